From an optimization exercise on the open Yosys and OpenROAD flow, aimed at small area and a short achievable clock period; shortcuts taken in it are not production practice.
The RTL was checked by simulation tests, not by an equivalence proof against the original design.
Runs are listed by start time; runs that overlapped did not see each other's results, and the first one shown may already differ from the original design.
Some runs may be left out. An edit can pass the tests and still lose a function that they never use.

<file path="design/flow/design.v">
`timescale 1ns/1ps
module mux2dimto1(in, sel, out);
parameter 	WIDTH=32,
			INPUTS=32;
localparam sel_width=$clog2(INPUTS);
input wire [WIDTH-1:0][INPUTS-1:0] in;
input wire [sel_width-1:0] sel;
output wire [WIDTH-1:0] out;
assign out=in[sel];
endmodule
`timescale 1ns/1ps
module register #(parameter WIDTH = 32) (clk, we, d, q, arst);
	input clk,we,arst;
	input [WIDTH-1:0] d;
	output reg [WIDTH-1:0] q;
	always @(posedge clk or negedge arst) begin 
		if(!arst) begin 
			q <= '0;
		end else if(we) begin
			q <= d;
		end else begin 
			q <= q;
		end 
	end
endmodule 
`timescale 1ns/1ps
module regfile  (clk, we, arstn, ra, rb, waddr, wdata, rd1, rd2, r31);
parameter 	REGS_NUM = 32,
			REGS_WIDTH = 32;
localparam addr_width = $clog2(REGS_NUM);
input wire clk;
input wire we;
input wire arstn;
input wire [addr_width-1:0] ra, rb, waddr;
input wire [REGS_WIDTH-1:0] wdata;
output wire [REGS_WIDTH-1:0] rd1, rd2, r31;
reg [REGS_WIDTH-1:1][REGS_NUM-1:0] regs; 
wire [REGS_WIDTH-1:0][REGS_NUM-1:0] state;
always_ff @ (posedge clk or negedge arstn) begin
	if(!arstn)regs <= '0;
	else if (we && waddr) regs[waddr] <= wdata;
	else regs <= regs;
end
assign state[31:1] = regs[31:1];
assign state[0] = 32'h0;
assign r31 = regs[31];
mux2dimto1 #(32,32) mux1 (.in(state),.out(rd1),.sel(ra));
mux2dimto1 #(32,32) mux2 (.in(state),.out(rd2),.sel(rb));
endmodule
`timescale 1ns/1ps
module barrel_shifter (data_in, bs_opsel, shift_amount, result);
parameter REGS_WIDTH = 32;
localparam addr_width = $clog2(REGS_WIDTH);
input wire [REGS_WIDTH-1:0] data_in;
input wire [2:0] bs_opsel;
input wire [addr_width-1:0] shift_amount;
output logic [REGS_WIDTH-1:0] result;
wire sign;
assign sign = data_in[REGS_WIDTH-1] & bs_opsel[2];
wire [REGS_WIDTH*2-1:0] left;
wire [REGS_WIDTH*2:0] right;
assign left = {data_in, data_in} << shift_amount;
assign right = $signed({sign, data_in, data_in}) >>> shift_amount;
always_comb begin
	casez(bs_opsel)
		3'b?00: result = left[0+:REGS_WIDTH]; 
		3'b010: result = right[REGS_WIDTH+:REGS_WIDTH];  
		3'b11?: result = right[REGS_WIDTH+:REGS_WIDTH];  
		3'b011: result = right[0+:REGS_WIDTH];  
		3'b?01: result = left[REGS_WIDTH+:REGS_WIDTH];  
	endcase
end
endmodule
`timescale 1ns/1ps
module alu #(parameter WIDTH = 32) (
    input logic [WIDTH-1:0] a, b,
    input logic [1:0] instr,
    input logic [1:0] alusel,
    output logic [WIDTH-1:0] y,
    output logic zero, carry, sign, ovf);
	wire [WIDTH-1:0] shout, logout, arout, mulout;
	wire cout, sf, of;
	assign carry = ((~|alusel) && cout);
	assign sign = ((~|alusel) && sf);
	assign ovf = ((~|alusel) && of);
	addsub #(WIDTH)  ar1(a, b, instr, arout, of, sf, cout);
	muldiv #(WIDTH)  md1(a, b, instr, mulout);
	logic_op #(WIDTH)  log1(instr, a, b, logout);
	sh_wrapper #(WIDTH)  sw1(a, b, instr, shout);
	always_comb begin
	    case (alusel)
	    	2'b00: y = arout;
	    	2'b01: y = mulout;
	    	2'b10: y = logout;
	    	2'b11: y = shout;  
	    	default: y = '0;
	   	endcase
	   	zero = ~| y;
	end        
endmodule
module addsub #(parameter WIDTH = 32) (input logic [WIDTH-1:0] a, b, input logic [1:0] f, output logic [WIDTH-1:0] y, output logic ovf, sign, carry);
	wire inv_b;
	wire [WIDTH-1:0] b_alu;
	wire cout;
	wire [WIDTH-1:0] temp_y;
	assign inv_b = |f;
	assign b_alu = b ^ {WIDTH{inv_b}};
	assign sign = temp_y[WIDTH-1];
	assign y = f[1] ? {{(WIDTH-1){1'b0}}, (f[0] ? (sign^ovf) : carry)} : temp_y;
	assign carry = cout;
	assign ovf = (a[31]^temp_y[31]) & (b_alu[31]^temp_y[31]);
	adder #(WIDTH) aluadder(a, b_alu, inv_b, temp_y, cout);
endmodule
module adder #(parameter WIDTH = 32) (input logic [WIDTH-1:0] a, b, input logic cin, output logic [WIDTH-1:0] y, output logic cout);
	var logic [WIDTH+1:0] temp;
	always_comb begin
		temp = {a, cin} + {b, cin};
		{cout, y} = temp[WIDTH+1:1];
	end
endmodule
module logic_op #(parameter WIDTH = 32) (input logic [1:0] f, input logic [WIDTH-1:0] a, b, output logic [WIDTH-1:0] y);
	always_comb begin 
		case(f)
			2'h0: y = a & b;
			2'h1: y = a | b;
			2'h2: y = ~(a | b); 
			2'h3: y = a ^ b;
			default: y = '0;
		endcase
	end
endmodule
module sh_wrapper #(parameter WIDTH = 32) (input logic [WIDTH-1:0] a, shamt, input logic [1:0] f, output logic [WIDTH-1:0] result);
	var logic [2:0] opsel;
	localparam sel_width = $clog2(WIDTH);
	always_comb begin 
		case(f)
			2'h0: opsel = 3'b000;
			2'h1: opsel = 3'b010;
			2'h2: opsel = 3'b110;
			2'h3: opsel = 3'b011;
			default: opsel = '0;
		endcase
	end
	barrel_shifter #(WIDTH) bs(a, opsel, shamt[sel_width-1:0], result);
endmodule
module muldiv #(parameter WIDTH = 32) (input logic [WIDTH-1:0] a, b, input logic [1:0] f, output logic [WIDTH-1:0] y);
	wire [WIDTH*2-1:0] mulout, divout;
	wire [WIDTH*2-1:0] result;
	mul #(WIDTH) mul1 (a, b, mulout);
	div #(WIDTH) div1(a, b, divout);
	assign result = (f[0]) ? divout : mulout;
	assign y = (f[1]) ? result[WIDTH+:WIDTH] : result[0+:WIDTH];
endmodule
module mul #(parameter WIDTH = 32) (input logic [WIDTH-1:0] a, b, output logic [WIDTH*2-1:0] y);
	assign y = $signed(a) * $signed(b);
endmodule
module div #(parameter WIDTH = 32) (input logic [WIDTH-1:0] a, b, output logic [WIDTH*2-1:0] y);
	wire b_zero = ~|b;
	wire d_ovf = (a == {1'b1, {(WIDTH-1){1'b0}}}) && (&b);
	wire [WIDTH-1:0] b_safe = (b_zero | d_ovf) ? {{(WIDTH-1){1'b0}}, 1'b1} : b;
	wire [WIDTH-1:0] q = $signed(a) / $signed(b_safe);
	wire [WIDTH-1:0] r = $signed(a) % $signed(b_safe);
	assign y[0+:WIDTH] = b_zero ? a : d_ovf ? {WIDTH{1'b0}} : r;
	assign y[WIDTH+:WIDTH] = b_zero ? {WIDTH{1'b1}} : d_ovf ? a : q;
endmodule
module timer #(parameter WIDTH=32) (
	input clk,     
	input 	rst_n,   
			tcnt_we, ocra_we, ocrb_we, ocrc_we, tccr_we, ext_clk,
	input 	[WIDTH-1:0] data_in,
	output 	inta, intb, intc, into, pwma, pwmb, pwmc,
	output [WIDTH-1:0] o_tcnt, o_ocra, o_ocrb, o_ocrc, o_tccr,
	output [4:0] extclk_select
);
reg [WIDTH-1:0] TCNT, OCRA, OCRB, OCRC, TCCR;
wire ctl_clear, ctl_count, ctl_direction, compa, compb, compc, presc_clken, edge_clken;
reg [WIDTH-1:0] TOP;
wire [1:0] TOPVAL;
wire DIR, PEA, PEB, PEC, INTAE, INTBE, INTCE, INTOE, CLKSRC;
wire [4:0] PRESCALE;
wire PCI, PBI, PAI, CNTEN;
const_div prescaler(clk, rst_n, (1<<PRESCALE), presc_clken);
edge_detector det  (clk, rst_n, ext_clk, edge_clken);
assign ctl_count = (CLKSRC)? edge_clken : presc_clken;
assign ctl_direction = !DIR;
assign {extclk_select, PRESCALE, CLKSRC, INTOE, INTCE, INTBE, INTAE, PCI, PEC, PBI, PEB, PAI, PEA, DIR, TOPVAL, CNTEN} = TCCR; 
assign inta = compa & INTAE;
assign intb = compb & INTBE;
assign intc = compc & INTCE;
assign into = ctl_clear & INTOE;
assign pwma = ((OCRA > TCNT)^PAI) & PEA;
assign pwmb = ((OCRB > TCNT)^PBI) & PEB;
assign pwmc = ((OCRC > TCNT)^PCI) & PEC;
assign compa = (OCRA == TCNT);
assign compb = (OCRB == TCNT);
assign compc = (OCRC == TCNT);
assign o_tcnt = TCNT;
assign o_ocra = OCRA;
assign o_ocrb = OCRB;
assign o_ocrc = OCRC;
assign o_tccr = TCCR;
always_comb begin
	casez(TOPVAL)
		2'h0: TOP = 32'hffffffff;
		2'h1: TOP = OCRA;
		2'h2: TOP = OCRB;
		2'h3: TOP = OCRC;
	endcase
end
assign ctl_clear = (!CNTEN) | (ctl_direction? (TCNT==TOP) : (TCNT==0));
always_ff @(posedge clk or negedge rst_n) begin
	if(~rst_n) begin
		TCNT <= 0;
	end else begin
		if (tcnt_we) begin
			TCNT <= data_in;
		end else begin
			if (ctl_clear) begin
				if (ctl_direction) begin
					TCNT <= 0;
				end else begin
					TCNT <= TOP;
				end
			end else begin
				if (ctl_count) begin
					if (ctl_direction) begin
						TCNT <= TCNT+1;
					end else begin 
						TCNT <= TCNT-1;
					end
				end
			end
		end
	end
end
always_ff @(posedge clk or negedge rst_n) begin
	if(~rst_n) begin
		OCRA <= 0;
	end else begin
		if (ocra_we) begin
			OCRA <= data_in;
		end
	end
end
always_ff @(posedge clk or negedge rst_n) begin
	if(~rst_n) begin
		OCRB <= 0;
	end else begin
		if (ocrb_we) begin
			OCRB <= data_in;
		end
	end
end
always_ff @(posedge clk or negedge rst_n) begin
	if(~rst_n) begin
		OCRC <= 0;
	end else begin
		if (ocrc_we) begin
			OCRC <= data_in;
		end
	end
end
always_ff @(posedge clk or negedge rst_n) begin
	if(~rst_n) begin
		TCCR <= 0;
	end else begin
		if (tccr_we) begin
			TCCR <= data_in;
		end else begin 
			if(into) TCCR[31]<=1;
			if(intc) TCCR[30]<=1;
			if(intb) TCCR[29]<=1;
			if(inta) TCCR[28]<=1;
		end
	end
end
endmodule
module edge_detector (
	input clk,     
	input rst_n,   
	input data,
	output wire edg
);
reg detector;
always_ff @(posedge clk or negedge rst_n) begin
	if(~rst_n) begin
		detector <= 0;
	end else begin
		detector <= data;
	end
end
assign edg = !detector & data;
endmodule
module const_div(i_clk, i_rst_n, i_div_by, o_event);
	input i_clk;
	input i_rst_n;
	output o_event;
	input wire [31:0] i_div_by;
	reg [32-1:0] cnt;
	wire [32-1:0] cnt_max = i_div_by-1;
	wire sync_rst_cnt = (cnt_max == cnt);
	assign o_event = sync_rst_cnt;
	always @(posedge i_clk, negedge i_rst_n) begin
		if(~i_rst_n) begin
			cnt <= 0;
		end else begin
			if (sync_rst_cnt)
				cnt <= 0;
			else
				cnt <= cnt + 1'b1;
			end
	end
endmodule
module memory #(parameter WIDTH = 32) (clk, we, addr, wd,rd, arst, dmem_we, dmem_addr, dmem_wdata, dmem_rdata,
		gpio_in, gpio_out, gpio_oe, inta, intb, intc, into);
	input  clk, we, arst;
	input  [WIDTH-1:0] addr, wd;
	output wire [WIDTH-1:0] rd;
	output wire inta, intb, intc, into;
	output wire dmem_we;
	output wire [6:0] dmem_addr;
	output wire [WIDTH-1:0] dmem_wdata;
	input  wire [WIDTH-1:0] dmem_rdata;
	input  wire [WIDTH-1:0] gpio_in;
	output wire [WIDTH-1:0] gpio_out, gpio_oe;
	wire ram_we, ddr_we, port_we, pin_we, af1_we, af2_we, tcnt_we, ocra_we, ocrb_we, ocrc_we, tccr_we;
	wire pwma, pwmb, pwmc, extclk;
	wire [WIDTH-1:0] ram_rd, ddr_out, port_out, pin_out, af1_out, af2_out, tcnt_out, ocra_out, ocrb_out, ocrc_out, tccr_out;
	wire [4:0] extclk_select;
	decoder #(32) dec(addr, ram_we, ddr_we, port_we, pin_we, af1_we, af2_we, tcnt_we, ocra_we, ocrb_we, ocrc_we, tccr_we);
	assign dmem_we = ram_we & we;
	assign dmem_addr = addr[6:0];
	assign dmem_wdata = wd;
	assign ram_rd = dmem_rdata;
	gpio #(32) gpio1(clk, arst, ddr_we&we, port_we&we, af1_we&we, af2_we&we, pwma, pwmb, pwmc, extclk_select, wd, 
		ddr_out, port_out, pin_out, af1_out, af2_out, extclk, gpio_in, gpio_out, gpio_oe);
	timer #(32) timer1(clk, arst, tcnt_we&we, ocra_we&we, ocrb_we&we, ocrc_we&we, tccr_we&we, extclk, wd, 
		inta, intb, intc, into, pwma, pwmb, pwmc, tcnt_out, ocra_out, ocrb_out, ocrc_out, tccr_out, extclk_select);
	assign rd = (ram_we) ? ram_rd :
				(ddr_we) ? ddr_out:
				(port_we)? port_out:
				(pin_we) ? pin_out:
				(af1_we) ? af1_out:
				(af2_we) ? af2_out:
				(tcnt_we)? tcnt_out:
				(ocra_we)? ocra_out:
				(ocrb_we)? ocrb_out:
				(ocrc_we)? ocrc_out:
				(tccr_we)? tccr_out:
				32'h0;
endmodule
module decoder #(parameter WIDTH = 32) (i_addr, ram_we, ddr_we, port_we, pin_we, af1_we, af2_we, tcnt_we, ocra_we, ocrb_we, ocrc_we, tccr_we);
	input [WIDTH-1:0] i_addr;
	output wire ram_we, ddr_we, port_we, pin_we, af1_we, af2_we, tcnt_we, ocra_we, ocrb_we, ocrc_we, tccr_we;
	assign ram_we = (i_addr<'h80);
	assign ddr_we = (i_addr=='h80);
	assign port_we = (i_addr=='h81);
	assign pin_we = (i_addr=='h82);
	assign af1_we = (i_addr=='h83);
	assign af2_we = (i_addr=='h84);
	assign tcnt_we = (i_addr=='h85);
	assign ocra_we = (i_addr=='h86);
	assign ocrb_we = (i_addr=='h87);
	assign ocrc_we = (i_addr=='h88);
	assign tccr_we = (i_addr=='h89);
endmodule
module gpio #(parameter WIDTH = 32) (clk, rst, ddr_we, port_we, af1_we, af2_we, pwma, pwmb, pwmc, extclk_select, data_in, 
										ddr_out, port_out, pin_out, af1_out, af2_out, extclk, ioport_in, ioport_out, ioport_oe);
	input clk;
	input rst;
	input ddr_we, port_we, af1_we, af2_we, pwma, pwmb, pwmc;
	input [4:0] extclk_select;
	input [WIDTH-1:0] data_in;
	output [WIDTH-1:0] ddr_out, port_out, pin_out, af1_out, af2_out;
	output extclk;
	input [WIDTH-1:0] ioport_in;
	output [WIDTH-1:0] ioport_out, ioport_oe;
	reg [WIDTH-1:0] ddr, port, pin, ibuffer, af1reg, af2reg;
	wire[WIDTH-1:0] ddrw, portw;
	wire[WIDTH*2-1:0] af = {af2reg, af1reg};
	assign port_out = port;
	assign pin_out = pin;
	assign ddr_out = ddr;
	assign af1_out = af1reg;
	assign af2_out = af2reg;
	assign ddrw = ddr;
	assign extclk = pin[extclk_select];
	genvar i;
	generate
		for (i = 0; i < WIDTH; i++) begin: portmap
			wire [3:0] port_vars = {pwmc, pwmb, pwma, port[i]};
			assign portw[i] = port_vars[af[i*2+:2]];
		end
	endgenerate
	generate
		for (i = 0; i < WIDTH; i++) begin : bidir
        	assign ioport_out[i] = portw[i];
        	assign ioport_oe[i] = ddrw[i];
		end
	endgenerate
	always_ff @(posedge clk or negedge rst) begin
		if(!rst) {ddr, port, pin, ibuffer, af1reg, af2reg} <= '0;
		else begin 
			if (ddr_we) ddr <= data_in;
			if (port_we) port <= data_in;
			if (af1_we) af1reg <= data_in;
			if (af2_we) af2reg <= data_in;
			pin <= ibuffer;
			ibuffer <= ioport_in;
		end
	end
endmodule
`timescale 1ns/1ps
module mips (
	input clk,
	input rst_n,
	output [3:0] LEDR,
	output [31:0] imem_addr,
	input [31:0] imem_rdata,
	output dmem_we,
	output [6:0] dmem_addr,
	output [31:0] dmem_wdata,
	input [31:0] dmem_rdata,
	input [31:0] ioport_in,
	output [31:0] ioport_out,
	output [31:0] ioport_oe
);
wire inta, intb, intc, into;
assign LEDR = {inta, intb, intc, into};	
	wire [31:0] pc_out, pc_in, instr, ra, rb, alu_b, aluout, ext_out, dmem_out, mmio_out, ram_out, regw_data, pcmux_jump, pcmux_next,r31;
	wire [4:0] rs, rt, rd, w_reg, shamt;
	wire [15:0] imm16;
	wire [25:0] jmp_imm;
	wire [5:0] opcode, funct;
	wire [1:0] alu_sel, alu_instr, jmp_cond;
	wire pcsrc, regdst, reg_write, alusrc, mem_write, memtoreg, zfi, cfi, sfi, ofi, b_inv, j, j_en, call, ret;
	reg cfr, zfr, sfr, ofr;
	register #(32) pc(clk, 1'b1, pcmux_jump, pc_out, rst_n);
	assign pcmux_next = pc_out+1;  
	assign imem_addr = pc_out;
	assign instr = imem_rdata;
	assign {opcode, rs, rt, rd, shamt, funct} = instr;  
	assign imm16 = instr[15:0];
	assign jmp_imm = instr[25:0];
	assign w_reg = call?5'h1f:(regdst)?rt:rd;
	regfile #(32, 32) register_file(clk, reg_write|call, rst_n, rs, rt, w_reg, regw_data, ra, rb,r31);
	signext extender(imm16, ext_out);
	assign alu_b = (alusrc)? ext_out:rb;
	alu #(32) main_alu(ra, alu_b, alu_instr, alu_sel, aluout, zfi, cfi, sfi, ofi);
	memory #(32) ram(clk, mem_write, aluout, rb, ram_out, rst_n, dmem_we, dmem_addr, dmem_wdata, dmem_rdata,
		ioport_in, ioport_out, ioport_oe, inta, intb, intc, into);
	assign dmem_out = ram_out;
	assign regw_data = call?pcmux_next:memtoreg?dmem_out:aluout;
	next_pc pc_ctrl(pcmux_next, r31, jmp_imm, zfr, cfr, sfr, ofr, jmp_cond, b_inv, j, j_en, call, ret, pcsrc, pcmux_jump);
	main_ctrl mc(opcode, regdst, reg_write, alusrc, j, b_inv, j_en, mem_write, memtoreg, call, ret, jmp_cond);
	alu_ctrl ac(opcode, funct, alu_instr, alu_sel);
	always_ff @(posedge clk) begin 
		sfr <= sfi;
		zfr <= zfi;
		cfr <= cfi;
		ofr <= ofi;
	end
endmodule
module signext(
	input logic [15:0] a,
	output logic [31:0] y);
	assign y = {{16{a[15]}}, a};
endmodule
module mux2 #(parameter WIDTH = 8) (
	input logic [WIDTH-1:0] d0, d1,
	input logic s,
	output logic [WIDTH-1:0] y);
	assign y = s ? d1 : d0;
endmodule
module next_pc( 
	input logic [31:0] nextpc, r31,
	input logic [25:0] imm26,
	input logic zf, cf, sf, of,
	input wire [1:0] cond,  
	input wire inv, j, j_en, call, ret,
	output wire pcsrc,
	output wire [31:0] newpc
	);
	wire [15:0] imm16;
	wire [31:0] b_addr, j_addr, b_disp;
	wire cof, ccf, csf, czf;
	assign imm16 = imm26[0+:16];
	signext se(imm16, b_disp);
	assign b_addr = nextpc + b_disp;  
	assign j_addr = {nextpc[31:26], imm26};
	assign newpc = (ret)? r31 : (j&j_en)? j_addr : (pcsrc)? b_addr : nextpc; 
	assign cof = (of ^ inv) & !cond[0] & !cond[1];
	assign csf = (sf ^ inv) & cond[0] & !cond[1];
	assign czf = (zf ^ inv) & !cond[0] & cond[1];
	assign ccf = (cf ^ inv) & cond[0] & cond[1];
	assign pcsrc = (cof | ccf | csf | czf) & j_en;
endmodule
module main_ctrl(
	input wire [5:0] opcode, 
	output logic regdst, regwrite, alusrc, j, j_inv, j_en, memwrite, memtoreg, call, ret,
	output logic [1:0] cond);
	wire rtype, itype;
	assign rtype = ~|opcode;
	assign itype = !opcode[5];
	assign j = (opcode[4]);
	assign call = (opcode == 6'b111000);
	assign ret = (opcode == 6'b111111);
	assign regdst = !rtype;
	assign regwrite = (rtype | itype) & (!memwrite);
	assign alusrc = !rtype;
	assign j_en = opcode[5];
	assign j_inv = opcode[3];
	assign memwrite = (opcode == 6'b000010);  
	assign memtoreg = (opcode == 6'b000100);  
	assign cond = opcode[1:0];
endmodule
module alu_ctrl(
	input wire [5:0] opcode, funct, 
	output logic [1:0] instr, alusel);
	always_comb begin
		{alusel, instr} = 0;
		if(~|opcode) begin
			{alusel, instr} = funct[3:0];
		end else if(!opcode[5]) begin 
			if(opcode[0]) begin
				{alusel, instr} = opcode[4:1];
			end 
		end
	end
endmodule
</file>
<file path="design/flow/run.sh">
#!/bin/bash
# synth_recipe.tcl (not shown) runs the flow's synth.tcl, then flattens the netlist and writes it again
# the make line also repeats each setting of config.mk as NAME=value (left out here)
make -C /OpenROAD-flow-scripts/flow DESIGN_CONFIG=/design/flow/config.mk WORK_HOME=/design/flow/orfs CLKGATE_MAP_FILE= SYNTH_SCRIPT=/design/flow/synth_recipe.tcl finish
</file>
<file path="design/flow/config.mk">
export PLATFORM = sky130hd
export DESIGN_NAME = mips
export DESIGN_NICKNAME = mips
export VERILOG_FILES = /design/flow/design.v
export SDC_FILE = /design/flow/constraint.sdc
export NUM_CORES = 4
export LEC_CHECK = 0
export CAP_MARGIN = 20
export CORE_MARGIN = 2
export CORE_UTILIZATION = 20
export PLACE_DENSITY = 0.3
export SLEW_MARGIN = 20
</file>
<file path="design/flow/constraint.sdc">
create_clock -name core_clock -period 150.0 [get_ports {clk}]
set_input_delay 30.0000 -clock core_clock [delete_from_list [all_inputs] [get_ports {clk}]]
set_output_delay 30.0000 -clock core_clock [all_outputs]
set_load 0.01 [all_outputs]
</file>
==> results of run 1 <==
==> cell families (layout without fill, tap and decap cells) <==
kind of cell / Yosys count / in the layout
xor+xnor: 713 / 713
flops: 1413 / 1413
simple gates: 6478 / 6478
buf+inv: 2893 / 5089
mux: 1062 / 1062
other cells: 0 / 32
fa+ha+maj: 2075 / 2075
compound gates: 4936 / 4936
==> worst max-delay path: cells and delay by family <==
family | cells | cell delay (ns)
fa+ha+maj | 32 | 9.11
simple gates | 126 | 21.98
mux | 5 | 1.67
buf+inv | 76 | 13.23
xor+xnor | 1 | 0.17
compound gates | 196 | 39.14
==> repair_timing <==
action                     in CTS  in global routing
gates resized for setup       102                433
pin swaps                       9                 80
gates cloned                    3                 11
setup endpoints to repair       8                  8
buffers inserted               18                 66
==> cell usage in the layout, fill, tap and decap left out, drive strengths merged, types with 91 or more instances in the layout <==
cell           count
and3             119
nor2            1937
mux2i            383
xor2             216
o31ai            229
xnor2            497
mux2             258
or3               91
nand3            363
dfrtp           1409
o21a             192
buf             2961
nor3             360
and2             111
nor2b            147
clkbuf           267
a22oi            148
mux4             421
a211oi           157
nand2           2715
nor4             123
inv             1566
o21ai           1461
clkdlybuf4s50    220
nand4            151
nand2b           138
a21o             227
a21oi           1077
o211ai           157
ha               989
a31oi            234
fa              1086
==> metal layers <==
metal,wire (um),vias to the layer above,global-route usage (%),share of wire [%]
li1,-,72675,-,-
met1,511000,87152,36.9,45
met2,513000,6024,42.7,45
met3,63900,1226,3.13,5.6
met4,51900,20,9.54,4.6
met5,145,-,0,0.013
==> worst max-delay path by stage <==
stage	depth (start not counted)	from	to	slack, ns
6_report	436	imem_rdata[17]	dmem_we	4.19
4_1_cts	424	imem_rdata[21]	dmem_we	0.04
2_1_floorplan	458	imem_rdata[21]	dmem_we	0.07
5_1_grt	435	imem_rdata[21]	dmem_we	-0.18
3_5_place_dp	418	imem_rdata[21]	dmem_we	-5.46
3_3_place_gp	431	imem_rdata[21]	dmem_we	-4.70
==> flip-flops by register name, indices dropped and copies added, names as in the netlist, 32 cells and up <==
signal and count:
pc.q 32, register_file.regs 992, ram.gpio1.ddr 32, ram.gpio1.ibuffer 32, ram.timer1.OCRA 32, ram.timer1.TCNT 32, ram.gpio1.pin 32, ram.gpio1.port 32
ram.timer1.OCRC 32, ram.gpio1.af2reg 32, ram.gpio1.af1reg 32, ram.timer1.OCRB 32, ram.timer1.prescaler.cnt 32, ram.timer1.TCCR 32
==> through the flow <==
step | setup TNS, ns | instance area [um2]
2_1_floorplan | 0 | 164000
3_3_place_gp | -12.18 | 198000
3_5_place_dp | -17.28 | 198000
4_1_cts | 0 | 205000
5_1_grt | -0.175 | 207000
6_report | 0 | 207000
==> area by class of cell <==
| cell class | count | area, um2 | share of cell area [%] |
|---|---|---|---|
| timing repair buffer | 3199 | 26100 | 12.6 |
| tap | 10855 | 13600 | 6.55 |
| inverter | 1589 | 5990 | 2.89 |
| sequential | 1413 | 35300 | 17.1 |
| multi-input combinational | 15264 | 121000 | 58.2 |
| clock inverter | 45 | 553 | 0.267 |
| clock buffer | 256 | 5070 | 2.45 |
| antenna | 32 | 80.1 | 0.0386 |
==> results.yml, run 1 <==
outcome:
  status: "complete, no violations"
yosys:
  synth_cells: 19570
  synth_top_family_by_area: "adder cells"
  synth_top_cell_by_area: "dfrtp_1"
  synth_fa_ha_area_share_pct: 20.8
  ys.warnings.count: 13
  yosysMostFrequentCell: "nand2_1"
  dominantRegCellSynth: "dfrtp_1"
  synth.area.top_cells: "dfrtp_1, fa_1, ha_1"
  synth_edf_count: 0
  synthDistinctLibCells: 129
  synth_xor_area_share_pct: 3.82
  async_reset_ff_share_pct: 99.7
  muxShareOfSynthArea_pct: 9.91
  synth_seq_area_share_pct: 21.6
  ys_top_cells_by_count: "nand2_1, nor2_1, inv_1"
  synthSimpleGateAreaFrac_pct: 17.4
  synth_area_per_cell_um2: 8.36
  ys_seq_elements: 1413
  synth_top_area_share_pct: 21.5
  syn_area_um2: 164000
  synth-compound-area-share_pct: 19.5
grt:
  grt_pass1_vias: 166710
  grt_max_degree: 94
  grt_antenna_before_repair: 113
  gr-total-overflow: 0
  track_usage_pct: 26.6
  grt_first_pass_wirelength_mm: 1520
floorplanning:
  rows: 332
  start_util_pct: 20.1
  coreArea_um2: 816000
  die_x_um: 909
  io_pins: 238
  die_y_um: 909
  dieArea_um2: 826000
cells_and_area:
  layout.cells.non_filler: 32653
  utilization_pct: 25.4
  drive_above_1_share_pct: 21.9
  areaGrowthSynthToFinish_pct: 26.6
  fill_cells: 89562
  fin_nets: 23815
clock_network:
  tritoncts: "built"
  hold_buffers: 0
  root_buffer: "clkbuf_16"
  max-clock-path-buffers: 4
  cts.sinks: 1413
  cts_buffers: 175
  worst_skew_pair.late_latency_ns: 0.94
  clk_pin_slew_ns: 0.06
  h-tree-depth: 4
drt:
  drcViolationCount: 0
  drt_iter0_markers: 16379
  first_pass_iters: 6
  wl_per_cell_um: 34.9
  ant_nets: 0
  finalWirelength_mm: 1140
  viasPerCell: 5.12
  vias: 167097
critical_path:
  r2r_end: "register_file.regs[50]"
  required_ns: 120.00
  rr_startpoint: "register_file.regs[970]"
  endpoint_kind: "primary output"
  worstPathArrival_ns: 115.81
  ff2ff_setup_slack_ns: 61.82
  r2r_cells: 433
  crit_type: "input port to primary output"
  crit_fanout: 21
  max_stage_delay_ns: 0.67
  cp-start-kind: "input port"
  cpMostUsedCell: "buf_4"
  cp_slowest_cell: "o311a_2"
placement:
  io_buffers: 237
  dp_worst_setup_slack_ns: -5.46
  hpwlAfterDp_mm: 889
  dp_cells: 32222
  globalplace.congestion: 0.982
timing:
  timing.final.ws_setup_ns: 4.19
  timing.fmax_ghz: 0.00686
  hold_viol_final: 0
  setup_viol: 0
  hold_slack_ns: 0.331
  fin_worst_skew_ns: 0.111
  tightest_slew_ns: 1.27
  period_share_pct: 97.2
  slew_headroom_pct: 14.6
  period_minus_slack_ns: 145.81
  drv_slew: 0
worst_hold_path:
  min_from: "ram.gpio1.ibuffer[10]"
  holdPathEnd: "ram.gpio1.pin[10]"
  hp-class: "register to register"
  worstHoldPathCells: 0
flow_run:
  max_cap_violations: 0
Power of run 1 is not shown: default switching activity piles up to over one toggle a cycle in this logic, so the estimate is an artifact.
==> run 2, diff against run 1 <==
==> design/flow/design.v (replaced) <==
`timescale 1ns/1ps
module div (input logic [31:0] a, b, output logic [31:0] q, r);
	wire sa = a[31];
	wire sb = b[31];
	wire bz = ~|b;
	wire [31:0] n = sa ? -a : a;
	wire [31:0] d = sb ? -b : b;
	wire s4 = ~|d[31:16];
	wire [31:0] d4 = s4 ? {d[15:0], 16'b0} : d;
	wire [63:0] n4 = s4 ? {16'b0, n, 16'b0} : {32'b0, n};
	wire s3 = ~|d4[31:24];
	wire [31:0] d3 = s3 ? {d4[23:0], 8'b0} : d4;
	wire [63:0] n3 = s3 ? {n4[55:0], 8'b0} : n4;
	wire s2 = ~|d3[31:28];
	wire [31:0] d2 = s2 ? {d3[27:0], 4'b0} : d3;
	wire [63:0] n2 = s2 ? {n3[59:0], 4'b0} : n3;
	wire s1 = ~|d2[31:30];
	wire [31:0] d1 = s1 ? {d2[29:0], 2'b0} : d2;
	wire [63:0] n1 = s1 ? {n2[61:0], 2'b0} : n2;
	wire s0 = ~d1[31];
	wire [31:0] dn = s0 ? {d1[30:0], 1'b0} : d1;
	wire [63:0] nn = s0 ? {n1[62:0], 1'b0} : n1;
	wire [4:0] s = {s4, s3, s2, s1, s0};
	logic [33:0] S [0:32];
	logic [33:0] C [0:32];
	logic [31:0] qp, qn;
	assign S[0] = {2'b00, nn[63:32]};
	assign C[0] = 34'b0;
	genvar j;
	generate
		for (j = 0; j < 32; j = j + 1) begin : step
			wire [3:0] est = S[j][33:30] + C[j][33:30];
			wire pos = ~est[3];             
			wire ng = est[3] & ~&est[2:0];  
			wire [33:0] x = {S[j][32:0], nn[31-j]};
			wire [33:0] y = {C[j][32:0], pos};
			wire [33:0] z = pos ? {2'b11, ~dn} : ng ? {2'b00, dn} : 34'b0;
			assign S[j+1] = x ^ y ^ z;
			wire [33:0] cy = (x & y) | (x & z) | (y & z);
			assign C[j+1] = {cy[32:0], 1'b0};
			assign qp[31-j] = pos;
			assign qn[31-j] = ng;
		end
	endgenerate
	wire [33:0] p = S[32] + C[32];
	wire neg = p[33];
	wire [31:0] rn = neg ? p[31:0] + dn : p[31:0];
	wire [31:0] uq = qp - qn - {31'b0, neg};
	wire [31:0] ur = rn >> s;
	assign q = bz ? 32'hffffffff : (sa ^ sb) ? -uq : uq;
	assign r = bz ? a : sa ? -ur : ur;
endmodule
`timescale 1ns/1ps
module register #(parameter WIDTH = 32) (clk, we, d, q, arst);
	input clk, we, arst;
	input [WIDTH-1:0] d;
	output reg [WIDTH-1:0] q;
	always @(posedge clk or negedge arst) begin
		if (!arst) q <= '0;
		else if (we) q <= d;
	end
endmodule
`timescale 1ns/1ps
module regfile (
	input  wire clk,
	input  wire we,
	input  wire arstn,
	input  wire [4:0] ra, rb, waddr,
	input  wire [31:0] wdata,
	output wire [31:0] rd1, rd2, r31);
	reg [31:1] valid;
	wire [31:0] regs [0:31];
	assign regs[0] = 32'h0;
	always_ff @(posedge clk or negedge arstn) begin
		if (!arstn) valid <= '0;
		else if (we && waddr != 5'd0) valid[waddr] <= 1'b1;
	end
	genvar k;
	generate
		for (k = 1; k < 32; k = k + 1) begin : r
			reg [31:0] q;
			always_ff @(posedge clk) begin
				if (we && waddr == k) q <= wdata;
			end
			assign regs[k] = q;
		end
	endgenerate
	wire [31:0] v = {valid, 1'b0};
	assign rd1 = regs[ra] & {32{v[ra]}};
	assign rd2 = regs[rb] & {32{v[rb]}};
	assign r31 = regs[31] & {32{valid[31]}};
endmodule
`timescale 1ns/1ps
module shifter (
	input  logic [31:0] a,
	input  logic [4:0] n,
	input  logic [1:0] f,
	output logic [31:0] y);
	wire left = (f == 2'd0);
	wire [4:0] amt = left ? -n : n;
	wire [31:0] r0 = amt[0] ? {a[0], a[31:1]} : a;
	wire [31:0] r1 = amt[1] ? {r0[1:0], r0[31:2]} : r0;
	wire [31:0] r2 = amt[2] ? {r1[3:0], r1[31:4]} : r1;
	wire [31:0] r3 = amt[3] ? {r2[7:0], r2[31:8]} : r2;
	wire [31:0] rot = amt[4] ? {r3[15:0], r3[31:16]} : r3;
	wire [31:0] keep = 32'hffffffff >> n;
	wire fill = (f == 2'd2) & a[31];
	integer i;
	always_comb begin
		for (i = 0; i < 32; i = i + 1) begin
			case (f)
				2'd0: y[i] = rot[i] & keep[31-i];        
				2'd3: y[i] = rot[i];
				default: y[i] = keep[i] ? rot[i] : fill;
			endcase
		end
	end
endmodule
`timescale 1ns/1ps
module alu #(parameter WIDTH = 32) (
	input  logic [WIDTH-1:0] a, b,
	input  logic [1:0] instr,
	input  logic [1:0] alusel,
	output logic [WIDTH-1:0] y,
	output logic [WIDTH-1:0] sum,      
	output logic zero, carry, sign, ovf);
	wire [WIDTH-1:0] shout, logout, arout, mulout;
	wire cout, sf, of;
	wire arith = ~|alusel;
	assign carry = arith & cout;
	assign sign  = arith & sf;
	assign ovf   = arith & of;
	addsub   #(WIDTH) ar1(a, b, instr, arout, sum, of, sf, cout);
	muldiv   #(WIDTH) md1(a, b, instr, mulout);
	logic_op #(WIDTH) log1(instr, a, b, logout);
	shifter  sh1(a, b[4:0], instr, shout);
	always_comb begin
		case (alusel)
			2'b00: y = arout;
			2'b01: y = mulout;
			2'b10: y = logout;
			default: y = shout;
		endcase
	end
	assign zero = ~|y;
endmodule
module addsub #(parameter WIDTH = 32) (
	input  logic [WIDTH-1:0] a, b,
	input  logic [1:0] f,
	output logic [WIDTH-1:0] y,
	output logic [WIDTH-1:0] sum,
	output logic ovf, sign, carry);
	wire inv_b = |f;
	wire [WIDTH-1:0] b_alu = b ^ {WIDTH{inv_b}};
	assign {carry, sum} = {1'b0, a} + {1'b0, b_alu} + {{WIDTH{1'b0}}, inv_b};
	assign sign = sum[WIDTH-1];
	assign ovf = (a[WIDTH-1] ^ sum[WIDTH-1]) & (b_alu[WIDTH-1] ^ sum[WIDTH-1]);
	assign y = f[1] ? {{(WIDTH-1){1'b0}}, (f[0] ? (sign ^ ovf) : carry)} : sum;
endmodule
module logic_op #(parameter WIDTH = 32) (input logic [1:0] f, input logic [WIDTH-1:0] a, b, output logic [WIDTH-1:0] y);
	always_comb begin
		case (f)
			2'h0: y = a & b;
			2'h1: y = a | b;
			2'h2: y = ~(a | b);
			default: y = a ^ b;
		endcase
	end
endmodule
module muldiv #(parameter WIDTH = 32) (input logic [WIDTH-1:0] a, b, input logic [1:0] f, output logic [WIDTH-1:0] y);
	wire [63:0] p;
	wire [31:0] q, r;
	mul  mul1(a, b, p);
	div  div1(a, b, q, r);
	always_comb begin
		case (f)
			2'd0: y = p[31:0];
			2'd1: y = r;
			2'd2: y = p[63:32];
			default: y = q;
		endcase
	end
endmodule
module mul (input logic [31:0] a, b, output logic [63:0] y);
	assign y = $signed(a) * $signed(b);
endmodule
module timer #(parameter WIDTH=32) (
	input clk,     
	input 	rst_n,   
			tcnt_we, ocra_we, ocrb_we, ocrc_we, tccr_we, ext_clk,
	input 	[WIDTH-1:0] data_in,
	output 	inta, intb, intc, into, pwma, pwmb, pwmc,
	output [WIDTH-1:0] o_tcnt, o_ocra, o_ocrb, o_ocrc, o_tccr,
	output [4:0] extclk_select
);
reg [WIDTH-1:0] TCNT, OCRA, OCRB, OCRC, TCCR;
wire ctl_clear, ctl_count, ctl_direction, compa, compb, compc, presc_clken, edge_clken;
reg [WIDTH-1:0] TOP;
wire [1:0] TOPVAL;
wire DIR, PEA, PEB, PEC, INTAE, INTBE, INTCE, INTOE, CLKSRC;
wire [4:0] PRESCALE;
wire PCI, PBI, PAI, CNTEN;
const_div prescaler(clk, rst_n, (1<<PRESCALE), presc_clken);
edge_detector det  (clk, rst_n, ext_clk, edge_clken);
assign ctl_count = (CLKSRC)? edge_clken : presc_clken;
assign ctl_direction = !DIR;
assign {extclk_select, PRESCALE, CLKSRC, INTOE, INTCE, INTBE, INTAE, PCI, PEC, PBI, PEB, PAI, PEA, DIR, TOPVAL, CNTEN} = TCCR; 
assign inta = compa & INTAE;
assign intb = compb & INTBE;
assign intc = compc & INTCE;
assign into = ctl_clear & INTOE;
assign pwma = ((OCRA > TCNT)^PAI) & PEA;
assign pwmb = ((OCRB > TCNT)^PBI) & PEB;
assign pwmc = ((OCRC > TCNT)^PCI) & PEC;
assign compa = (OCRA == TCNT);
assign compb = (OCRB == TCNT);
assign compc = (OCRC == TCNT);
assign o_tcnt = TCNT;
assign o_ocra = OCRA;
assign o_ocrb = OCRB;
assign o_ocrc = OCRC;
assign o_tccr = TCCR;
always_comb begin
	casez(TOPVAL)
		2'h0: TOP = 32'hffffffff;
		2'h1: TOP = OCRA;
		2'h2: TOP = OCRB;
		2'h3: TOP = OCRC;
	endcase
end
assign ctl_clear = (!CNTEN) | (ctl_direction? (TCNT==TOP) : (TCNT==0));
always_ff @(posedge clk or negedge rst_n) begin
	if(~rst_n) begin
		TCNT <= 0;
	end else begin
		if (tcnt_we) begin
			TCNT <= data_in;
		end else begin
			if (ctl_clear) begin
				if (ctl_direction) begin
					TCNT <= 0;
				end else begin
					TCNT <= TOP;
				end
			end else begin
				if (ctl_count) begin
					if (ctl_direction) begin
						TCNT <= TCNT+1;
					end else begin 
						TCNT <= TCNT-1;
					end
				end
			end
		end
	end
end
always_ff @(posedge clk or negedge rst_n) begin
	if(~rst_n) begin
		OCRA <= 0;
	end else begin
		if (ocra_we) begin
			OCRA <= data_in;
		end
	end
end
always_ff @(posedge clk or negedge rst_n) begin
	if(~rst_n) begin
		OCRB <= 0;
	end else begin
		if (ocrb_we) begin
			OCRB <= data_in;
		end
	end
end
always_ff @(posedge clk or negedge rst_n) begin
	if(~rst_n) begin
		OCRC <= 0;
	end else begin
		if (ocrc_we) begin
			OCRC <= data_in;
		end
	end
end
always_ff @(posedge clk or negedge rst_n) begin
	if(~rst_n) begin
		TCCR <= 0;
	end else begin
		if (tccr_we) begin
			TCCR <= data_in;
		end else begin 
			if(into) TCCR[31]<=1;
			if(intc) TCCR[30]<=1;
			if(intb) TCCR[29]<=1;
			if(inta) TCCR[28]<=1;
		end
	end
end
endmodule
module edge_detector (
	input clk,     
	input rst_n,   
	input data,
	output wire edg
);
reg detector;
always_ff @(posedge clk or negedge rst_n) begin
	if(~rst_n) begin
		detector <= 0;
	end else begin
		detector <= data;
	end
end
assign edg = !detector & data;
endmodule
module const_div(i_clk, i_rst_n, i_div_by, o_event);
	input i_clk;
	input i_rst_n;
	output o_event;
	input wire [31:0] i_div_by;
	reg [32-1:0] cnt;
	wire [32-1:0] cnt_max = i_div_by-1;
	wire sync_rst_cnt = (cnt_max == cnt);
	assign o_event = sync_rst_cnt;
	always @(posedge i_clk, negedge i_rst_n) begin
		if(~i_rst_n) begin
			cnt <= 0;
		end else begin
			if (sync_rst_cnt)
				cnt <= 0;
			else
				cnt <= cnt + 1'b1;
			end
	end
endmodule
`timescale 1ns/1ps
module memory (clk, arst, we, addr, wd, rd, dmem_we, dmem_addr, dmem_wdata, dmem_rdata,
		gpio_in, gpio_out, gpio_oe, inta, intb, intc, into);
	input  clk, arst, we;
	input  [31:0] addr, wd;
	output wire [31:0] rd;
	output wire inta, intb, intc, into;
	output wire dmem_we;
	output wire [6:0] dmem_addr;
	output wire [31:0] dmem_wdata;
	input  wire [31:0] dmem_rdata;
	input  wire [31:0] gpio_in;
	output wire [31:0] gpio_out, gpio_oe;
	wire pwma, pwmb, pwmc, extclk;
	wire [31:0] ddr_out, port_out, pin_out, af1_out, af2_out, tcnt_out, ocra_out, ocrb_out, ocrc_out, tccr_out;
	wire [4:0] extclk_select;
	wire hi_zero = ~|addr[31:8];
	wire ram_sel = hi_zero & ~addr[7];
	wire io = hi_zero & addr[7] & ~|addr[6:4];
	wire [15:0] sel;
	assign sel = io ? (16'h1 << addr[3:0]) : 16'h0;
	assign dmem_we = ram_sel & we;
	assign dmem_addr = addr[6:0];
	assign dmem_wdata = wd;
	gpio gpio1(clk, arst, sel[0] & we, sel[1] & we, sel[3] & we, sel[4] & we, pwma, pwmb, pwmc, extclk_select, wd,
		ddr_out, port_out, pin_out, af1_out, af2_out, extclk, gpio_in, gpio_out, gpio_oe);
	timer #(32) timer1(clk, arst, sel[5] & we, sel[6] & we, sel[7] & we, sel[8] & we, sel[9] & we, extclk, wd,
		inta, intb, intc, into, pwma, pwmb, pwmc, tcnt_out, ocra_out, ocrb_out, ocrc_out, tccr_out, extclk_select);
	assign rd = ({32{ram_sel}} & dmem_rdata) |
	            ({32{sel[0]}} & ddr_out) |
	            ({32{sel[1]}} & port_out) |
	            ({32{sel[2]}} & pin_out) |
	            ({32{sel[3]}} & af1_out) |
	            ({32{sel[4]}} & af2_out) |
	            ({32{sel[5]}} & tcnt_out) |
	            ({32{sel[6]}} & ocra_out) |
	            ({32{sel[7]}} & ocrb_out) |
	            ({32{sel[8]}} & ocrc_out) |
	            ({32{sel[9]}} & tccr_out);
endmodule
module gpio (clk, rst, ddr_we, port_we, af1_we, af2_we, pwma, pwmb, pwmc, extclk_select, data_in,
		ddr_out, port_out, pin_out, af1_out, af2_out, extclk, ioport_in, ioport_out, ioport_oe);
	input clk;
	input rst;
	input ddr_we, port_we, af1_we, af2_we, pwma, pwmb, pwmc;
	input [4:0] extclk_select;
	input [31:0] data_in;
	output [31:0] ddr_out, port_out, pin_out, af1_out, af2_out;
	output extclk;
	input [31:0] ioport_in;
	output [31:0] ioport_out, ioport_oe;
	reg [31:0] ddr, port, pin, ibuffer, af1reg, af2reg;
	wire [63:0] af = {af2reg, af1reg};
	assign port_out = port;
	assign pin_out = pin;
	assign ddr_out = ddr;
	assign af1_out = af1reg;
	assign af2_out = af2reg;
	assign extclk = pin[extclk_select];
	assign ioport_oe = ddr;
	genvar i;
	generate
		for (i = 0; i < 32; i = i + 1) begin : portmap
			wire [3:0] port_vars = {pwmc, pwmb, pwma, port[i]};
			assign ioport_out[i] = port_vars[af[i*2+:2]];
		end
	endgenerate
	always_ff @(posedge clk or negedge rst) begin
		if (!rst) {ddr, port, pin, ibuffer, af1reg, af2reg} <= '0;
		else begin
			if (ddr_we) ddr <= data_in;
			if (port_we) port <= data_in;
			if (af1_we) af1reg <= data_in;
			if (af2_we) af2reg <= data_in;
			pin <= ibuffer;
			ibuffer <= ioport_in;
		end
	end
endmodule
`timescale 1ns/1ps
module mips (
	input clk,
	input rst_n,
	output [3:0] LEDR,
	output [31:0] imem_addr,
	input [31:0] imem_rdata,
	output dmem_we,
	output [6:0] dmem_addr,
	output [31:0] dmem_wdata,
	input [31:0] dmem_rdata,
	input [31:0] ioport_in,
	output [31:0] ioport_out,
	output [31:0] ioport_oe
);
	wire inta, intb, intc, into;
	assign LEDR = {inta, intb, intc, into};
	wire [31:0] pc_out, pc_in, ra, rb, r31, alu_b, aluout, sum, mem_rd, regw_data, pc_plus1, b_addr;
	wire [31:0] instr = imem_rdata;
	wire [5:0] opcode = instr[31:26];
	wire [4:0] rs = instr[25:21];
	wire [4:0] rt = instr[20:16];
	wire [4:0] rd = instr[15:11];
	wire [5:0] funct = instr[5:0];
	wire [31:0] ext = {{16{instr[15]}}, instr[15:0]};
	wire zfi, cfi, sfi, ofi;
	reg cfr, zfr, sfr, ofr;
	wire rtype = ~|opcode;
	wire itype = ~opcode[5];
	wire call = (opcode == 6'b111000);
	wire ret = (opcode == 6'b111111);
	wire mem_write = (opcode == 6'b000010);
	wire memtoreg = (opcode == 6'b000100);
	wire reg_write = (rtype | itype) & ~mem_write;
	wire [4:0] w_reg = call ? 5'h1f : rtype ? rd : rt;
	wire [3:0] aluop = rtype ? funct[3:0] : (itype & opcode[0]) ? opcode[4:1] : 4'b0;
	register #(32) pc(clk, 1'b1, pc_in, pc_out, rst_n);
	assign imem_addr = pc_out;
	regfile register_file(clk, reg_write | call, rst_n, rs, rt, w_reg, regw_data, ra, rb, r31);
	assign alu_b = rtype ? rb : ext;
	alu #(32) main_alu(ra, alu_b, aluop[1:0], aluop[3:2], aluout, sum, zfi, cfi, sfi, ofi);
	memory ram(clk, rst_n, mem_write, sum, rb, mem_rd, dmem_we, dmem_addr, dmem_wdata, dmem_rdata,
		ioport_in, ioport_out, ioport_oe, inta, intb, intc, into);
	assign pc_plus1 = pc_out + 32'd1;
	assign regw_data = call ? pc_plus1 : memtoreg ? mem_rd : aluout;
	assign b_addr = pc_plus1 + ext;
	reg flag;
	always_comb begin
		case (opcode[1:0])
			2'd0: flag = ofr;
			2'd1: flag = sfr;
			2'd2: flag = zfr;
			default: flag = cfr;
		endcase
	end
	wire taken = opcode[5] & (flag ^ opcode[3]);
	assign pc_in = ret ? r31 :
	               (opcode[5] & opcode[4]) ? {pc_plus1[31:26], instr[25:0]} :
	               taken ? b_addr : pc_plus1;
	always_ff @(posedge clk) begin
		sfr <= sfi;
		zfr <= zfi;
		cfr <= cfi;
		ofr <= ofi;
	end
endmodule
==> results.yml, run 2 <==
floorplanning:
  die_y_um: 917
  dieArea_um2: 842000
  die_x_um: 917
  coreArea_um2: 832000
  io_pins: 238
  start_util_pct: 20.1
  rows: 335
drt:
  ant_nets: 0
  drcViolationCount: 0
  vias: 149358
  viasPerCell: 5.12
  finalWirelength_mm: 1080
  first_pass_iters: 13
  wl_per_cell_um: 37.0
  drt_iter0_markers: 18584
grt:
  grt_first_pass_wirelength_mm: 1430
  grt_max_degree: 90
  grt_pass1_vias: 149502
  grt_antenna_before_repair: 132
  track_usage_pct: 24.9
  gr-total-overflow: 0
timing:
  timing.fmax_ghz: 0.00705
  slew_headroom_pct: 15.7
  period_minus_slack_ns: 141.78
  tightest_slew_ns: 1.26
  timing.final.ws_setup_ns: 8.22
  fin_tns_setup_ns: 0
  drv_slew: 0
  rsz0062_at_grt: "no"
  setup_viol: 0
  hold_viol_final: 0
  fin_worst_skew_ns: 0.0819
  period_share_pct: 94.5
placement:
  dp_worst_setup_slack_ns: -1.30
  io_buffers: 237
  hpwlAfterDp_mm: 808
  globalplace.congestion: 0.975
  post_dp_cell_area_um2: 186000
critical_path:
  crit_fanout: 57
  max_stage_delay_ns: 0.85
  ff2ff_setup_slack_ns: 38.38
  rr_startpoint: "register_file.valid[3]"
  crit_type: "input port to register"
  cp_slowest_cell: "nor2b_4"
  r2r_cells: 455
  required_ns: 150.61
  cpMostUsedCell: "a21oi_1"
  crit_family: "buffers and inverters"
  worstPathArrival_ns: 142.39
  cp-start-kind: "input port"
  cp.buffers_inverters: 125
  r2r_end: "register_file.r[20].q[20]"
  endpoint_kind: "register"
clock_network:
  cts.sinks: 1444
  clk_pin_slew_ns: 0.06
  root_buffer: "clkbuf_16"
  tritoncts: "built"
  hold_buffers: 0
  h-tree-depth: 4
  cts_buffers: 181
  worst_skew_pair.late_latency_ns: 0.91
  max-clock-path-buffers: 4
cells_and_area:
  layout_commonest_cell: "fa_1"
  drive_above_1_share_pct: 9.26
  fin_nets: 20765
  top_register: "register_file.r.q"
  areaGrowthSynthToFinish_pct: 15.5
  fill_cells: 90613
  largest_reg_flops: 992
  final_cell_mix: "fa_1, nand2_1, inv_1"
  stdcell_area_um2: 193000
yosys:
  synth_seq_area_share_pct: 24.6
  synthDistinctLibCells: 121
  dominantRegCellSynth: "edfxtp_1"
  synth_edf_count: 992
  ys_top_cells_by_count: "fa_1, nand2_1, inv_1"
  syn_area_um2: 167000
  synth_top_area_share_pct: 25.0
  synth_top_cell_by_area: "fa_1"
  ys.warnings.count: 14
  synth.area.top_cells: "fa_1, edfxtp_1, dfrtp_1"
  async_reset_ff_share_pct: 31.0
  yosysMostFrequentCell: "fa_1"
  synth_cells: 17959
  ys_seq_elements: 1444
  synth_area_per_cell_um2: 9.29
flow_run:
  max_cap_violations: 0
outcome:
  status: "complete, no violations"
worst_hold_path:
  worstHoldPathCells: 0
  holdPathEnd: "ram.gpio1.pin[15]"
  min_from: "ram.gpio1.ibuffer[15]"
  hp-class: "register to register"
## run 2: cell types whose count changed after synthesis, sizes merged, moves of 244 or more
cell    delta
fa       +997
dfrtp    -961
inv      +316
nor2     -362
mux4     -349
a22oi    +369
edfxtp   +992
ha       -249
nand2    -800
o21ai    -545
and3     +244
## run 2: cell families (layout without fill, tap and decap cells)
| logic type | count (synthesis) | count (layout) | share of synthesized area (%) |
|---|---|---|---|
| compound gates | 4024 | 4026 | 15.5 |
| xor+xnor | 620 | 623 | 3.32 |
| fa+ha+maj | 2823 | 2823 | 30.5 |
| buf+inv | 3189 | 3200 | 7.31 |
| flops | 1444 | 1444 | 24.6 |
| mux | 708 | 708 | 4.85 |
| other cells | 1 | 66 | 0.00225 |
| simple gates | 5150 | 5151 | 13.9 |
## run 2: worst max-delay path by stage
stage                     cells past startpoint      startpoint                   endpoint
after global routing                        475  imem_rdata[19]  register_file.r[12].q[31]
after CTS                                   462  imem_rdata[16]  register_file.r[14].q[30]
after floorplan                             432  imem_rdata[31]  register_file.r[10].q[29]
final                                       456  imem_rdata[16]   register_file.r[2].q[20]
after detailed placement                    462  imem_rdata[16]  register_file.r[14].q[30]
after global placement                      455  imem_rdata[16]  register_file.r[21].q[26]
## run 2: worst reg2reg max path, delay by kind of cell, from the launching register on
kind / cells / cell delay (ns)
mux: 3 / 0.78
flops: 1 / 0.37
compound gates: 110 / 18.35
simple gates: 79 / 18.50
fa+ha+maj: 68 / 24.22
xor+xnor: 71 / 17.01
buf+inv: 124 / 32.02
## run 2: layer usage
layer  vias up  wire length [um]  global-route usage, %
met2      7429            482000                   39.3
met1     78409            464000                   33.5
met5         -               824                      0
li1      61596                 -                      -
met3      1867             73100                   4.34
met4        57             60300                   11.2
## run 2: timing repair
item | in CTS | in global routing
buffers inserted | 0 | 22
setup endpoints to repair | 62 | 993
pin swaps | 0 | 9
gates cloned | 0 | 7
gates resized for setup | 2 | 59
## run 2: per-stage QoR
stage / utilization, % / hold WS [ns] / cells
after floorplan: - / 0.331 / 17960
after global placement: 22.3 / 0.338 / 28738
after detailed placement: 22.3 / 0.340 / 28742
after CTS: 23.1 / 0.352 / 29058
after global routing: 23.1 / 0.360 / 29108
final: 23.2 / 0.349 / 29162
## run 2: layout make-up
cell class	count	area (um2)	share of cell area, %
multi-input cells	13333	116000	60.4
clock inverters	84	1110	0.576
repair buffers	954	7900	4.10
clock buffers	232	4900	2.55
diodes	64	160	0.0831
well taps	11121	13900	7.22
inverters	1929	7290	3.79
repair inverters	1	5.00	0.00260
flip-flops and latches	1444	41100	21.3
Power of run 2 is left out for the same reason.
## Run 3: large edit since run 2, in outline
design/flow/design.v: 479 -> 2235 lines; modules unchanged: 13
  div: edited, 51 -> 66 lines
  mul: edited, 3 -> 1744 lines, shown in part
==> module div as of run 3 <==
module div (input logic [31:0] a, b, output logic [31:0] q, r);
	wire sa = a[31];
	wire sb = b[31];
	wire bz = ~|b;
	wire [31:0] n = sa ? -a : a;
	wire [31:0] d = sb ? -b : b;
	wire s4 = ~|d[31:16];
	wire [31:0] d4 = s4 ? {d[15:0], 16'b0} : d;
	wire [63:0] n4 = s4 ? {16'b0, n, 16'b0} : {32'b0, n};
	wire s3 = ~|d4[31:24];
	wire [31:0] d3 = s3 ? {d4[23:0], 8'b0} : d4;
	wire [63:0] n3 = s3 ? {n4[55:0], 8'b0} : n4;
	wire s2 = ~|d3[31:28];
	wire [31:0] d2 = s2 ? {d3[27:0], 4'b0} : d3;
	wire [63:0] n2 = s2 ? {n3[59:0], 4'b0} : n3;
	wire s1 = ~|d2[31:30];
	wire [31:0] d1 = s1 ? {d2[29:0], 2'b0} : d2;
	wire [63:0] n1 = s1 ? {n2[61:0], 2'b0} : n2;
	wire s0 = ~d1[31];
	wire [31:0] dn = s0 ? {d1[30:0], 1'b0} : d1;
	wire [63:0] nn = s0 ? {n1[62:0], 1'b0} : n1;
	wire [4:0] s = {s4, s3, s2, s1, s0};
	logic [33:0] S [0:32];
	logic [33:0] C [0:32];
	logic [32:0] pos, ng;               
	logic [31:0] qp, qn;
	assign S[0] = {2'b00, nn[63:32]};
	assign C[0] = 34'b0;
	wire [3:0] est0 = {2'b00, nn[63:62]};
	assign pos[0] = ~est0[3];
	assign ng[0] = est0[3] & ~&est0[2:0];
	wire [4:0] zp = {2'b11, ~dn[31:29]};    
	wire [4:0] zn = {2'b00, dn[31:29]};     
	genvar j;
	generate
		for (j = 0; j < 32; j = j + 1) begin : step
			wire [33:0] x = {S[j][32:0], nn[31-j]};
			wire [33:0] y = {C[j][32:0], pos[j]};
			wire [33:0] z = pos[j] ? {2'b11, ~dn} : ng[j] ? {2'b00, dn} : 34'b0;
			assign S[j+1] = x ^ y ^ z;
			wire [33:0] cy = (x & y) | (x & z) | (y & z);
			assign C[j+1] = {cy[32:0], 1'b0};
			assign qp[31-j] = pos[j];
			assign qn[31-j] = ng[j];
			wire [4:0] xt = S[j][32:28];
			wire [4:0] yt = C[j][32:28];
			wire [3:0] e_p = (xt[4:1] ^ yt[4:1] ^ zp[4:1]) +
			                 {(xt[3:0] & yt[3:0]) | (xt[3:0] & zp[3:0]) | (yt[3:0] & zp[3:0])};
			wire [3:0] e_n = (xt[4:1] ^ yt[4:1] ^ zn[4:1]) +
			                 {(xt[3:0] & yt[3:0]) | (xt[3:0] & zn[3:0]) | (yt[3:0] & zn[3:0])};
			wire [3:0] e_z = (xt[4:1] ^ yt[4:1]) + (xt[3:0] & yt[3:0]);
			wire p_p = ~e_p[3], n_p = e_p[3] & ~&e_p[2:0];
			wire p_n = ~e_n[3], n_n = e_n[3] & ~&e_n[2:0];
			wire p_z = ~e_z[3], n_z = e_z[3] & ~&e_z[2:0];
			assign pos[j+1] = pos[j] ? p_p : ng[j] ? p_n : p_z;
			assign ng[j+1]  = pos[j] ? n_p : ng[j] ? n_n : n_z;
		end
	endgenerate
	wire [33:0] p = S[32] + C[32];
	wire neg = p[33];
	wire [31:0] rn = neg ? p[31:0] + dn : p[31:0];
	wire [31:0] uq = qp - qn - {31'b0, neg};
	wire [31:0] ur = rn >> s;
	assign q = bz ? 32'hffffffff : (sa ^ sb) ? -uq : uq;
	assign r = bz ? a : sa ? -ur : ur;
endmodule
==> module mul, changes in run 3, first 33 of 1746 lines <==
@@ -1,3 +1,1744 @@
 module mul (input logic [31:0] a, b, output logic [63:0] y);
-	assign y = $signed(a) * $signed(b);
+	wire one0 = b[0] ^ 1'b0;
+	wire two0 = (b[1] & ~b[0] & ~1'b0) | (~b[1] & b[0] & 1'b0);
+	wire neg0 = b[1] & ~(b[0] & 1'b0);
+	wire [32:0] e0;
+	assign e0[0] = ((one0 & a[0]) | (two0 & 1'b0)) ^ neg0;
+	assign e0[1] = ((one0 & a[1]) | (two0 & a[0])) ^ neg0;
+	assign e0[2] = ((one0 & a[2]) | (two0 & a[1])) ^ neg0;
+	assign e0[3] = ((one0 & a[3]) | (two0 & a[2])) ^ neg0;
+	assign e0[4] = ((one0 & a[4]) | (two0 & a[3])) ^ neg0;
+	assign e0[5] = ((one0 & a[5]) | (two0 & a[4])) ^ neg0;
+	assign e0[6] = ((one0 & a[6]) | (two0 & a[5])) ^ neg0;
+	assign e0[7] = ((one0 & a[7]) | (two0 & a[6])) ^ neg0;
+	assign e0[8] = ((one0 & a[8]) | (two0 & a[7])) ^ neg0;
+	assign e0[9] = ((one0 & a[9]) | (two0 & a[8])) ^ neg0;
+	assign e0[10] = ((one0 & a[10]) | (two0 & a[9])) ^ neg0;
+	assign e0[11] = ((one0 & a[11]) | (two0 & a[10])) ^ neg0;
+	assign e0[12] = ((one0 & a[12]) | (two0 & a[11])) ^ neg0;
+	assign e0[13] = ((one0 & a[13]) | (two0 & a[12])) ^ neg0;
+	assign e0[14] = ((one0 & a[14]) | (two0 & a[13])) ^ neg0;
+	assign e0[15] = ((one0 & a[15]) | (two0 & a[14])) ^ neg0;
+	assign e0[16] = ((one0 & a[16]) | (two0 & a[15])) ^ neg0;
+	assign e0[17] = ((one0 & a[17]) | (two0 & a[16])) ^ neg0;
+	assign e0[18] = ((one0 & a[18]) | (two0 & a[17])) ^ neg0;
+	assign e0[19] = ((one0 & a[19]) | (two0 & a[18])) ^ neg0;
+	assign e0[20] = ((one0 & a[20]) | (two0 & a[19])) ^ neg0;
+	assign e0[21] = ((one0 & a[21]) | (two0 & a[20])) ^ neg0;
+	assign e0[22] = ((one0 & a[22]) | (two0 & a[21])) ^ neg0;
+	assign e0[23] = ((one0 & a[23]) | (two0 & a[22])) ^ neg0;
+	assign e0[24] = ((one0 & a[24]) | (two0 & a[23])) ^ neg0;
+	assign e0[25] = ((one0 & a[25]) | (two0 & a[24])) ^ neg0;
==> results.yml, run 3 <==
worst_hold_path:
  worstHoldPathCells: 0
  min_from: "ram.gpio1.ibuffer[31]"
  hp-class: "register to register"
  holdPathEnd: "ram.gpio1.pin[31]"
timing:
  hold_viol_final: 0
  hold_slack_ns: 0.347
  fin_tns_setup_ns: 0
  slew_headroom_pct: 9.66
  drv_slew: 0
  period_minus_slack_ns: 123.86
  fin_worst_skew_ns: 0.0998
  setup_viol: 0
  timing.final.ws_setup_ns: 26.14
  period_share_pct: 82.6
  timing.fmax_ghz: 0.00807
  rsz0062_at_grt: "no"
  tightest_slew_ns: 1.32
yosys:
  async_reset_ff_share_pct: 31.0
  syn_area_um2: 172000
  synthDistinctLibCells: 163
  dominantRegCellSynth: "edfxtp_1"
  ys_top_cells_by_count: "fa_1, inv_1, nor2_1"
  yosysMostFrequentCell: "fa_1"
  synth_seq_area_share_pct: 23.9
  synth.area.top_cells: "fa_1, edfxtp_1, ha_1"
  ys.warnings.count: 14
  synth_area_per_cell_um2: 9.31
  synth_edf_count: 992
  synth_top_cell_by_area: "fa_1"
  synth_top_area_share_pct: 18.6
  synth_cells: 18433
  ys_seq_elements: 1444
grt:
  grt_pass1_vias: 154077
  grt_antenna_before_repair: 87
  grt_max_degree: 140
  grt_first_pass_wirelength_mm: 1440
  track_usage_pct: 24.1
  gr-total-overflow: 0
critical_path:
  rr_startpoint: "register_file.r[24].q[21]"
  cp.buffers_inverters: 58
  cp-start-kind: "input port"
  cpMostUsedCell: "a21oi_1"
  ff2ff_setup_slack_ns: 56.31
  cp_slowest_cell: "a211oi_1"
  crit_type: "input port to register"
  worstPathArrival_ns: 124.48
  required_ns: 150.62
  max_stage_delay_ns: 1.07
  r2r_cells: 347
  critPathLaunch: "imem_rdata[18]"
  r2r_end: "register_file.r[17].q[29]"
  crit_family: "compound AO/OA/AOI/OAI gates"
  endpoint_kind: "register"
  crit_fanout: 64
clock_network:
  cts_buffers: 179
  clk_pin_slew_ns: 0.06
  worst_skew_pair.late_latency_ns: 0.97
  post_cts_buffers: 0
  root_buffer: "clkbuf_16"
  tritoncts: "built"
  h-tree-depth: 4
  max-clock-path-buffers: 4
  post_cts_resized: 0
  cts.sinks: 1444
  hold_buffers: 0
drt:
  finalWirelength_mm: 1080
  ant_nets: 0
  wl_per_cell_um: 36.1
  vias: 153569
  viasPerCell: 5.15
  drcViolationCount: 0
  first_pass_iters: 7
  drt_iter0_markers: 16724
outcome:
  status: "complete, no violations"
floorplanning:
  rows: 340
  coreArea_um2: 856000
  io_pins: 238
  die_x_um: 930
  die_y_um: 930
  start_util_pct: 20.0
  dieArea_um2: 865000
placement:
  globalplace.congestion: 0.974
  dp_cells: 29464
  io_buffers: 237
  hpwlAfterDp_mm: 799
  dp_worst_setup_slack_ns: 24.94
cells_and_area:
  fin_nets: 20878
  layout_commonest_cell: "fa_1"
  areaGrowthSynthToFinish_pct: 14.5
  drive_above_1_share_pct: 9.48
  final_cell_mix: "fa_1, inv_1, a21oi_1"
  top_register: "register_file.r.q"
  largest_reg_flops: 992
  layout.cells.non_filler: 29832
flow_run:
  max_cap_violations: 0
## run 3: cell types whose count changed after synthesis, moves of 91 or more
| cell | change |
|---|---|
| nand2_1 | -623 |
| fa_1 | -492 |
| a22oi_1 | +479 |
| inv_1 | -398 |
| xnor2_1 | +359 |
| xor2_1 | +305 |
| nor2_1 | -262 |
| ha_1 | +260 |
| and3_1 | -191 |
| a21o_1 | +151 |
| o21ai_0 | +141 |
| nand3_1 | +140 |
| o21bai_1 | +112 |
| clkbuf_1 | +91 |
## run 3: how the worst max path moves through the flow
stage | to | slack, ns | cells after the start
after detailed placement | register_file.r[30].q[31] | 24.94 | 352
after CTS | register_file.r[9].q[31] | 25.57 | 352
final | register_file.r[17].q[29] | 26.14 | 349
after floorplan | register_file.r[10].q[24] | 44.20 | 357
after global routing | register_file.r[11].q[24] | 19.63 | 349
after global placement | register_file.r[11].q[26] | 23.42 | 346
## run 3: kinds of logic (layout without fill, tap and decap cells)
| logic type | after synthesis | count (layout) | synth area share, % |
|---|---|---|---|
| compound gates | 5042 | 5042 | 19.5 |
| simple gates | 4357 | 4357 | 11.9 |
| buf+inv | 2928 | 2823 | 6.81 |
| fa+ha+maj | 2591 | 2591 | 25.9 |
| flops | 1444 | 1444 | 23.9 |
| xor+xnor | 1285 | 1285 | 6.63 |
| mux | 785 | 785 | 5.28 |
| other cells | 1 | 48 | 0.00219 |
## run 3: routing by layer
| layer | routed length (um) | vias to the layer above | GRT usage [%] |
|---|---|---|---|
| met1 | 459000 | 80274 | 31.6 |
| met2 | 498000 | 6565 | 39.5 |
| li1 | - | 65037 | - |
| met3 | 62300 | 1677 | 3.20 |
| met4 | 59200 | 16 | 10.9 |
| met5 | 106 | - | 0 |
## run 3: cell type report
type | instances | area (um2)
Inverter | 1521 | 5730
Timing Repair Buffer | 981 | 8150
Multi-Input combinational cell | 14062 | 121000
Fill cell | 92872 | 659000
Clock buffer | 229 | 4860
Tap cell | 11457 | 14300
Antenna cell | 46 | 115
Clock inverter | 92 | 1170
Sequential cell | 1444 | 41100
## run 3: worst reg2reg max path: cells and delay by family (launching register included)
kind,cells,cell delay (ns)
compound gates,143,32.72
xor+xnor,18,4.53
fa+ha+maj,51,22.48
buf+inv,57,17.03
flops,1,0.41
mux,11,3.09
simple gates,67,13.06
## run 3: through the flow
step / area (um2) / util [%]
6_report: 196000 / 23.0
5_1_grt: 196000 / 22.9
4_1_cts: 196000 / 22.9
3_5_place_dp: 190000 / 22.2
3_3_place_gp: 190000 / 22.2
2_1_floorplan: 172000 / -
Power of run 3 is left out for the same reason.
==> run 4, diff against run 3 <==
--- a/design/flow/design.v
+++ b/design/flow/design.v
@@ -18,7 +18,7 @@
 	wire [31:0] d1 = s1 ? {d2[29:0], 2'b0} : d2;
 	wire [63:0] n1 = s1 ? {n2[61:0], 2'b0} : n2;
 	wire s0 = ~d1[31];
-	wire [31:0] dn = s0 ? {d1[30:0], 1'b0} : d1;
+	wire [31:0] dn = {1'b1, s0 ? d1[29:0] : d1[30:1], s0 ? 1'b0 : d1[0]};
 	wire [63:0] nn = s0 ? {n1[62:0], 1'b0} : n1;
 	wire [4:0] s = {s4, s3, s2, s1, s0};
 	logic [33:0] S [0:32];
@@ -27,44 +27,63 @@
 	logic [31:0] qp, qn;
 	assign S[0] = {2'b00, nn[63:32]};
 	assign C[0] = 34'b0;
-	wire [3:0] est0 = {2'b00, nn[63:62]};
-	assign pos[0] = ~est0[3];
-	assign ng[0] = est0[3] & ~&est0[2:0];
-	wire [4:0] zp = {2'b11, ~dn[31:29]};    
-	wire [4:0] zn = {2'b00, dn[31:29]};     
+	assign pos[0] = 1'b1;               
+	assign ng[0] = 1'b0;
+	wire [4:0] zp = {2'b11, 1'b0, ~dn[30:29]};    
+	wire [4:0] zn = {2'b00, 1'b1, dn[30:29]};     
 	genvar j;
 	generate
 		for (j = 0; j < 32; j = j + 1) begin : step
+			wire [3:0] est = S[j][33:30] + C[j][33:30];
+			wire pos_s = ~est[3];
+			wire ng_s = est[3] & ~&est[2:0];
 			wire [33:0] x = {S[j][32:0], nn[31-j]};
-			wire [33:0] y = {C[j][32:0], pos[j]};
-			wire [33:0] z = pos[j] ? {2'b11, ~dn} : ng[j] ? {2'b00, dn} : 34'b0;
+			wire [33:0] y = {C[j][32:0], pos_s};
+			wire [33:0] zf = pos[j] ? {2'b11, ~dn} : ng[j] ? {2'b00, dn} : 34'b0;
+			wire [33:0] zs = pos_s ? {2'b11, ~dn} : ng_s ? {2'b00, dn} : 34'b0;
+			wire [33:0] z = {zf[33:27], zs[26:0]};
 			assign S[j+1] = x ^ y ^ z;
 			wire [33:0] cy = (x & y) | (x & z) | (y & z);
 			assign C[j+1] = {cy[32:0], 1'b0};
-			assign qp[31-j] = pos[j];
-			assign qn[31-j] = ng[j];
+			assign qp[31-j] = (j == 31) ? pos[j] : pos_s;
+			assign qn[31-j] = (j == 31) ? ng[j] : ng_s;
 			wire [4:0] xt = S[j][32:28];
 			wire [4:0] yt = C[j][32:28];
-			wire [3:0] e_p = (xt[4:1] ^ yt[4:1] ^ zp[4:1]) +
-			                 {(xt[3:0] & yt[3:0]) | (xt[3:0] & zp[3:0]) | (yt[3:0] & zp[3:0])};
-			wire [3:0] e_n = (xt[4:1] ^ yt[4:1] ^ zn[4:1]) +
-			                 {(xt[3:0] & yt[3:0]) | (xt[3:0] & zn[3:0]) | (yt[3:0] & zn[3:0])};
-			wire [3:0] e_z = (xt[4:1] ^ yt[4:1]) + (xt[3:0] & yt[3:0]);
-			wire p_p = ~e_p[3], n_p = e_p[3] & ~&e_p[2:0];
-			wire p_n = ~e_n[3], n_n = e_n[3] & ~&e_n[2:0];
-			wire p_z = ~e_z[3], n_z = e_z[3] & ~&e_z[2:0];
+			wire p_p, n_p, p_n, n_n, p_z, n_z;
+			srt_sel sel_p(xt, yt, zp, p_p, n_p);
+			srt_sel sel_n(xt, yt, zn, p_n, n_n);
+			srt_sel sel_z(xt, yt, 5'b0, p_z, n_z);
 			assign pos[j+1] = pos[j] ? p_p : ng[j] ? p_n : p_z;
 			assign ng[j+1]  = pos[j] ? n_p : ng[j] ? n_n : n_z;
 		end
 	endgenerate
-	wire [33:0] p = S[32] + C[32];
-	wire neg = p[33];
-	wire [31:0] rn = neg ? p[31:0] + dn : p[31:0];
-	wire [31:0] uq = qp - qn - {31'b0, neg};
+	wire [33:0] p0 = S[32] + C[32];
+	wire neg = p0[33];
+	wire [31:0] p1 = S[32][31:0] + C[32][31:0] + dn;
+	wire [31:0] rn = neg ? p1 : p0[31:0];
 	wire [31:0] ur = rn >> s;
-	assign q = bz ? 32'hffffffff : (sa ^ sb) ? -uq : uq;
+	wire qs = sa ^ sb;
+	wire [31:0] qx = qs ? qn : qp;
+	wire [31:0] qy = qs ? qp : qn;
+	wire [31:0] sq = qx - qy + (neg ? (qs ? 32'd1 : 32'hffffffff) : 32'd0);
+	assign q = bz ? 32'hffffffff : sq;
 	assign r = bz ? a : sa ? -ur : ur;
 endmodule
+module srt_sel (input logic [4:0] x, y, z, output logic p, n);
+	wire [3:0] s = x[4:1] ^ y[4:1] ^ z[4:1];
+	wire [3:0] c = (x[3:0] & y[3:0]) | (x[3:0] & z[3:0]) | (y[3:0] & z[3:0]);
+	wire [3:0] g = s & c;
+	wire [3:0] t = s ^ c;
+	wire c1 = g[0];
+	wire c2 = g[1] | (t[1] & g[0]);
+	wire c3 = g[2] | (t[2] & g[1]) | (t[2] & t[1] & g[0]);
+	wire e3 = t[3] ^ c3;
+	wire e2 = t[2] ^ c2;
+	wire e1 = t[1] ^ c1;
+	wire e0 = t[0];
+	assign p = ~e3;
+	assign n = e3 & ~(e2 & e1 & e0);
+endmodule
 `timescale 1ns/1ps
 module register #(parameter WIDTH = 32) (clk, we, d, q, arst);
 	input clk, we, arst;
@@ -1952,22 +1971,23 @@
 reg [WIDTH-1:0] TCNT, OCRA, OCRB, OCRC, TCCR;
 wire ctl_clear, ctl_count, ctl_direction, compa, compb, compc, presc_clken, edge_clken;
 reg [WIDTH-1:0] TOP;
+reg at_top;
 wire [1:0] TOPVAL;
 wire DIR, PEA, PEB, PEC, INTAE, INTBE, INTCE, INTOE, CLKSRC;
 wire [4:0] PRESCALE;
 wire PCI, PBI, PAI, CNTEN;
-const_div prescaler(clk, rst_n, (1<<PRESCALE), presc_clken);
-edge_detector det  (clk, rst_n, ext_clk, edge_clken);
-assign ctl_count = (CLKSRC)? edge_clken : presc_clken;
+const_div prescaler(clk, rst_n, PRESCALE, presc_clken);
+edge_detector det(clk, rst_n, ext_clk, edge_clken);
+assign ctl_count = CLKSRC ? edge_clken : presc_clken;
 assign ctl_direction = !DIR;
-assign {extclk_select, PRESCALE, CLKSRC, INTOE, INTCE, INTBE, INTAE, PCI, PEC, PBI, PEB, PAI, PEA, DIR, TOPVAL, CNTEN} = TCCR; 
+assign {extclk_select, PRESCALE, CLKSRC, INTOE, INTCE, INTBE, INTAE, PCI, PEC, PBI, PEB, PAI, PEA, DIR, TOPVAL, CNTEN} = TCCR[24:0];
 assign inta = compa & INTAE;
 assign intb = compb & INTBE;
 assign intc = compc & INTCE;
 assign into = ctl_clear & INTOE;
-assign pwma = ((OCRA > TCNT)^PAI) & PEA;
-assign pwmb = ((OCRB > TCNT)^PBI) & PEB;
-assign pwmc = ((OCRC > TCNT)^PCI) & PEC;
+assign pwma = ((OCRA > TCNT) ^ PAI) & PEA;
+assign pwmb = ((OCRB > TCNT) ^ PBI) & PEB;
+assign pwmc = ((OCRC > TCNT) ^ PCI) & PEC;
 assign compa = (OCRA == TCNT);
 assign compb = (OCRB == TCNT);
 assign compc = (OCRC == TCNT);
@@ -1977,78 +1997,40 @@
 assign o_ocrc = OCRC;
 assign o_tccr = TCCR;
 always_comb begin
-	casez(TOPVAL)
-		2'h0: TOP = 32'hffffffff;
-		2'h1: TOP = OCRA;
-		2'h2: TOP = OCRB;
-		2'h3: TOP = OCRC;
+	case (TOPVAL)
+		2'h0: begin TOP = 32'hffffffff; at_top = &TCNT; end
+		2'h1: begin TOP = OCRA; at_top = compa; end
+		2'h2: begin TOP = OCRB; at_top = compb; end
+		default: begin TOP = OCRC; at_top = compc; end
 	endcase
 end
-assign ctl_clear = (!CNTEN) | (ctl_direction? (TCNT==TOP) : (TCNT==0));
+assign ctl_clear = !CNTEN | (ctl_direction ? at_top : ~|TCNT);
 always_ff @(posedge clk or negedge rst_n) begin
-	if(~rst_n) begin
-		TCNT <= 0;
-	end else begin
-		if (tcnt_we) begin
-			TCNT <= data_in;
-		end else begin
-			if (ctl_clear) begin
-				if (ctl_direction) begin
-					TCNT <= 0;
-				end else begin
-					TCNT <= TOP;
-				end
-			end else begin
-				if (ctl_count) begin
-					if (ctl_direction) begin
-						TCNT <= TCNT+1;
-					end else begin 
-						TCNT <= TCNT-1;
-					end
-				end
-			end
-		end
-	end
+	if (~rst_n) TCNT <= 0;
+	else if (tcnt_we) TCNT <= data_in;
+	else if (ctl_clear) TCNT <= ctl_direction ? 32'h0 : TOP;
+	else if (ctl_count) TCNT <= TCNT + {{31{DIR}}, 1'b1};
 end
 always_ff @(posedge clk or negedge rst_n) begin
-	if(~rst_n) begin
-		OCRA <= 0;
-	end else begin
-		if (ocra_we) begin
-			OCRA <= data_in;
-		end
-	end
+	if (~rst_n) OCRA <= 0;
+	else if (ocra_we) OCRA <= data_in;
 end
 always_ff @(posedge clk or negedge rst_n) begin
-	if(~rst_n) begin
-		OCRB <= 0;
-	end else begin
-		if (ocrb_we) begin
-			OCRB <= data_in;
-		end
-	end
+	if (~rst_n) OCRB <= 0;
+	else if (ocrb_we) OCRB <= data_in;
 end
 always_ff @(posedge clk or negedge rst_n) begin
-	if(~rst_n) begin
-		OCRC <= 0;
-	end else begin
-		if (ocrc_we) begin
-			OCRC <= data_in;
-		end
-	end
+	if (~rst_n) OCRC <= 0;
+	else if (ocrc_we) OCRC <= data_in;
 end
 always_ff @(posedge clk or negedge rst_n) begin
-	if(~rst_n) begin
-		TCCR <= 0;
-	end else begin
-		if (tccr_we) begin
-			TCCR <= data_in;
-		end else begin 
-			if(into) TCCR[31]<=1;
-			if(intc) TCCR[30]<=1;
-			if(intb) TCCR[29]<=1;
-			if(inta) TCCR[28]<=1;
-		end
+	if (~rst_n) TCCR <= 0;
+	else if (tccr_we) TCCR <= data_in;
+	else begin
+		if (into) TCCR[31] <= 1;
+		if (intc) TCCR[30] <= 1;
+		if (intb) TCCR[29] <= 1;
+		if (inta) TCCR[28] <= 1;
 	end
 end
 endmodule
@@ -2060,32 +2042,24 @@
 );
 reg detector;
 always_ff @(posedge clk or negedge rst_n) begin
-	if(~rst_n) begin
-		detector <= 0;
-	end else begin
-		detector <= data;
-	end
+	if (~rst_n) detector <= 0;
+	else detector <= data;
 end
 assign edg = !detector & data;
 endmodule
-module const_div(i_clk, i_rst_n, i_div_by, o_event);
+module const_div(i_clk, i_rst_n, i_prescale, o_event);
 	input i_clk;
 	input i_rst_n;
+	input [4:0] i_prescale;
 	output o_event;
-	input wire [31:0] i_div_by;
-	reg [32-1:0] cnt;
-	wire [32-1:0] cnt_max = i_div_by-1;
+	reg [31:0] cnt;
+	wire [31:0] cnt_max = ~(32'hffffffff << i_prescale);
 	wire sync_rst_cnt = (cnt_max == cnt);
 	assign o_event = sync_rst_cnt;
 	always @(posedge i_clk, negedge i_rst_n) begin
-		if(~i_rst_n) begin
-			cnt <= 0;
-		end else begin
-			if (sync_rst_cnt)
-				cnt <= 0;
-			else
-				cnt <= cnt + 1'b1;
-			end
+		if (~i_rst_n) cnt <= 0;
+		else if (sync_rst_cnt) cnt <= 0;
+		else cnt <= cnt + 1'b1;
 	end
 endmodule
 `timescale 1ns/1ps
--- a/design/flow/config.mk
+++ b/design/flow/config.mk
@@ -7,6 +7,6 @@
 export LEC_CHECK = 0
 export CAP_MARGIN = 20
 export CORE_MARGIN = 2
-export CORE_UTILIZATION = 20
-export PLACE_DENSITY = 0.3
+export CORE_UTILIZATION = 50
+export PLACE_DENSITY = 0.62
 export SLEW_MARGIN = 20
==> results.yml, run 4 <==
yosys:
  synth_top_cell_by_area: "fa_1"
  synthDistinctLibCells: 141
  dominantRegCellSynth: "edfxtp_1"
  synth_seq_area_share_pct: 24.2
  ys_seq_elements: 1444
  synth_cells: 17488
  synth_edf_count: 992
  async_reset_ff_share_pct: 31.0
  syn_area_um2: 170000
  yosysMostFrequentCell: "fa_1"
  synth_area_per_cell_um2: 9.71
  synth.area.top_cells: "fa_1, edfxtp_1, ha_1"
  ys_top_cells_by_count: "fa_1, inv_1, nand2_1"
  ys.warnings.count: 14
  synth_top_area_share_pct: 20.2
clock_network:
  h-tree-depth: 4
  cts.sinks: 1444
  tritoncts: "built"
  worst_skew_pair.late_latency_ns: 0.97
  max-clock-path-buffers: 4
  hold_buffers: 0
  clk_pin_slew_ns: 0.06
  cts_buffers: 164
  root_buffer: "clkbuf_16"
  post_cts_buffers: 0
  post_cts_resized: 0
drt:
  viasPerCell: 6.84
  vias: 149535
  wl_per_cell_um: 35.3
  drcViolationCount: 0
  first_pass_iters: 15
  drt_iter0_markers: 23603
  ant_nets: 0
  finalWirelength_mm: 772
floorplanning:
  die_x_um: 587
  coreArea_um2: 337000
  rows: 213
  die_y_um: 587
  io_pins: 238
  dieArea_um2: 344000
  start_util_pct: 50.3
critical_path:
  ff2ff_setup_slack_ns: 66.18
  required_ns: 150.61
  cp.buffers_inverters: 50
  crit_fanout: 58
  max_stage_delay_ns: 0.76
  crit_type: "input port to register"
  cpMostUsedCell: "a21oi_1"
  cp_slowest_cell: "o32ai_2"
  cp-start-kind: "input port"
  worstPathArrival_ns: 114.78
  crit_family: "compound AO/OA/AOI/OAI gates"
  endpoint_kind: "register"
cells_and_area:
  multi_input_area_um2: 120000
  top_register: "register_file.r.q"
  drive_above_1_share_pct: 9.73
  final_cell_mix: "fa_1, inv_1, nand2_1"
  largest_reg_flops: 992
  ff_latch_area_um2: 41100
  fin_nets: 20019
  areaGrowthSynthToFinish_pct: 8.99
  fill_cells: 30386
  layout_commonest_cell: "fa_1"
grt:
  grt_max_degree: 154
  track_usage_pct: 44.0
  grt_first_pass_wirelength_mm: 1100
  grt_antenna_before_repair: 65
  grt_pass1_vias: 145594
  gr-total-overflow: 0
placement:
  hpwlAfterDp_mm: 549
  dp_worst_setup_slack_ns: 36.29
  io_buffers: 237
  globalplace.congestion: 1.08
timing:
  tightest_slew_ns: 1.37
  period_minus_slack_ns: 114.17
  fin_worst_skew_ns: 0.144
  slew_headroom_pct: 6.59
  hold_viol_final: 0
  rsz0062_at_grt: "no"
  timing.fmax_ghz: 0.00876
  period_share_pct: 76.1
  setup_viol: 0
  drv_slew: 0
  timing.final.ws_setup_ns: 35.83
  fin_tns_setup_ns: 0
flow_run:
  max_cap_violations: 0
worst_hold_path:
  hp-class: "register to register"
outcome:
  status: "complete, no violations"
==> run 4: path summary, 6_finish.rpt <==
path,from,end,depth (start not counted)
min,ram.gpio1.ibuffer[5],ram.gpio1.pin[5],0
min reg2reg,ram.gpio1.ibuffer[5],ram.gpio1.pin[5],0
max,imem_rdata[20],register_file.r[23].q[31],345
max in group asynchronous,rst_n,register_file.valid[16],2
max reg2reg,register_file.valid[15],register_file.r[17].q[31],340
min in group asynchronous,rst_n,ram.timer1.prescaler.cnt[5],1
==> run 4: logic make-up after synthesis <==
| family | synth area share (%) |
|---|---|
| flip-flops | 24.2 |
| AND/OR/NAND/NOR | 9.39 |
| AO/OA/AOI/OAI | 17.7 |
| buffers and inverters | 6.72 |
| XOR/XNOR | 6.36 |
| multiplexers | 7.80 |
| other | 0.00221 |
| adder cells (fa/ha/maj) | 27.8 |
==> run 4: worst reg2reg max path: cells and delay by family, from the launching register on <==
family	cells	cell delay, ns
AOI/OAI and AO/OA	143	28.44
adders and majority gates	56	23.70
and+or+nand+nor	55	13.45
buffers and inverters	48	9.72
muxes	18	4.65
xor gates and xnor gates	20	3.23
DFF	1	0.39
==> run 4: per-stage QoR <==
step	cells	instance area (um2)	util (%)	hold WS (ns)
global placement	21518	179000	53.2	0.333
global route	21828	185000	54.9	0.349
detailed placement	21519	179000	53.2	0.335
CTS	21810	185000	54.8	0.346
floorplan	17489	170000	-	0.331
finish	21860	185000	54.9	0.345
==> run 4: routing by layer <==
layer  wire length, um  GRT usage (%)  vias up  part of all wire (%)
li1                  -              -    61133                     -
met1            286000           57.1    74051                    37
met2            314000           62.2    11416                    41
met3            113000           17.2     2900                    15
met4             57600           25.0       35                   7.5
met5               666           1.05        -                 0.086
==> run 4: layout make-up <==
cell class / instances / area share (%)
Multi-Input combinational cell: 13053 / 64.6
Sequential cell: 1444 / 22.2
Timing Repair Buffer: 809 / 3.67
Inverter: 1704 / 3.47
Tap cell: 4515 / 3.05
Clock buffer: 203 / 2.37
Clock inverter: 88 / 0.549
Antenna cell: 44 / 0.0595
Power of run 4 is left out for the same reason.
==> run 5, diff against run 4 <==
--- a/design/flow/design.v
+++ b/design/flow/design.v
@@ -57,17 +57,22 @@
 			assign ng[j+1]  = pos[j] ? n_p : ng[j] ? n_n : n_z;
 		end
 	endgenerate
-	wire [33:0] p0 = S[32] + C[32];
-	wire neg = p0[33];
-	wire [31:0] p1 = S[32][31:0] + C[32][31:0] + dn;
-	wire [31:0] rn = neg ? p1 : p0[31:0];
-	wire [31:0] ur = rn >> s;
+	wire [33:0] sf = S[32];
+	wire [33:0] cf = C[32];
+	wire [33:0] a0 = sf + cf;                           
+	wire neg = a0[33];
+	wire [33:0] a1 = sf + cf + {2'b00, dn};             
+	wire [33:0] na0 = ~sf + ~cf + 34'd2;                
+	wire [33:0] na1 = ~sf + ~cf + {2'b11, ~dn} + 34'd3;  
+	wire [33:0] rs = sa ? (neg ? na1 : na0) : (neg ? a1 : a0);
+	wire [33:0] rsh = $signed(rs) >>> s;
 	wire qs = sa ^ sb;
 	wire [31:0] qx = qs ? qn : qp;
 	wire [31:0] qy = qs ? qp : qn;
-	wire [31:0] sq = qx - qy + (neg ? (qs ? 32'd1 : 32'hffffffff) : 32'd0);
-	assign q = bz ? 32'hffffffff : sq;
-	assign r = bz ? a : sa ? -ur : ur;
+	wire [31:0] h0 = qx + ~qy + 32'd1;
+	wire [31:0] h1 = qx + ~qy + {30'b0, qs, 1'b0};
+	assign q = bz ? 32'hffffffff : neg ? h1 : h0;
+	assign r = bz ? a : rsh[31:0];
 endmodule
 module srt_sel (input logic [4:0] x, y, z, output logic p, n);
 	wire [3:0] s = x[4:1] ^ y[4:1] ^ z[4:1];
--- a/design/flow/config.mk
+++ b/design/flow/config.mk
@@ -7,6 +7,6 @@
 export LEC_CHECK = 0
 export CAP_MARGIN = 20
 export CORE_MARGIN = 2
-export CORE_UTILIZATION = 50
-export PLACE_DENSITY = 0.62
+export CORE_UTILIZATION = 40
+export PLACE_DENSITY = 0.5
 export SLEW_MARGIN = 20
==> results.yml, run 5 <==
cells_and_area:
  final_cell_mix: "fa_1, inv_1, ha_1"
  layout_commonest_cell: "fa_1"
  drive_above_1_share_pct: 10.0
  utilization_pct: 44.0
  fin_nets: 20454
  top_register: "register_file.r.q"
  areaGrowthSynthToFinish_pct: 9.41
  largest_reg_flops: 992
  fill_cells: 41886
flow_run:
  max_cap_violations: 0
floorplanning:
  start_util_pct: 40.2
  io_pins: 238
  die_x_um: 662
  coreArea_um2: 431000
  die_y_um: 662
  dieArea_um2: 438000
  rows: 241
clock_network:
  root_buffer: "clkbuf_16"
  worst_skew_pair.late_latency_ns: 0.91
  post_cts_resized: 0
  cts_buffers: 152
  h-tree-depth: 4
  max-clock-path-buffers: 4
  cts.sinks: 1444
  tritoncts: "built"
  post_cts_buffers: 0
  clk_pin_slew_ns: 0.07
  hold_buffers: 0
worst_hold_path:
  worstHoldPathCells: 0
  hp-class: "register to register"
critical_path:
  cp.buffers_inverters: 38
  worstPathArrival_ns: 116.52
  cpMostUsedCell: "a21oi_1"
  r2r_cells: 304
  cp-start-kind: "input port"
  endpoint_kind: "register"
  crit_family: "compound AO/OA/AOI/OAI gates"
  worst-path-stages: 309
  max_stage_delay_ns: 0.90
  crit_type: "input port to register"
  required_ns: 150.57
  crit_fanout: 50
  cp_slowest_cell: "clkdlybuf4s50_1"
grt:
  grt_pass1_vias: 148915
  track_usage_pct: 37.9
  grt_first_pass_wirelength_mm: 1180
  gr-total-overflow: 0
  grt_max_degree: 105
  grt_antenna_before_repair: 78
timing:
  timing.fmax_ghz: 0.00862
  period_share_pct: 77.3
  setup_viol: 0
  tightest_slew_ns: 1.42
  fin_worst_skew_ns: 0.118
  hold_viol_final: 0
  period_minus_slack_ns: 115.95
  slew_headroom_pct: 5.06
  fin_tns_setup_ns: 0
  rsz0062_at_grt: "no"
  drv_slew: 0
  timing.final.ws_setup_ns: 34.05
drt:
  finalWirelength_mm: 849
  drt_iter0_markers: 22317
  drcViolationCount: 0
  vias: 152528
  first_pass_iters: 14
  ant_nets: 0
  wl_per_cell_um: 36.3
  viasPerCell: 6.51
yosys:
  synth_area_per_cell_um2: 9.68
  synth_seq_area_share_pct: 23.7
  dominantRegCellSynth: "edfxtp_1"
  ys.warnings.count: 14
  synth_cells: 17906
  async_reset_ff_share_pct: 31.0
  ys_top_cells_by_count: "fa_1, inv_1, ha_1"
  yosysMostFrequentCell: "fa_1"
  synth_edf_count: 992
  synth_top_cell_by_area: "fa_1"
  synth.area.top_cells: "fa_1, edfxtp_1, ha_1"
  ys_seq_elements: 1444
  synthDistinctLibCells: 136
  synth_top_area_share_pct: 19.1
  syn_area_um2: 173000
placement:
  io_buffers: 237
  globalplace.congestion: 1.02
  dp_worst_setup_slack_ns: 35.02
  hpwlAfterDp_mm: 618
outcome:
  status: "complete, no violations"
-- run 5: layer usage --
metal  vias up  global-route usage (%)  wire length [um]
li1      63109                       -                 -
met3      2261                    11.4            101000
met2      9968                    55.2            353000
met1     77138                    50.7            340000
met4        52                    19.6             54400
met5         -                  0.0439               617
-- run 5: layout make-up --
type / instances / area, um2 / area share [%]
clock buffers: 176 / 4040 / 2.13
well taps: 5710 / 7140 / 3.77
inverters: 1662 / 6250 / 3.30
repair buffers: 806 / 6690 / 3.53
diodes: 33 / 82.6 / 0.0436
flip-flops and latches: 1444 / 41100 / 21.7
multi-input cells: 13508 / 123000 / 65.1
clock inverters: 85 / 837 / 0.442
-- run 5: path summary, 6_finish.rpt --
| check | startpoint | end | slack [ns] |
|---|---|---|---|
| setup / recovery | imem_rdata[19] | register_file.r[8].q[18] | 34.05 |
| hold / removal | ram.gpio1.ibuffer[14] | ram.gpio1.pin[14] | 0.33 |
| setup reg to reg | register_file.valid[7] | register_file.r[8].q[18] | 64.52 |
| hold reg to reg | ram.gpio1.ibuffer[14] | ram.gpio1.pin[14] | 0.33 |
| max in group asynchronous | rst_n | ram.gpio1.pin[30] | 117.70 |
| min in group asynchronous | rst_n | ram.gpio1.ddr[30] | 29.15 |
-- run 5: logic make-up after synthesis --
family	share of synthesized area [%]
XOR/XNOR	6.55
buffers and inverters	6.45
multiplexers	8.45
AO/OA/AOI/OAI	18.1
other	0.00216
AND/OR/NAND/NOR	9.44
adder cells (fa/ha/maj)	27.2
flip-flops	23.7
-- run 5: worst reg2reg max path: cells and delay by family, from the launching register on --
kind,cells,cell delay [ns]
AND/OR/NAND/NOR,67,15.97
buffers and inverters,36,7.36
AO/OA/AOI/OAI,118,28.93
XOR/XNOR,17,4.06
flip-flops,1,0.41
multiplexers,9,2.91
adder cells (fa/ha/maj),57,25.42
-- run 5: metrics by stage --
step / hold WS [ns] / cells / instance area (um2)
floorplan: 0.331 / 17908 / 173000
global placement: 0.332 / 23128 / 185000
detailed placement: 0.335 / 23128 / 185000
CTS: 0.329 / 23389 / 189000
global route: 0.338 / 23400 / 190000
finish: 0.325 / 23424 / 190000
Power of run 5 is left out for the same reason.
==> run 6, diff against run 5 <==
--- a/design/flow/design.v
+++ b/design/flow/design.v
@@ -5,22 +5,35 @@
 	wire bz = ~|b;
 	wire [31:0] n = sa ? -a : a;
 	wire [31:0] d = sb ? -b : b;
-	wire s4 = ~|d[31:16];
-	wire [31:0] d4 = s4 ? {d[15:0], 16'b0} : d;
-	wire [63:0] n4 = s4 ? {16'b0, n, 16'b0} : {32'b0, n};
-	wire s3 = ~|d4[31:24];
-	wire [31:0] d3 = s3 ? {d4[23:0], 8'b0} : d4;
-	wire [63:0] n3 = s3 ? {n4[55:0], 8'b0} : n4;
-	wire s2 = ~|d3[31:28];
-	wire [31:0] d2 = s2 ? {d3[27:0], 4'b0} : d3;
-	wire [63:0] n2 = s2 ? {n3[59:0], 4'b0} : n3;
-	wire s1 = ~|d2[31:30];
-	wire [31:0] d1 = s1 ? {d2[29:0], 2'b0} : d2;
-	wire [63:0] n1 = s1 ? {n2[61:0], 2'b0} : n2;
-	wire s0 = ~d1[31];
-	wire [31:0] dn = {1'b1, s0 ? d1[29:0] : d1[30:1], s0 ? 1'b0 : d1[0]};
-	wire [63:0] nn = s0 ? {n1[62:0], 1'b0} : n1;
-	wire [4:0] s = {s4, s3, s2, s1, s0};
+	wire [7:0] nz;                        
+	wire [15:0] nlz;                      
+	genvar g;
+	generate
+		for (g = 0; g < 8; g = g + 1) begin : nib
+			wire [3:0] v = d[4*g+3:4*g];
+			assign nz[g] = |v;
+			assign nlz[2*g+1:2*g] = v[3] ? 2'd0 : v[2] ? 2'd1 : v[1] ? 2'd2 : 2'd3;
+		end
+	endgenerate
+	reg [2:0] nsel;                       
+	always_comb begin
+		casez (nz)
+			8'b1???????: nsel = 3'd0;
+			8'b01??????: nsel = 3'd1;
+			8'b001?????: nsel = 3'd2;
+			8'b0001????: nsel = 3'd3;
+			8'b00001???: nsel = 3'd4;
+			8'b000001??: nsel = 3'd5;
+			8'b0000001?: nsel = 3'd6;
+			default:     nsel = 3'd7;
+		endcase
+	end
+	wire [2:0] nidx = 3'd7 - nsel;
+	wire [1:0] lzn = nlz[2*nidx +: 2];
+	wire [4:0] s = {nsel, lzn};
+	wire [31:0] dsh = d << s;
+	wire [31:0] dn = {1'b1, dsh[30:0]};
+	wire [63:0] nn = {32'b0, n} << s;
 	logic [33:0] S [0:32];
 	logic [33:0] C [0:32];
 	logic [32:0] pos, ng;               
@@ -125,8 +138,20 @@
 		end
 	endgenerate
 	wire [31:0] v = {valid, 1'b0};
-	assign rd1 = regs[ra] & {32{v[ra]}};
-	assign rd2 = regs[rb] & {32{v[rb]}};
+	wire [31:0] sa = (32'h1 << ra) & v;
+	wire [31:0] sb = (32'h1 << rb) & v;
+	reg [31:0] o1, o2;
+	integer i;
+	always_comb begin
+		o1 = 32'h0;
+		o2 = 32'h0;
+		for (i = 1; i < 32; i = i + 1) begin
+			o1 = o1 | (regs[i] & {32{sa[i]}});
+			o2 = o2 | (regs[i] & {32{sb[i]}});
+		end
+	end
+	assign rd1 = o1;
+	assign rd2 = o2;
 	assign r31 = regs[31] & {32{valid[31]}};
 endmodule
 `timescale 1ns/1ps
==> results.yml, run 6 <==
yosys:
  ys.warnings.count: 14
  yosysMostFrequentCell: "fa_1"
  syn_area_um2: 171000
  synth.area.top_cells: "fa_1, edfxtp_1, ha_1"
  synthDistinctLibCells: 124
  dominantRegCellSynth: "edfxtp_1"
  synth_top_cell_by_area: "fa_1"
  synth_area_per_cell_um2: 9.63
  synth_cells: 17734
  synth_seq_area_share_pct: 24.1
  ys_seq_elements: 1444
  synth_top_area_share_pct: 19.0
  async_reset_ff_share_pct: 31.0
  ys_top_cells_by_count: "fa_1, inv_1, clkbuf_1"
  synth_edf_count: 992
floorplanning:
  io_pins: 238
  coreArea_um2: 424000
  rows: 239
  die_y_um: 657
  die_x_um: 657
  dieArea_um2: 432000
  start_util_pct: 40.2
clock_network:
  cts.sinks: 1444
  max-clock-path-buffers: 4
  h-tree-depth: 4
  tritoncts: "built"
  post_cts_resized: 0
  clk_pin_slew_ns: 0.07
  cts_buffers: 148
  post_cts_buffers: 0
  root_buffer: "clkbuf_16"
  worst_skew_pair.late_latency_ns: 0.86
  hold_buffers: 0
drt:
  drcViolationCount: 0
  viasPerCell: 6.52
  vias: 151258
  ant_nets: 0
  wl_per_cell_um: 36.7
  first_pass_iters: 11
  finalWirelength_mm: 852
  drt_iter0_markers: 22942
critical_path:
  worstPathArrival_ns: 113.09
  cpMostUsedCell: "a21oi_1"
  crit_family: "compound AO/OA/AOI/OAI gates"
  required_ns: 150.50
  cp_slowest_cell: "a221oi_1"
  crit_type: "input port to register"
  cp-start-kind: "input port"
  max_stage_delay_ns: 1.00
  critPathLaunch: "imem_rdata[17]"
  cp.buffers_inverters: 42
  crit_fanout: 58
  endpoint_kind: "register"
  rr_startpoint: "register_file.valid[5]"
timing:
  drv_slew: 0
  fin_worst_skew_ns: 0.101
  period_minus_slack_ns: 112.59
  fin_tns_setup_ns: 0
  setup_viol: 0
  period_share_pct: 75.1
  rsz0062_at_grt: "no"
  slew_headroom_pct: 13.1
  tightest_slew_ns: 1.30
  timing.fmax_ghz: 0.00888
  hold_viol_final: 0
cells_and_area:
  drive_above_1_share_pct: 9.15
  ff_latch_area_um2: 41100
  top_register: "register_file.r.q"
  fill_cells: 41098
  layout_commonest_cell: "fa_1"
  largest_reg_flops: 992
  final_cell_mix: "fa_1, inv_1, ha_1"
  multi_input_area_um2: 120000
  fin_nets: 20234
  areaGrowthSynthToFinish_pct: 9.12
grt:
  gr-total-overflow: 0
  track_usage_pct: 38.4
  grt_first_pass_wirelength_mm: 1180
  grt_pass1_vias: 147978
  grt_antenna_before_repair: 53
  grt_max_degree: 169
outcome:
  status: "complete, no violations"
worst_hold_path:
  min_from: "ram.gpio1.ibuffer[20]"
  hp-class: "register to register"
placement:
  io_buffers: 237
  hpwlAfterDp_mm: 619
  globalplace.congestion: 1.05
flow_run:
  max_cap_violations: 0
## run 6: per-stage QoR
step / hold WS (ns) / util, % / instances / setup WS [ns] / area (um2)
after global routing: 0.346 / 43.9 / 23160 / 32.74 / 186000
final: 0.333 / 43.9 / 23186 / 37.41 / 186000
after floorplan: 0.331 / - / 17736 / 53.58 / 171000
after global placement: 0.332 / 42.8 / 22886 / 38.40 / 181000
after detailed placement: 0.335 / 42.8 / 22897 / 38.23 / 182000
after CTS: 0.332 / 43.9 / 23152 / 38.82 / 186000
## run 6: layout make-up
cell class	count	share of cell area (%)
timing repair buffer	855	3.81
antenna	31	0.0416
sequential	1444	22.0
tap	5663	3.80
clock buffer	180	2.11
clock inverter	75	0.356
inverter	1602	3.23
multi-input combinational	13336	64.6
## run 6: routing by layer
metal  up-vias  GRT usage [%]  part of all wire (%)
li1      62495              -                     -
met2     10008           57.9                    43
met3      2819           10.3                    11
met5         -          0.222                 0.082
met4        54           25.1                   8.2
met1     75882           48.5                    38
## run 6: worst reg2reg max path, delay by kind of cell, from the launching register on
family | cells | cell delay, ns
multiplexers | 10 | 2.80
buffers and inverters | 41 | 9.43
AND/OR/NAND/NOR | 41 | 11.08
flip-flops | 1 | 0.42
adder cells (fa/ha/maj) | 50 | 21.36
XOR/XNOR | 18 | 4.60
AO/OA/AOI/OAI | 133 | 32.61
## run 6: cell families (layout without fill, tap and decap cells)
| family | after synthesis | count (layout) | share of synthesized area, % |
|---|---|---|---|
| AND/OR/NAND/NOR | 3407 | 3407 | 9.30 |
| adder cells (fa/ha/maj) | 2749 | 2749 | 27.3 |
| AO/OA/AOI/OAI | 4687 | 4687 | 18.7 |
| multiplexers | 1175 | 1175 | 7.42 |
| flip-flops | 1444 | 1444 | 24.1 |
| XOR/XNOR | 1315 | 1315 | 6.74 |
| buffers and inverters | 2956 | 2712 | 6.53 |
| other | 1 | 34 | 0.00220 |
## run 6: worst paths after layout
path | endpoint | slack, ns | cells after the start
worst max register to register | register_file.r[29].q[4] | 67.28 | 293
worst min register to register | ram.gpio1.pin[20] | 0.33 | 0
max in group asynchronous | register_file.valid[11] | 118.56 | 3
worst min-delay path | ram.gpio1.pin[20] | 0.33 | 0
min in group asynchronous | ram.timer1.OCRA[20] | 29.31 | 1
worst max-delay path | register_file.r[29].q[4] | 37.41 | 295
Power of run 6 is left out for the same reason.
==> run 7, diff against run 6 <==
--- a/design/flow/config.mk
+++ b/design/flow/config.mk
@@ -7,6 +7,6 @@
 export LEC_CHECK = 0
 export CAP_MARGIN = 20
 export CORE_MARGIN = 2
-export CORE_UTILIZATION = 40
-export PLACE_DENSITY = 0.5
+export CORE_UTILIZATION = 50
+export PLACE_DENSITY = 0.62
 export SLEW_MARGIN = 20
==> results.yml, run 7 <==
outcome:
  status: "complete, no violations"
clock_network:
  worst_skew_pair.late_latency_ns: 0.82
  post_cts_buffers: 0
  cts.sinks: 1444
  clk_pin_slew_ns: 0.07
  cts_buffers: 121
  root_buffer: "clkbuf_16"
  h-tree-depth: 3
  tritoncts: "built"
  max-clock-path-buffers: 3
  hold_buffers: 0
  post_cts_resized: 0
floorplanning:
  die_y_um: 588
  start_util_pct: 50.3
  coreArea_um2: 340000
  io_pins: 238
  rows: 214
  die_x_um: 588
  dieArea_um2: 346000
drt:
  drt_iter0_markers: 25675
  vias: 153481
  finalWirelength_mm: 780
  first_pass_iters: 17
  viasPerCell: 6.99
  ant_nets: 0
  drcViolationCount: 0
  wl_per_cell_um: 35.5
critical_path:
  required_ns: 150.42
  max_stage_delay_ns: 0.92
  cp_slowest_cell: "fa_1"
  worstPathArrival_ns: 112.71
  crit_type: "input port to register"
  cp-start-kind: "input port"
  critPathLaunch: "imem_rdata[17]"
  cpMostUsedCell: "a21oi_1"
  crit_fanout: 50
  r2r_end: "register_file.r[4].q[16]"
  ff2ff_setup_slack_ns: 67.47
  rr_startpoint: "register_file.valid[31]"
  endpoint_kind: "register"
  r2r_cells: 301
timing:
  period_minus_slack_ns: 112.30
  tightest_slew_ns: 1.43
  fin_tns_setup_ns: 0
  setup_viol: 0
  drv_slew: 0
  period_share_pct: 74.9
  fin_worst_skew_ns: 0.132
  slew_headroom_pct: 4.90
  timing.fmax_ghz: 0.00890
  hold_viol_final: 0
  rsz0062_at_grt: "no"
worst_hold_path:
  min_from: "ram.gpio1.ibuffer[28]"
  hp-class: "register to register"
  holdPathEnd: "ram.gpio1.pin[28]"
  worstHoldPathCells: 0
placement:
  globalplace.congestion: 1.08
  io_buffers: 237
  hpwlAfterDp_mm: 552
yosys:
  synthDistinctLibCells: 124
  synth_cells: 17734
  synth_area_per_cell_um2: 9.63
  ys_top_cells_by_count: "fa_1, inv_1, clkbuf_1"
  synth_top_cell_by_area: "fa_1"
  ys.warnings.count: 14
  synth.area.top_cells: "fa_1, edfxtp_1, ha_1"
  yosysMostFrequentCell: "fa_1"
  ys_seq_elements: 1444
  synth_edf_count: 992
  synth_top_area_share_pct: 19.0
  async_reset_ff_share_pct: 31.0
  syn_area_um2: 171000
  dominantRegCellSynth: "edfxtp_1"
  synth_seq_area_share_pct: 24.1
grt:
  grt_max_degree: 162
  grt_antenna_before_repair: 49
  grt_first_pass_wirelength_mm: 1100
  gr-total-overflow: 0
  track_usage_pct: 44.0
  grt_pass1_vias: 148682
cells_and_area:
  fin_nets: 20131
  areaGrowthSynthToFinish_pct: 7.80
  largest_reg_flops: 992
  drive_above_1_share_pct: 8.68
  fill_cells: 30564
  layout_commonest_cell: "fa_1"
  top_register: "register_file.r.q"
  final_cell_mix: "fa_1, inv_1, ha_1"
flow_run:
  max_cap_violations: 0
[run 7: cell counts after synthesis]
Identical to the previous run, type by type.
[run 7: final cells by class]
type / instances / area [um2] / share of cell area [%]
repair buffers: 779 / 6500 / 3.53
flip-flops and latches: 1444 / 41100 / 22.3
well taps: 4536 / 5680 / 3.08
inverters: 1602 / 6020 / 3.27
multi-input cells: 13336 / 120000 / 65.3
clock inverters: 76 / 1130 / 0.614
clock buffers: 153 / 3310 / 1.80
diodes: 44 / 110 / 0.0598
[run 7: worst max-delay path by stage]
stage	cells after the start	slack [ns]	endpoint
2_1_floorplan	308	53.58	register_file.r[10].q[10]
6_report	302	37.70	register_file.r[4].q[16]
4_1_cts	301	39.25	register_file.r[20].q[18]
3_5_place_dp	304	38.73	register_file.r[10].q[18]
5_1_grt	305	32.89	register_file.r[5].q[16]
3_3_place_gp	299	38.87	register_file.r[10].q[18]
[run 7: kinds of logic after synthesis]
group           count (synthesis)  synth area share [%]
mux                          1175                  7.42
xor+xnor                     1315                  6.74
compound gates               4687                  18.7
simple gates                 3407                  9.30
other cells                     1               0.00220
fa+ha+maj                    2749                  27.3
flops                        1444                  24.1
buf+inv                      2956                  6.53
[run 7: worst max-delay path: cells and delay by family]
| family | cells | cell delay (ns) |
|---|---|---|
| AO/OA/AOI/OAI | 125 | 30.52 |
| XOR/XNOR | 18 | 4.15 |
| adder cells (fa/ha/maj) | 51 | 22.11 |
| buffers and inverters | 42 | 8.46 |
| multiplexers | 15 | 3.56 |
| AND/OR/NAND/NOR | 51 | 13.62 |
[run 7: per-layer routing]
layer	GRT usage, %	share of wire [%]	wire length [um]	up-vias
met4	27.9	8.3	64900	52
met1	55.1	36	284000	75614
li1	-	-	-	62286
met2	63.7	41	321000	12155
met5	1.45	0.12	954	-
met3	16.5	14	109000	3374
[run 7: stage by stage]
stage | setup WS, ns | hold WS (ns) | utilization [%] | instances | cell area (um2)
global placement | 38.87 | 0.335 | 52.8 | 21681 | 179000
detailed placement | 38.73 | 0.335 | 52.8 | 21691 | 179000
finish | 37.70 | 0.352 | 54.2 | 21970 | 184000
floorplan | 53.58 | 0.331 | - | 17736 | 171000
CTS | 39.25 | 0.350 | 54.1 | 21920 | 184000
global route | 32.89 | 0.358 | 54.2 | 21929 | 184000
Power of run 7 is left out for the same reason.
==> run 8, diff against run 7 <==
--- a/design/flow/design.v
+++ b/design/flow/design.v
@@ -82,9 +82,16 @@
 	wire qs = sa ^ sb;
 	wire [31:0] qx = qs ? qn : qp;
 	wire [31:0] qy = qs ? qp : qn;
-	wire [31:0] h0 = qx + ~qy + 32'd1;
-	wire [31:0] h1 = qx + ~qy + {30'b0, qs, 1'b0};
-	assign q = bz ? 32'hffffffff : neg ? h1 : h0;
+	wire [23:0] u0 = qx[31:8] + ~qy[31:8];
+	wire [23:0] u1 = qx[31:8] + ~qy[31:8] + 24'd1;
+	wire [23:0] u2 = qx[31:8] + ~qy[31:8] + 24'd2;
+	wire [9:0] l0 = {2'b0, qx[7:0]} + {2'b0, ~qy[7:0]};
+	wire [9:0] l1 = {2'b0, qx[7:0]} + {2'b0, ~qy[7:0]} + 10'd1;
+	wire [9:0] l2 = {2'b0, qx[7:0]} + {2'b0, ~qy[7:0]} + 10'd2;
+	wire [31:0] q0 = {l0[8] ? u1 : u0, l0[7:0]};
+	wire [31:0] q1 = {l1[8] ? u1 : u0, l1[7:0]};
+	wire [31:0] q2 = {l2[9] ? u2 : l2[8] ? u1 : u0, l2[7:0]};
+	assign q = bz ? 32'hffffffff : neg ? (qs ? q2 : q0) : q1;
 	assign r = bz ? a : rsh[31:0];
 endmodule
 module srt_sel (input logic [4:0] x, y, z, output logic p, n);
==> results.yml, run 8 <==
floorplanning:
  die_x_um: 589
  dieArea_um2: 346000
  io_pins: 238
  rows: 214
  die_y_um: 589
  start_util_pct: 50.3
  coreArea_um2: 340000
placement:
  hpwlAfterDp_mm: 572
  globalplace.congestion: 1.07
  dp_worst_setup_slack_ns: 39.44
  io_buffers: 237
clock_network:
  post_cts_resized: 0
  cts_buffers: 120
  worst_skew_pair.late_latency_ns: 0.81
  h-tree-depth: 3
  root_buffer: "clkbuf_16"
  clk_pin_slew_ns: 0.07
  cts.sinks: 1444
  post_cts_buffers: 0
  tritoncts: "built"
  max-clock-path-buffers: 3
  hold_buffers: 0
yosys:
  synth_cells: 18282
  synth_seq_area_share_pct: 24.0
  synthDistinctLibCells: 144
  ys.warnings.count: 14
  synth_top_cell_by_area: "fa_1"
  dominantRegCellSynth: "edfxtp_1"
  synth_edf_count: 992
  async_reset_ff_share_pct: 31.0
  synth.area.top_cells: "fa_1, edfxtp_1, ha_1"
  synth_top_area_share_pct: 19.0
  syn_area_um2: 171000
  ys_seq_elements: 1444
  yosysMostFrequentCell: "fa_1"
  synth_area_per_cell_um2: 9.35
  ys_top_cells_by_count: "fa_1, inv_1, a21oi_1"
cells_and_area:
  top_register: "register_file.r.q"
  largest_reg_flops: 992
  areaGrowthSynthToFinish_pct: 7.62
  final_cell_mix: "fa_1, inv_1, a21oi_1"
  drive_above_1_share_pct: 8.63
  layout_commonest_cell: "fa_1"
  fin_nets: 20657
timing:
  setup_viol: 0
  period_minus_slack_ns: 111.59
  slew_headroom_pct: 16.0
  rsz0062_at_grt: "no"
  period_share_pct: 74.4
  drv_slew: 0
  tightest_slew_ns: 1.26
  timing.final.ws_setup_ns: 38.41
  timing.fmax_ghz: 0.00896
  fin_worst_skew_ns: 0.0864
  fin_tns_setup_ns: 0
  hold_viol_final: 0
drt:
  wl_per_cell_um: 35.8
  viasPerCell: 6.93
  vias: 155951
  drcViolationCount: 0
  finalWirelength_mm: 805
  drt_iter0_markers: 25260
  first_pass_iters: 12
  ant_nets: 0
grt:
  track_usage_pct: 45.4
  grt_max_degree: 109
  grt_pass1_vias: 150513
  grt_first_pass_wirelength_mm: 1130
  gr-total-overflow: 0
  grt_antenna_before_repair: 71
critical_path:
  worstPathArrival_ns: 112.03
  cpMostUsedCell: "a21oi_1"
  crit_fanout: 70
  endpoint_kind: "register"
  cp_slowest_cell: "or4_1"
  crit_type: "input port to register"
  cp-start-kind: "input port"
  required_ns: 150.44
  max_stage_delay_ns: 1.04
outcome:
  status: "complete, no violations"
worst_hold_path:
  hp-class: "register to register"
flow_run:
  max_cap_violations: 0
run 8: per-layer routing:
layer	up-vias	global-route usage, %	routed length [um]
met5	-	0.493	703
met3	3497	16.9	113000
met1	76163	55.6	285000
li1	63850	-	-
met4	65	33.1	75300
met2	12376	65.6	331000
run 8: kinds of logic after synthesis:
group                      Yosys count  share of synthesized area [%]
DFF                               1444                           24.0
AOI/OAI and AO/OA                 5170                           20.2
and+or+nand+nor                   3918                           10.5
xor gates and xnor gates          1298                           6.68
other                                1                        0.00219
muxes                              677                           4.53
buffers and inverters             3023                           6.76
adders and majority gates         2751                           27.3
run 8: path summary, 6_finish.rpt:
path | end | slack, ns | cells past startpoint | start
setup / recovery | register_file.r[11].q[17] | 38.41 | 293 | imem_rdata[20]
hold / removal | ram.gpio1.pin[4] | 0.34 | 0 | ram.gpio1.ibuffer[4]
setup reg to reg | register_file.r[11].q[17] | 68.23 | 292 | register_file.valid[20]
hold reg to reg | ram.gpio1.pin[4] | 0.34 | 0 | ram.gpio1.ibuffer[4]
max in group asynchronous | ram.timer1.TCCR[2] | 118.38 | 3 | rst_n
min in group asynchronous | ram.timer1.OCRB[13] | 29.25 | 1 | rst_n
run 8: critical path: cells and delay by family:
family | cells | cell delay (ns)
multiplexers | 9 | 2.54
buffers and inverters | 35 | 8.29
adder cells (fa/ha/maj) | 50 | 22.28
XOR/XNOR | 17 | 4.51
AO/OA/AOI/OAI | 123 | 29.51
AND/OR/NAND/NOR | 59 | 14.53
run 8: cell type report:
type | count | area (um2)
antenna | 55 | 138
clock inverter | 88 | 1070
sequential | 1444 | 41100
tap | 4536 | 5680
timing repair buffer | 826 | 6880
clock buffer | 136 | 3140
fill | 30960 | 156000
multi-input combinational | 13817 | 120000
inverter | 1599 | 6030
run 8: per-stage QoR:
stage	cells	instance area (um2)	util (%)	hold slack, ns
2_1_floorplan	18284	171000	-	0.331
3_3_place_gp	22214	179000	52.8	0.333
3_5_place_dp	22218	179000	52.8	0.336
4_1_cts	22442	184000	54.0	0.352
5_1_grt	22456	184000	54.1	0.359
6_report	22501	184000	54.1	0.342
Power of run 8 is left out for the same reason.
==> run 9, diff against run 8 <==
--- a/design/flow/design.v
+++ b/design/flow/design.v
@@ -5,12 +5,13 @@
 	wire bz = ~|b;
 	wire [31:0] n = sa ? -a : a;
 	wire [31:0] d = sb ? -b : b;
+	wire [31:0] d1 = b ^ {32{sb}};
 	wire [7:0] nz;                        
 	wire [15:0] nlz;                      
 	genvar g;
 	generate
 		for (g = 0; g < 8; g = g + 1) begin : nib
-			wire [3:0] v = d[4*g+3:4*g];
+			wire [3:0] v = d1[4*g+3:4*g];
 			assign nz[g] = |v;
 			assign nlz[2*g+1:2*g] = v[3] ? 2'd0 : v[2] ? 2'd1 : v[1] ? 2'd2 : 2'd3;
 		end
@@ -30,10 +31,13 @@
 	end
 	wire [2:0] nidx = 3'd7 - nsel;
 	wire [1:0] lzn = nlz[2*nidx +: 2];
-	wire [4:0] s = {nsel, lzn};
-	wire [31:0] dsh = d << s;
-	wire [31:0] dn = {1'b1, dsh[30:0]};
-	wire [63:0] nn = {32'b0, n} << s;
+	wire [4:0] s1 = {nsel, lzn};          
+	wire pow = sb & (d1 == (32'hffffffff >> s1)) & (|d1);
+	wire [4:0] s = s1 - {4'b0, pow};
+	wire [31:0] dsh = d << s1;            
+	wire [31:0] dn = pow ? 32'h80000000 : {1'b1, dsh[30:0]};
+	wire [63:0] nn1 = {32'b0, n} << s1;
+	wire [63:0] nn = pow ? {1'b0, nn1[63:1]} : nn1;
 	logic [33:0] S [0:32];
 	logic [33:0] C [0:32];
 	logic [32:0] pos, ng;               
@@ -82,16 +86,9 @@
 	wire qs = sa ^ sb;
 	wire [31:0] qx = qs ? qn : qp;
 	wire [31:0] qy = qs ? qp : qn;
-	wire [23:0] u0 = qx[31:8] + ~qy[31:8];
-	wire [23:0] u1 = qx[31:8] + ~qy[31:8] + 24'd1;
-	wire [23:0] u2 = qx[31:8] + ~qy[31:8] + 24'd2;
-	wire [9:0] l0 = {2'b0, qx[7:0]} + {2'b0, ~qy[7:0]};
-	wire [9:0] l1 = {2'b0, qx[7:0]} + {2'b0, ~qy[7:0]} + 10'd1;
-	wire [9:0] l2 = {2'b0, qx[7:0]} + {2'b0, ~qy[7:0]} + 10'd2;
-	wire [31:0] q0 = {l0[8] ? u1 : u0, l0[7:0]};
-	wire [31:0] q1 = {l1[8] ? u1 : u0, l1[7:0]};
-	wire [31:0] q2 = {l2[9] ? u2 : l2[8] ? u1 : u0, l2[7:0]};
-	assign q = bz ? 32'hffffffff : neg ? (qs ? q2 : q0) : q1;
+	wire [31:0] h0 = qx + ~qy + 32'd1;
+	wire [31:0] h1 = qx + ~qy + {30'b0, qs, 1'b0};
+	assign q = bz ? 32'hffffffff : neg ? h1 : h0;
 	assign r = bz ? a : rsh[31:0];
 endmodule
 module srt_sel (input logic [4:0] x, y, z, output logic p, n);
==> results.yml, run 9 <==
timing:
  period_share_pct: 72.6
  fin_worst_skew_ns: 0.0867
  fin_tns_setup_ns: 0
  period_minus_slack_ns: 108.96
  timing.final.ws_setup_ns: 41.04
  rsz0062_at_grt: "no"
  drv_slew: 0
  setup_viol: 0
  timing.fmax_ghz: 0.00918
  hold_viol_final: 0
  tightest_slew_ns: 1.32
  hold_slack_ns: 0.335
  slew_headroom_pct: 11.9
placement:
  dp_worst_setup_slack_ns: 41.59
  hpwlAfterDp_mm: 587
  io_buffers: 237
  globalplace.congestion: 1.09
clock_network:
  hold_buffers: 0
  root_buffer: "clkbuf_16"
  cts_buffers: 145
  post_cts_resized: 0
  clk_pin_slew_ns: 0.06
  tritoncts: "built"
  cts.sinks: 1444
  max-clock-path-buffers: 3
  worst_skew_pair.late_latency_ns: 0.89
  post_cts_buffers: 0
  h-tree-depth: 4
yosys:
  syn_area_um2: 173000
  synthDistinctLibCells: 142
  synth.area.top_cells: "fa_1, edfxtp_1, ha_1"
  synth_top_area_share_pct: 19.1
  dominantRegCellSynth: "edfxtp_1"
  ys_top_cells_by_count: "fa_1, inv_1, clkbuf_1"
  synth_area_per_cell_um2: 9.59
  synth_top_cell_by_area: "fa_1"
  yosysMostFrequentCell: "fa_1"
  synth_seq_area_share_pct: 23.7
  async_reset_ff_share_pct: 31.0
  ys_seq_elements: 1444
  synth_edf_count: 992
  synth_cells: 18056
  ys.warnings.count: 14
drt:
  drcViolationCount: 0
  route.met3.wl_mm: 110
  first_pass_iters: 17
  vias: 155984
  top_layer: "met5"
  ant_nets: 0
  drt_iter0_markers: 26226
  met1_length_mm: 283
  wl_per_cell_um: 36.9
  finalWirelength_mm: 826
  viasPerCell: 6.97
  dr_wl_met2_mm: 342
critical_path:
  crit_family: "compound AO/OA/AOI/OAI gates"
  worstPathArrival_ns: 109.41
  cp-start-kind: "input port"
  critPathLaunch: "imem_rdata[17]"
  cpMostUsedCell: "inv_1"
  r2r_cells: 280
  max_stage_delay_ns: 1.10
  cp.buffers_inverters: 50
  r2r_end: "register_file.r[10].q[14]"
  crit_fanout: 53
  worst-path-stages: 281
  endpoint_kind: "register"
  cp_slowest_cell: "or4_2"
  crit_end: "register_file.r[10].q[14]"
  ff2ff_setup_slack_ns: 70.75
  required_ns: 150.46
  crit_type: "input port to register"
  rr_startpoint: "register_file.valid[31]"
floorplanning:
  dieArea_um2: 351000
  start_util_pct: 50.1
  io_pins: 238
  rows: 216
  die_x_um: 593
  die_y_um: 593
  coreArea_um2: 345000
cells_and_area:
  final_cell_mix: "fa_1, inv_1, ha_1"
  largest_reg_flops: 992
  areaGrowthSynthToFinish_pct: 8.17
  drive_above_1_share_pct: 9.14
  fill_cells: 31278
  fin_nets: 20522
  top_register: "register_file.r.q"
  multi_input_area_um2: 122000
  ff_latch_area_um2: 41100
  layout_commonest_cell: "fa_1"
grt:
  track_usage_pct: 46.4
  grt_first_pass_wirelength_mm: 1160
  grt_max_degree: 76
  grt_antenna_before_repair: 80
  grt_pass1_vias: 151239
  gr-total-overflow: 0
outcome:
  status: "complete, no violations"
worst_hold_path:
  hp-class: "register to register"
  worstHoldPathCells: 0
flow_run:
  max_cap_violations: 0
## run 9: cell types whose count changed in the layout (fill, tap and decap cells not counted), sizes merged, moves of 30 or more
| cell | previous run | this run |
|---|---|---|
| a21oi | 1431 | 1086 |
| a22oi | 1102 | 1058 |
| clkbuf | 136 | 176 |
| fa | 1622 | 1653 |
| mux2i | 440 | 865 |
| nand2b | 109 | 69 |
| nand3 | 457 | 487 |
| nor2 | 1379 | 1025 |
| o21ai | 833 | 796 |
## run 9: final cells by class
class,count,area share (%)
diodes,55,0.0735
flip-flops and latches,1444,21.9
inverters,1624,3.26
repair buffers,815,3.63
clock buffers,175,2.04
multi-input cells,13608,65.3
well taps,4578,3.06
clock inverters,90,0.680
## run 9: kinds of logic (layout without fill, tap and decap cells)
kind of cell | Yosys count | in the layout | share of synthesized area (%)
XOR/XNOR | 1311 | 1311 | 6.65
buffers and inverters | 3006 | 2704 | 6.59
multiplexers | 1152 | 1152 | 7.36
AND/OR/NAND/NOR | 3608 | 3608 | 9.63
AO/OA/AOI/OAI | 4747 | 4747 | 18.8
other | 1 | 58 | 0.00217
flip-flops | 1444 | 1444 | 23.7
adder cells (fa/ha/maj) | 2787 | 2787 | 27.3
## run 9: worst reg2reg max path, delay by kind of cell (launching register included)
| kind | cells | cell delay, ns |
|---|---|---|
| buffers and inverters | 50 | 10.10 |
| multiplexers | 13 | 3.07 |
| flip-flops | 1 | 0.36 |
| AND/OR/NAND/NOR | 45 | 9.89 |
| XOR/XNOR | 17 | 3.98 |
| AO/OA/AOI/OAI | 101 | 26.44 |
| adder cells (fa/ha/maj) | 54 | 24.99 |
## run 9: layer usage
layer / GRT usage, % / vias up
met5: 1.58 / -
met4: 40.0 / 68
met3: 17.3 / 3727
met2: 66.7 / 12228
met1: 54.4 / 76548
li1: - / 63413
## run 9: through the flow
stage | utilization, % | cell area (um2) | instances
3_5_place_dp | 52.7 | 182000 | 22062
3_3_place_gp | 52.6 | 182000 | 22059
2_1_floorplan | - | 173000 | 18058
5_1_grt | 54.2 | 187000 | 22354
4_1_cts | 54.1 | 187000 | 22327
6_report | 54.2 | 187000 | 22389
## run 9: how the worst min path moves through the flow
stage                                from                 to  slack (ns)
finish              ram.gpio1.ibuffer[10]  ram.gpio1.pin[10]        0.33
global route        ram.gpio1.ibuffer[15]  ram.gpio1.pin[15]        0.36
CTS                 ram.gpio1.ibuffer[10]  ram.gpio1.pin[10]        0.35
detailed placement  ram.gpio1.ibuffer[10]  ram.gpio1.pin[10]        0.33
global placement    ram.gpio1.ibuffer[31]  ram.gpio1.pin[31]        0.33
floorplan            ram.gpio1.ibuffer[0]   ram.gpio1.pin[0]        0.33
Power of run 9 is left out for the same reason.

-- static timing again, ports no longer ideal --
How much do the figures lean on ideal ports? The routed layouts below were timed once more, with nothing changed but the port constraints.
Step 1 (the two cells are an assumption about what drives the block):
set clk [get_ports {clk}]
set_driving_cell -lib_cell sky130_fd_sc_hd__clkbuf_16 $clk
set_driving_cell -lib_cell sky130_fd_sc_hd__buf_2 [delete_from_list [all_inputs] $clk]
Step 2 times the ports against the registers' clock, not the clock port: input delays grow and output delays shrink by t, the midpoint of the rising clock arrivals with the driver on.
Three values: ideal ports, drivers, drivers and shift; two values: the first two.
run | shift t [ns] | setup slack, ns | hold slack, ns | slew at the worst register clock pin (ns)
run 1 | 0.999 | 4.191 / 3.867 / 3.867 | 0.331 / 0.331 / 0.331 | 0.07 / 0.07
run 2 | 0.977 | 8.218 / 8.300 / 7.323 | 0.349 / 0.349 / 0.349 | 0.07 / 0.07
run 3 | 1.052 | 26.141 / 26.251 / 25.199 | 0.347 / 0.347 / 0.347 | 0.07 / 0.07
run 4 | 1.020 | 35.834 / 35.769 / 34.749 | 0.345 / 0.345 / 0.345 | 0.07 / 0.07
run 5 | 0.936 | 34.050 / 34.013 / 33.077 | 0.325 / 0.325 / 0.325 | 0.08 / 0.08
run 6 | 0.905 | 37.408 / 37.478 / 36.573 | 0.333 / 0.333 / 0.333 | 0.08 / 0.08
run 7 | 0.839 | 37.702 / 37.754 / 36.915 | 0.352 / 0.352 / 0.352 | 0.09 / 0.09
run 8 | 0.854 | 38.407 / 38.299 / 37.445 | 0.342 / 0.342 / 0.342 | 0.08 / 0.08
run 9 | 0.922 | 41.043 / 41.100 / 40.178 | 0.335 / 0.335 / 0.335 | 0.09 / 0.09
After both steps every run listed still meets setup and hold. For run 4, which loses most, drivers alone change the setup slack by -0.065 ns; drivers and shift together by -1.085 ns.
